Context: an optimization exercise on an open-source flow, tuned for small area, a short achievable clock period and few clock cycles. The choices shown serve that exercise and are no tape-out recipe.
Where RTL was checked, it was by simulation tests only, not by an equivalence proof against the original.
The runs stand in the order in which they began. Some may have run side by side, so a run need not build on the results above it, and the first need not be the original design.
Not every run is shown, and edits may drop behaviour that the tests do not exercise.
Function not checked in runs 3, 4 and 7 to 13: the RTL went through the layout flow alone.
Power is estimated from default activity; no workload was simulated.

**flow/run.sh**
```bash
#!/bin/bash
# synth_recipe.tcl (not shown) runs the flow's synth.tcl, then flattens the netlist and writes it again
# the make line also repeats each setting of config.mk as NAME=value (left out here)
make -C /OpenROAD-flow-scripts/flow DESIGN_CONFIG=/design/flow/config.mk WORK_HOME=/design/flow/orfs CLKGATE_MAP_FILE= SYNTH_SCRIPT=/design/flow/synth_recipe.tcl finish
```
**flow/config.mk**
```make
export PLATFORM = sky130hd
export DESIGN_NAME = min_cpu
export DESIGN_NICKNAME = min_cpu
export VERILOG_FILES = /design/flow/design.v
export SDC_FILE = /design/flow/constraint.sdc
export NUM_CORES = 4
export LEC_CHECK = 0
export CAP_MARGIN = 20
export CORE_MARGIN = 2
export CORE_UTILIZATION = 40
export SLEW_MARGIN = 20
```
**flow/constraint.sdc**
```tcl
create_clock -name core_clock -period 8.0 [get_ports {clk}]
set_input_delay 1.6000 -clock core_clock [delete_from_list [all_inputs] [get_ports {clk}]]
set_output_delay 1.6000 -clock core_clock [all_outputs]
set_load 0.01 [all_outputs]
```
**flow/design.v**
```verilog
`timescale 1us/1ns
module controlstore (address, clock, reset, controlword);
    input [4:0] address;
    input clock;
    input reset;
    output [24:0] controlword;
    reg [24:0] controlword;
    reg [24:0] romword;
    always @(*) begin
        case (address)
        5'd0  : romword = 25 'b011_00_000_000_001_010_0_00_10111;		 
        5'd1  : romword = 25 'b011_00_000_000_001_001_0_00_00010;    	 
        5'd2  : romword = 25 'b101_11_000_000_000_000_0_00_00011;		 
        5'd3  : romword = 25 'b010_00_111_000_010_000_0_00_00100;		 
        5'd4  : romword = 25 'b101_01_000_000_000_001_0_10_00000;		 
        5'd5  : romword = 25 'b000_00_010_100_000_101_0_10_00000;		 
        5'd6  : romword = 25 'b011_00_000_000_001_010_0_00_00111;		 
        5'd7  : romword = 25 'b000_00_101_011_000_000_1_01_00000;		 
        5'd8  : romword = 25 'b110_00_101_011_100_000_1_01_00000;		 
        5'd9  : romword = 25 'b010_00_000_000_001_010_0_11_00110;		 
        5'd10 : romword = 25 'b011_00_111_101_001_010_0_00_01000;	 
        5'd11 : romword = 25 'b001_00_110_000_100_111_0_00_00110;	 
        5'd12 : romword = 25 'b001_00_111_000_110_000_0_00_01101;	 
        5'd13 : romword = 25 'b101_00_110_000_000_111_0_00_00110;	 
        5'd14 : romword = 25 'b011_00_111_100_001_010_0_00_01000;	 
        5'd15 : romword = 25 'b011_00_010_101_001_010_0_00_01000;	 
        5'd16 : romword = 25 'b011_00_001_110_001_010_0_00_01000;	 
        5'd17 : romword = 25 'b001_00_010_000_110_000_0_00_10010;	 
        5'd18 : romword = 25 'b011_00_101_010_001_010_0_00_00111;	 
        5'd19 : romword = 25 'b010_00_000_000_001_001_0_00_10100;	 
        5'd20 : romword = 25 'b101_10_111_001_000_000_0_00_00110;	 
        5'd21 : romword = 25 'b010_00_000_000_011_000_0_00_10110;	 
        5'd22 : romword = 25 'b001_00_101_010_000_111_0_00_00110;	 
        5'd23 : romword = 25 'b101_11_000_000_000_000_1_01_00000;	 
        default: romword = 25 'b000_00_000_000_000_000_0_00_00000;
        endcase
    end
    always @(posedge clock)
        if (reset) controlword <= 25 'b000_00_000_000_000_000_0_00_00000;
        else       controlword <= romword;
endmodule
`timescale 1us/1ns
module mineu (eucntl, opcntl, clock, reset, zflag, ifd, mem_addr, mem_we, mem_wdata, mem_rdata);
    input [17 : 0] eucntl;	 
    input [2 : 0] opcntl;	 
    input  clock;		 
    input  reset;		 
    output zflag;	 
    output [15:0] ifd;	 
    output [15:0] mem_addr;	 
    output mem_we;		 
    output [15:0] mem_wdata;	 
    input [15:0] mem_rdata;	 
    reg [3 : 0] cc;
    reg signed [15 : 0] regfile [0: 15], pc, t1, t2, di, irf, ire;
    reg signed [15 : 0] a, b;	 
    reg [2 : 0] alucntl;		 
    reg signed [ 15 : 0 ] aluout;	 
    reg carry;	 
    reg ccset;	 
    reg [3 : 0] ccreg;	 
    assign zflag = ccreg[0];
    reg[3 : 0] rx, ry;	 
    reg [2 : 0] asrccntl, bsrccntl, bdestcntl, memcntl;	 
    reg [1 : 0] adestcntl;	 
    wire ldt1 = 1'b1;	 
    assign ifd = irf;
    assign mem_addr = (memcntl == 3'b101 || memcntl == 3'b111) ? b : ((memcntl == 3'b000) ? 16'd0 : a);
    assign mem_we = (memcntl == 3'b111);
    assign mem_wdata = a;
        always @ (*)
    begin
        rx = ire [9 : 6];
        ry = ire [3 : 0];
    end
    always @(*)
    begin
    asrccntl = eucntl [ 17 : 15 ];	 
    bsrccntl = eucntl [ 12 : 10 ]; 	 
    alucntl = eucntl [ 6 : 4 ]; 	 
    adestcntl = eucntl [ 14 : 13];	 
        bdestcntl = eucntl [ 9 : 7 ];	 
    memcntl = eucntl [ 3 : 1 ];	 
    end
    always @ (*)
    begin
        case (asrccntl)
            3 'b011  :  a = pc;
            3 'b101  :  a = t1;
            3 'b010  :  a = regfile [ ry ];
            3 'b110  :  a = t2;
            3 'b001  :  a = regfile [ rx ];
            default  :  a = 0;
        endcase
        case (bsrccntl)
            3 'b111  :  b = di;
            3 'b010  :  b = regfile [ ry ];
            3 'b101  :  b = t1;
            3 'b110  :  b = t2;
            3 'b001  :  b = regfile [ rx ];
            default  :  b = 0;
        endcase
    end
    always @ (*)
    begin
    case (alucntl)
            3'b001  :  begin  ccset = 0; {carry , aluout} = a + 1; end
            3'b010  :  begin  ccset = 0; {carry , aluout} = a + b; end
            3'b110  :  begin
                            ccset = 1;
                            case (opcntl)
                                3 'b001  :  {carry , aluout} = a + b;
                                3 'b010  :  {carry , aluout} = a - b;
                                3 'b011  :  {carry , aluout} = {1'b0, a & b};
                                default  :  {carry , aluout} = a + 0;
                             endcase
                         end
            3'b100  :  begin  ccset = 1;  {carry , aluout} = a + 0;  end
            3'b011  :  begin  ccset = 0;  {carry , aluout} = a - 1;  end
            default :  begin  ccset = 0;  {carry , aluout} = a + 0;  end
        endcase
    end
    always @ (posedge clock)
    begin
        if (ldt1) t1 <= aluout;
        case (memcntl)
        3'b001  :  di <= mem_rdata;
        3'b010  :  irf <= mem_rdata;
        3'b101  :  di <= mem_rdata;
        default :  ;
    endcase
    case (adestcntl)
        2'b11  :  pc <= a;
        2'b01  :  t2 <= a;
        2'b10  :  regfile[ ry ] <= a;
        default :  ;
    endcase
    case (bdestcntl)
        3'b100  :  t2 <= b;
        3'b011  :  pc <= b;
        3'b101  :
            begin
                regfile [ rx ] <= b;
                t2 <= b;
            end
        3'b110  :
            begin
                regfile [ry ] <= b;
                t2 <= b;
            end
        3'b010  :  regfile [ ry ] <= b;
        3'b001  :  regfile [ rx ] <= b;
        default :  ;
    endcase
    if (reset) pc <= 0;
    end
    always @ (*) begin
        if (aluout == 0)  cc[0] = 1'b1;		 
        else
            cc [0] = 1 'b0;
            cc [1] = aluout [ 15 ];	 
            cc [2] = carry;		 
            cc [3] = 0; 	 
    end
    always @ (posedge clock)
        if (ccset) ccreg <= cc;
    always @(posedge clock)
        if (eucntl [ 0 ]) ire <= irf;
endmodule
`timescale 1us/1ns
module instdecoder (instcode, ib, sb, op_s);
    input [15:0] instcode;
    output [4:0] ib, sb;
    output [2:0] op_s;
    reg [4:0] ib, sb;
    reg [2:0] op_s;
    always @(*) begin
        casex (instcode)
            16'b001100xxxx00xxxx, 16'b010100xxxx00xxxx, 16'b011100xxxx00xxxx: 
                begin  ib = 17; sb = 0; op_s = instcode [15:13];  end
            16'b001100xxxx01xxxx, 16'b010100xxxx01xxxx, 16'b011100xxxx01xxxx:
                begin  ib = 5; sb = 12; op_s = instcode [15:13]; end
            16'b001100xxxx10xxxx, 16'b010100xxxx10xxxx, 16'b011100xxxx10xxxx:
                begin ib = 1; sb = 12; op_s = instcode[15:13]; end
            16'b000001xxxx00xxxx:
                begin ib = 15; sb = 0; op_s = instcode[15:13]; end
            16'b000001xxxx01xxxx:
                begin ib = 5; sb = 10; op_s = instcode[15:13]; end
            16'b000001xxxx10xxxx:
                begin ib = 1; sb = 10; op_s = instcode[15:13]; end
            16'b000010xxxx00xxxx:
                begin ib = 16; sb = 0; op_s = instcode[15:13]; end
            16'b000010xxxx01xxxx:
                begin ib = 5; sb = 11; op_s = instcode[15:13]; end
            16'b000010xxxx10xxxx:
                begin ib = 1; sb = 11; op_s = instcode[15:13]; end
            16'b000101xxxxxxxxxx:
                begin ib = 9; sb = 0; op_s = instcode[15:13]; end
            16'b000110xxxxxxxxxx:
                begin ib = 19; sb = 0; op_s = instcode[15:13]; end
            16'b001110xxxxxxxxxx:
                begin ib = 21; sb = 0; op_s = instcode[15:13]; end
            16'b000011xxxx01xxxx:
                begin ib = 5; sb = 14; op_s = instcode[15:13]; end
            16'b000011xxxx10xxxx:
                begin ib = 1; sb = 14; op_s = instcode[15:13]; end
            default:
                begin 
                ib = 31; sb = 31; op_s = 7;
                end
        endcase
    end
endmodule
`timescale 1us / 1ns
module nslogic (ibin, sbin, dbin, cbin, nssel, nextst);
    input [4:0] ibin, sbin, dbin;	 
    input cbin;	 
    input [1:0] nssel;	 
    output [4:0] nextst;	 
    reg [4:0] nextst;
    always @(*) begin
        case (nssel)
            2 'b00: nextst = dbin; 	 
            2 'b01: nextst = ibin;	 
            2 'b10: nextst = sbin;	 
            default: nextst = {dbin[4:1], cbin};	 
        endcase
    end
endmodule
`timescale 1us/1ns
module min_cpu (clk, rst, mem_addr, mem_we, mem_wdata, mem_rdata);
    input clk;			 
    input rst;			 
    output [15:0] mem_addr;	 
    output mem_we;		 
    output [15:0] mem_wdata;	 
    input [15:0] mem_rdata;	 
    wire [24:0] wcontword;
    wire [17:0] weucntl;
    wire [4:0] wnextst, wib, wsb, wdb;
    wire [15:0] wifd;
    wire [2:0] wop_s;
    wire [1:0] wnssel;
    wire wccz;
    assign wdb = wcontword [4:0];
    assign wnssel = wcontword [6:5];
    assign weucntl = wcontword [24:7];
    controlstore controlgen (.address (wnextst), .clock (clk), .reset (rst), .controlword (wcontword));
    mineu execunit (.eucntl (weucntl), .opcntl (wop_s), .clock (clk), .reset (rst), .zflag (wccz), .ifd (wifd),
                    .mem_addr (mem_addr), .mem_we (mem_we), .mem_wdata (mem_wdata), .mem_rdata (mem_rdata));
    instdecoder decoder (.instcode (wifd), .ib (wib), .sb (wsb), .op_s (wop_s));
    nslogic nextstgen (.ibin (wib), .sbin (wsb), .dbin (wdb), .cbin (wccz), .nssel (wnssel), .nextst (wnextst));
endmodule
```
==> results of run 1 <==
==> power breakdown <==
group	switching, µW	leakage [µW]	total (µW)	internal (µW)
clock network	874	0.000752	2190	1310
logic	4190	0.00652	6630	2450
registers	339	0.00341	3050	2720
total	5400	0.0107	11900	6480
==> registers in the layout (all words and copies together), names as in the netlist, named ones only <==
register and count:
controlgen.controlword 25, execunit.ccreg 1, execunit.di 16, execunit.ire 8, execunit.irf 16, execunit.pc 16
execunit.regfile 256, execunit.t1 16, execunit.t2 16
==> cell type report <==
type | instances | area (µm²) | area share (%)
Inverter | 71 | 269 | 0.973
Tap cell | 790 | 988 | 3.58
Clock inverter | 28 | 344 | 1.24
Sequential cell | 378 | 10700 | 38.8
Clock buffer | 55 | 1210 | 4.40
Timing Repair Buffer | 135 | 1140 | 4.12
Multi-Input combinational cell | 1703 | 13000 | 46.9
==> synthesized netlist by cell type (all sizes together) (18+ instances only) <==
| master | count |
|---|---|
| a211oi | 30 |
| nand2 | 147 |
| nand2b | 24 |
| buf | 39 |
| o21ai | 98 |
| nand3 | 36 |
| mux2i | 164 |
| nor2 | 302 |
| a21oi | 264 |
| mux2 | 34 |
| a22oi | 37 |
| clkbuf | 179 |
| dfxtp | 65 |
| a221oi | 29 |
| ha | 52 |
| inv | 69 |
| xnor2 | 18 |
| nor2b | 23 |
| nor3 | 24 |
| o22ai | 33 |
| edfxtp | 313 |
| mux4 | 122 |
==> metrics by stage <==
step | instances | area (µm²) | hold slack (ps) | utilization (%) | power [µW]
final | 3160 | 27600 | 453 | 45.0 | 11900
after global routing | 3160 | 27600 | 457 | 45.0 | 12500
after CTS | 3159 | 27600 | 451 | 45.0 | 11700
after detailed placement | 3076 | 26100 | 435 | 42.4 | 9490
after global placement | 3076 | 26000 | 433 | 42.4 | 9400
after floorplan | 2370 | 24700 | 420 | - | 7420
==> worst reg2reg max path: cells and delay by family (launching register included) <==
kind | cells | cell delay [ps]
AND/OR/NAND/NOR | 4 | 1890
buffers and inverters | 1 | 200
adder cells (fa/ha/maj) | 1 | 440
AO/OA/AOI/OAI | 9 | 3090
flip-flops | 1 | 930
==> kinds of logic (layout without fill, tap and decap cells) <==
logic type / after synthesis / in the layout / share of synthesized area (%)
fa+ha+maj: 55 / 55 / 2.88
buf+inv: 289 / 289 / 4.83
flops: 378 / 378 / 43.3
compound gates: 656 / 656 / 17.0
xor+xnor: 31 / 31 / 1.10
mux: 320 / 320 / 19.3
simple gates: 641 / 641 / 11.6
==> how the worst max path moves through the flow <==
stage	endpoint	depth (start not counted)	start
floorplan	execunit.ccreg[0]	25	register
global placement	execunit.ccreg[0]	15	controlgen.controlword[17]
detailed placement	execunit.ccreg[0]	15	controlgen.controlword[17]
CTS	execunit.ccreg[0]	15	controlgen.controlword[17]
global route	execunit.ccreg[0]	15	controlgen.controlword[17]
finish	execunit.ccreg[0]	15	controlgen.controlword[17]
==> routing by layer <==
| metal | track usage (%) | vias up |
|---|---|---|
| li1 | - | 8930 |
| met1 | 37.7 | 10200 |
| met2 | 46.0 | 1350 |
| met3 | 5.82 | 280 |
| met4 | 15.3 | 6 |
| met5 | 0 | - |
==> flow_summary.ini, run 1 <==
[setup_path]
crit_family = compound AO/OA/AOI/OAI gates
cp_slowest_cell = nor2b_2
rr_worst_depth = 15
r2r_slack_ps = 1250
crit_top_cell = a221oi_1
crit_chain = nor2b_2 > a221oi_1 > a21oi_2 > inv_1 > ha_1 > a221oi_1 > o31ai_1 > o31a_1 > a221o_1 > a221oi_2 > a21o_1 > o311ai_1 > nor4_1 > nand4b_1 > nor4b_2
arrival_ps = 7140
worstSetupEndpointType = register
cp_max_fo = 21
crit_type = register to register
crit_required_ps = 8390
r2r_end = execunit.ccreg[0]
r2r_start = controlgen.controlword[17]
crit_path_max_incr_delay_ps = 950
crit_buf_inv = 1
crit_path_start_kind = register

[logic_synthesis]
syn-num-nets = 2443
syn_avg_cell_area_um2 = 10.4
yosysWarnings = 4
synthArstFlopShare_pct = 0
synth_area_leader_cell = edfxtp_1
syn_area_um2 = 24700
ys_types = 90
ys_seq_area_share_pct = 43.3
synth.top_cells.by_area = edfxtp_1 (38%), mux4_2 (11%), mux2i_1 (6.6%)
ys_seq_elements = 378
synthFlopType = edfxtp_1
synth_top_area_share_pct = 38.0
synthCells = 2370
synth_edf_count = 313

[drt]
wl_per_cell_um = 29.7
wirelength_mm = 93.7
met1_length_mm = 35.7
drt-pass1-iter-count = 6
drc_errors = 0
dr_total_vias = 20700
wl_met3_mm = 9.54
drtAntennaViolNets = 0
top_layer = met5
first_iter_violations = 2758
dr_wl_met2_mm = 42.6
vias_per_cell = 6.56

[sta]
final-setup-viol-count = 0
tightest_slew_ps = 1090
fin_crit_sh_pct = 84.4
fmax_mhz = 148
rsz0062_at_grt = no
relSlewSlack_pct = 27.0
setup_slack_ps = 1250
layout_min_cycle_time_ps = 6750
hold_viol_final = 0
drv_slew = 0
fin_tns_setup_ps = 0
fin_skew_ps = 30.0

[clock_network]
cts_made_buffers = 45
hold_buffers = 0
clock_sinks = 378
path_clk_slew_ps = 60
cts_tree = done
cts_resized = 0
cts-root-buf = clkbuf_16
cts_setup_buffers = 0
cts_buffer_depth = 3
clk_latency_ps = 590
ctsHtreeMaxLevel = 2

[global_route]
grt_max_degree = 41
grt_pass1_vias = 19800
antenna_found_initial = 2
grt_usage_pct = 29.1
grt_first_pass_wirelength_mm = 136
overflow = 0

[worst_hold_path]
holdPathStages = 0
hold_path_startpoint = execunit.irf[6]
hp-class = register to register
holdPathEnd = execunit.ire[6]

[power_and_ir_drop]
p_leak_uw = 0.0107
p_per_area_nw_per_um2 = 430
peakVddDrop_mv = 0.233

[cells_and_area]
diodes = 0
synthToLayoutAreaGrowth_pct = 11.9
nNetsFinal = 2407
layout-drive-gt1-share_pct = 15.7
final_common_cell = edfxtp_1
final_cell_mix = edfxtp_1 (313), nor2_1 (301), a21oi_1 (256)
fillerInstances = 5630

[flow_run]
cap_violations = 0

[die]
initial_utilization_pct = 40.3
ioPinCount = 51
core_um2 = 61400
floorplan.rows = 91
die_x_um = 253
dieArea_um2 = 63800
dieHeight_um = 253

[place]
pre_cts_slack_ps = 1540
gp_congestion = 1.00
portBuffers = 50
dp_hpwl_mm = 64.6

[run_status]
status = timing/DRC/antenna clean
Testbench counts, summed over its fixed seeds: cycles 365,101.
==> run 2: changes to the inputs <==
==> flow/design.v (replaced) <==
module min_cpu (clk, rst, mem_addr, mem_we, mem_wdata, mem_rdata);
    input clk;
    input rst;
    output [15:0] mem_addr;
    output mem_we;
    output [15:0] mem_wdata;
    input [15:0] mem_rdata;
    reg [15:0] rf [0:15];
    reg [15:0] pc, ir, opa, opb;
    reg [1:0] ph;
    reg z, boot;
    wire [2:0] op  = ir[15:13];
    wire [2:0] cls = ir[12:10];
    wire [3:0] rx  = ir[9:6];
    wire [1:0] md  = ir[5:4];
    wire [3:0] ry  = ir[3:0];
    wire c_alu   = (cls == 3'b100);
    wire c_load  = (cls == 3'b001);
    wire c_store = (cls == 3'b010);
    wire c_test  = (cls == 3'b011);
    wire c_bz    = (cls == 3'b101);
    wire c_stk   = (cls == 3'b110);
    wire c_push  = c_stk & op[0];
    wire c_pop   = c_stk & ~op[0];
    wire memop   = (c_alu | c_load | c_store | c_test) & (md != 2'b00);
    wire ab      = md[1];
    wire rr      = (md == 2'b00);
    wire s_x = ~boot & memop & ab & (ph == 2'd0);
    wire s_d = ~boot & ((memop & (ph == {1'b0, ab})) | (c_stk & (ph == 2'd0)));
    wire s_w = ~boot & c_alu & memop & (ph == (ab ? 2'd2 : 2'd1));
    wire s_f = ~(s_x | s_d | s_w);
    wire ex  = ~boot;              
    wire [15:0] y = s_d ? mem_rdata : opb;
    reg  [15:0] alu;
    always @(*) begin
        case (op[1:0])
            2'b01:   alu = opa + y;
            2'b10:   alu = opa - y;
            default: alu = opa & y;
        endcase
    end
    wire [15:0] incdec = opb + (c_push ? 16'hFFFF : 16'h0001);
    wire taken = c_bz & z & ex;
    wire [15:0] faddr = taken ? opb : pc;
    assign mem_addr  = s_f ? faddr : (s_x ? pc : (c_push ? incdec : opb));
    assign mem_we    = (s_d & (c_store | c_push)) | s_w;
    assign mem_wdata = opa;
    reg        wen;
    reg [3:0]  wa;
    reg [15:0] wd;
    always @(*) begin
        wen = 1'b0; wa = ry; wd = alu;
        if (s_f & ex) begin
            if (c_alu & rr)        begin wen = 1'b1; wa = ry; wd = alu;    end
            else if (c_load & rr)  begin wen = 1'b1; wa = rx; wd = opb;    end
            else if (c_store & rr) begin wen = 1'b1; wa = ry; wd = opa;    end
            else if (c_pop)        begin wen = (rx != ry); wa = ry; wd = incdec; end
        end else if (s_d) begin
            if (c_load | c_pop)    begin wen = 1'b1; wa = rx; wd = mem_rdata; end
            else if (c_push)       begin wen = 1'b1; wa = ry; wd = incdec; end
        end
    end
    wire [3:0] nrx = mem_rdata[9:6];
    wire [3:0] nry = mem_rdata[3:0];
    wire [15:0] ra = (wen & (wa == nrx)) ? wd : rf[nrx];
    wire [15:0] rb = (wen & (wa == nry)) ? wd : rf[nry];
    always @(posedge clk) begin
        if (wen) rf[wa] <= wd;
    end
    always @(posedge clk) begin
        if (rst) begin
            boot <= 1'b1;
            ph <= 2'd0;
            pc <= 16'd0;
        end else begin
            boot <= 1'b0;
            if (s_f) begin
                ph <= 2'd0;
                pc <= faddr + 16'd1;
            end else begin
                ph <= ph + 2'd1;
                if (s_x) pc <= pc + 16'd1;
            end
        end
    end
    always @(posedge clk) begin
        if (s_f) begin
            ir  <= mem_rdata;
            opa <= ra;
            opb <= rb;
        end else if (s_x) begin
            opb <= opb + mem_rdata;
        end else if (s_d & c_alu) begin
            opa <= alu;
        end
    end
    always @(posedge clk) begin
        if (s_f & ex) begin
            if (c_alu & rr) z <= (alu == 16'd0);
            else if (c_load & rr) z <= (opb == 16'd0);
            else if (c_store & rr) z <= (opa == 16'd0);
        end else if (s_d) begin
            if (c_load | c_test) z <= (mem_rdata == 16'd0);
            else if (c_store) z <= (opa == 16'd0);
        end else if (s_w) begin
            z <= (opa == 16'd0);
        end
    end
endmodule
==> run 2 against run 1 <==
  * Power is 40% lower
  * Clock skew is 0.89 ps higher
  * Maximum frequency is 1.4% higher
  * Combinational power is 58% lower
  * Non-clock buffer count is 33 lower
  * Sequential share of layout area is 3.2 points higher
  * Critical endpoint is now mem_addr[12]
  * Routed wire length is 30% lower
  * Worst setup slack better by 96 ps
  * Largest power group unchanged
==> flow_summary.ini, run 2 <==
[sta]
fmax_mhz = 150
fin_tns_setup_ps = 0
fin_skew_ps = 30.9
drv_slew = 0
relSlewSlack_pct = 24.1
hold_viol_final = 0
rsz0062_at_grt = no
fin_crit_sh_pct = 83.2
final-setup-viol-count = 0
tightest_slew_ps = 1130
layout_min_cycle_time_ps = 6660
hold_ws_ps = 522

[logic_synthesis]
yosysWarnings = 1
synthArstFlopShare_pct = 0
syn_avg_cell_area_um2 = 12.4
yosysMostFrequentCell = edfxtp_1
ys_seq_elements = 323
yosys-top-cells-count = edfxtp_1 (304), mux4_2 (160), nand2_1 (141)
syn_area_um2 = 20100
synthCells = 1624
syn-num-nets = 1693
synth.top_cells.by_area = edfxtp_1 (45%), mux4_2 (18%), ha_1 (3.0%)
synth_top_area_share_pct = 45.4
synthFlopType = edfxtp_1
ys_seq_area_share_pct = 47.3
synth_area_leader_cell = edfxtp_1
ys_types = 81
synth_edf_count = 304

[drt]
vias_per_cell = 6.50
drtAntennaViolNets = 0
wl_per_cell_um = 28.0
wirelength_mm = 65.9
drt-pass1-iter-count = 7
dr_total_vias = 15300
first_iter_violations = 1630
drc_errors = 0

[cells_and_area]
seqCellArea_um2 = 9510
nNetsFinal = 1725
final_common_cell = edfxtp_1
fillerInstances = 4568
multi_input_area_um2 = 10100
largest_reg_flops = 256
final_cell_mix = edfxtp_1 (304), mux4_2 (160), nand2_1 (141)
regMostFlops = rf
final_core_util_pct = 45.5
diodes = 0
layout-drive-gt1-share_pct = 18.7
synthToLayoutAreaGrowth_pct = 12.9

[setup_path]
crit_path_start_kind = register
crit_buf_inv = 2
crit_chain = or3b_4 > a211oi_4 > a21o_1 > buf_4 > nand2_1 > nor3_1 > a221o_1 > clkdlybuf4s50_1
cp_slowest_cell = nor3_1
cp_max_fo = 24
worstSetupEndpointType = output port
r2r_start = ir[10]
rr_worst_depth = 16
crit_family = simple AND/OR/NAND/NOR gates
arrival_ps = 5060
crit_required_ps = 6400
crit_path_max_incr_delay_ps = 750
crit_type = register to output port
r2r_slack_ps = 1660
r2r_end = rf[3][14]

[clock_network]
cts-root-buf = clkbuf_16
cts_made_buffers = 37
cts_tree = done
hold_buffers = 0
cts_buffer_depth = 3
cts_setup_buffers = 0
cts_resized = 0
clk_latency_ps = 570
clock_sinks = 323
ctsHtreeMaxLevel = 2
path_clk_slew_ps = 70

[global_route]
grt_first_pass_wirelength_mm = 97.5
overflow = 0
antenna_found_initial = 1
grt_usage_pct = 24.9
grt_max_degree = 66
grt_pass1_vias = 15000

[worst_hold_path]
holdPathStages = 2
hold_path_startpoint = pc[1]
holdPathEnd = pc[1]
hp-class = register to register

[power_and_ir_drop]
peakVddDrop_mv = 0.198
p_leak_uw = 0.00755
p_per_area_nw_per_um2 = 314

[die]
initial_utilization_pct = 40.3
core_um2 = 49900
dieHeight_um = 228
die_x_um = 228
dieArea_um2 = 52000
floorplan.rows = 82
ioPinCount = 51

[place]
dp_hpwl_mm = 44.2
portBuffers = 50
gp_congestion = 0.962

[flow_run]
cap_violations = 0

[run_status]
status = timing/DRC/antenna clean
[run 2: worst register-to-register path, stage by stage (launching register included)]
cell and delay, ps:
edfxtp_1 550, or3b_4 480, a211oi_4 330, a21o_1 560, buf_4 480, mux2i_1 420, xor2_1 190, ha_1 340
and2_1 210, nand2_1 70, a21oi_1 50, o21ai_0 620, a211oi_1 170, a311oi_1 450, nand3_1 130, a221oi_1 530
inv_1 370
[run 2: metrics by stage]
step                      power, µW  instance area [µm²]  cells  worst slack [ps]
after CTS                      7090                22700   2353              1400
final                          7120                22700   2353              1340
after global routing           7430                22700   2353              1200
after detailed placement       5320                21400   2289              1130
after global placement         5280                21400   2289              1190
after floorplan                4320                20100   1624              1890
[run 2: worst max-delay path by stage]
stage / from / endpoint / slack [ps] / cells after the start
finish: ir[10] / mem_addr[12] / 1340 / 8
global route: ir[10] / mem_addr[12] / 1200 / 13
CTS: ir[10] / mem_addr[12] / 1400 / 8
detailed placement: mem_rdata[2] / rf[3][14] / 1130 / 17
global placement: mem_rdata[2] / rf[10][14] / 1190 / 17
floorplan: mem_rdata[6] / opa[9] / 1890 / 18
[run 2: final cells by class]
type / instances / area share (%)
multi-input cells: 1160 / 44.5
flip-flops and latches: 323 / 41.9
clock buffers: 45 / 4.45
repair buffers: 102 / 3.83
well taps: 672 / 3.71
clock inverters: 19 / 0.994
inverters: 32 / 0.530
[run 2: per-layer routing]
metal  up-vias  part of all wire, %  track usage, %
li1       6639                    -               -
met1      7740                   40            33.1
met2       760                   48            41.5
met3       152                  7.9            3.79
met4         2                  3.6            8.95
met5         -                0.077               0
[run 2: kinds of logic after synthesis]
group	share of synthesized area [%]
adders and majority gates	3.29
buffers and inverters	2.79
muxes	19.6
DFF	47.3
xor gates and xnor gates	2.27
AOI/OAI and AO/OA	13.7
and+or+nand+nor	11.0
[run 2: power by group]
group | total [µW] | internal, µW | switching (µW)
Clock | 1760 | 1030 | 728
Sequential | 2600 | 2370 | 230
Combinational | 2760 | 984 | 1770
Testbench counts for the RTL of run 2, summed over its fixed seeds: cycles 165,203.
==> run 3: changes to the inputs <==
==> flow/design.v (replaced) <==
module min_cpu (clk, rst, mem_addr, mem_we, mem_wdata, mem_rdata);
    input clk;
    input rst;
    output [15:0] mem_addr;
    output mem_we;
    output [15:0] mem_wdata;
    input [15:0] mem_rdata;
    function [15:0] add16;
        input [15:0] a, b;
        input ci;
        reg [15:0] g, p, gg, pp;
        reg [15:0] ng, np;
        integer i, l, s;
        begin
            g = a & b;
            p = a ^ b;
            gg = g; pp = p;
            gg[0] = g[0] | (p[0] & ci);
            for (l = 0; l < 4; l = l + 1) begin
                s = 1 << l;
                ng = gg; np = pp;
                for (i = 0; i < 16; i = i + 1)
                    if ((i & s) != 0) begin
                        ng[i] = gg[i] | (pp[i] & gg[(i & ~(s - 1)) - 1]);
                        np[i] = pp[i] & pp[(i & ~(s - 1)) - 1];
                    end
                gg = ng; pp = np;
            end
            add16 = p ^ {gg[14:0], ci};
        end
    endfunction
    function [15:0] aluf;
        input [1:0] op;
        input [15:0] a, b;
        begin
            if (op == 2'b11) aluf = a & b;
            else if (op == 2'b10) aluf = add16(a, ~b, 1'b1);
            else aluf = add16(a, b, 1'b0);
        end
    endfunction
    reg [15:0] rf [0:15];
    reg [15:0] pc, opa, opb;
    reg [3:0]  rx, ry;
    reg [1:0]  op;
    reg z;
    reg s_f, s_x, s_p, s_d, s_w;
    reg k_alurr, k_ldrr, k_strr, k_alum, k_ldm, k_stm, k_tst, k_bz, k_push, k_pop, k_popw;
    reg we, asel;
    wire [15:0] n = mem_rdata;
    wire [2:0] n_cls = n[12:10];
    wire n_m   = (n[5:4] != 2'b00);
    wire n_ab  = n[5];
    wire n_mcl = (n_cls == 3'b100) | (n_cls == 3'b001) | (n_cls == 3'b010) | (n_cls == 3'b011);
    wire n_stk = (n_cls == 3'b110);
    wire n_push = n_stk & n[13];
    wire n_bz  = (n_cls == 3'b101);
    wire n_x   = n_mcl & n_m & n_ab;
    wire n_p   = n_push;
    wire n_d   = (n_mcl & n_m & ~n_ab) | (n_stk & ~n[13]);
    wire [15:0] ralu = aluf(op, opa, opb);
    wire [15:0] malu = aluf(s_x ? 2'b01 : op, s_x ? opb : opa, mem_rdata);
    wire [15:0] incdec = add16(opb, {{15{k_push}}, 1'b1}, 1'b0);
    assign mem_addr  = asel ? pc : opb;
    assign mem_we    = we;
    assign mem_wdata = opa;
    reg        wen;
    reg [3:0]  wa;
    reg [15:0] wd;
    always @(*) begin
        wen = 1'b0; wa = ry; wd = ralu;
        if (s_f) begin
            if (k_alurr)     begin wen = 1'b1; wa = ry; wd = ralu;   end
            else if (k_ldrr) begin wen = 1'b1; wa = rx; wd = opb;    end
            else if (k_strr) begin wen = 1'b1; wa = ry; wd = opa;    end
            else if (k_popw) begin wen = 1'b1; wa = ry; wd = incdec; end
        end else if (s_p) begin
            wen = 1'b1; wa = ry; wd = incdec;
        end else if (s_d & (k_ldm | k_pop)) begin
            wen = 1'b1; wa = rx; wd = mem_rdata;
        end
    end
    wire [3:0] nrx = n[9:6];
    wire [3:0] nry = n[3:0];
    wire fwd = s_f & (k_alurr | k_ldrr | k_strr | k_popw);
    wire [15:0] ra = (fwd & (wa == nrx)) ? wd : rf[nrx];
    wire [15:0] rb = (fwd & (wa == nry)) ? wd : rf[nry];
    always @(posedge clk) begin
        if (wen) rf[wa] <= wd;
    end
    reg zn;
    always @(*) begin
        zn = z;
        if (s_f & (k_alurr | k_ldrr | k_strr)) zn = (wd == 16'd0);
        else if (s_d & (k_ldm | k_tst)) zn = (mem_rdata == 16'd0);
        else if ((s_d & k_stm) | s_w) zn = (opa == 16'd0);
    end
    always @(posedge clk) z <= zn;
    wire taken = k_bz & z;
    wire [15:0] faddr = taken ? opb : pc;
    always @(posedge clk) begin
        if (rst) begin
            s_f <= 1'b1; s_x <= 1'b0; s_p <= 1'b0; s_d <= 1'b0; s_w <= 1'b0;
            k_alurr <= 1'b0; k_ldrr <= 1'b0; k_strr <= 1'b0; k_alum <= 1'b0;
            k_ldm <= 1'b0; k_stm <= 1'b0; k_tst <= 1'b0; k_bz <= 1'b0;
            k_push <= 1'b0; k_pop <= 1'b0; k_popw <= 1'b0;
            we <= 1'b0;
            asel <= 1'b1;
            pc <= 16'd0;
        end else begin
            if (s_f) begin
                pc <= add16(faddr, 16'd0, 1'b1);
                s_f <= ~(n_x | n_p | n_d); s_x <= n_x; s_p <= n_p; s_d <= n_d; s_w <= 1'b0;
                k_alurr <= (n_cls == 3'b100) & ~n_m;
                k_ldrr  <= (n_cls == 3'b001) & ~n_m;
                k_strr  <= (n_cls == 3'b010) & ~n_m;
                k_alum  <= (n_cls == 3'b100) & n_m;
                k_ldm   <= (n_cls == 3'b001) & n_m;
                k_stm   <= (n_cls == 3'b010) & n_m;
                k_tst   <= (n_cls == 3'b011);
                k_bz    <= n_bz;
                k_push  <= n_push;
                k_pop   <= n_stk & ~n[13];
                k_popw  <= n_stk & ~n[13] & (nrx != nry);
                we      <= (n_cls == 3'b010) & n_m & ~n_ab;
                asel    <= n_x | ~(n_d | n_p | (n_bz & zn));
            end else begin
                if (s_x) pc <= add16(pc, 16'd0, 1'b1);
                s_x <= 1'b0;
                s_p <= 1'b0;
                s_d <= s_x | s_p;
                s_w <= s_d & k_alum;
                s_f <= (s_d & ~k_alum) | s_w;
                we  <= (s_x & k_stm) | s_p | (s_d & k_alum);
                asel <= (s_d & ~k_alum) | s_w;
            end
        end
    end
    always @(posedge clk) begin
        if (s_f) begin
            rx  <= nrx;
            ry  <= nry;
            op  <= n[14:13];
            opa <= ra;
            opb <= rb;
        end else if (s_x | s_p) begin
            opb <= s_x ? malu : incdec;
        end else if (s_d & k_alum) begin
            opa <= malu;
        end
    end
endmodule
--- a/flow/config.mk
+++ b/flow/config.mk
@@ -9,3 +9,4 @@
 export CORE_MARGIN = 2
 export CORE_UTILIZATION = 40
+export SETUP_SLACK_MARGIN = 4.5
 export SLEW_MARGIN = 20
==> run 3 against run 2 <==
  * Global-route usage rose by 0.91 points
  * First-iteration DRC count rose by 16%
  * Sequential share of layout area fell by 5.0 points
  * Hold slack got worse by 62 ps
  * Core utilization rose by 4.3 points
  * Combinational power fell by 1%
  * Synthesized area rose by 6.0%
  * Power fell by 4.9%
  * Routed wire length rose by 11%
  * Worst setup slack improved by 2300 ps
  * Critical endpoint is now asel
==> flow_summary.ini, run 3 <==
[run_status]
status = timing/DRC/antenna clean

[cells_and_area]
layout-drive-gt1-share_pct = 31.7
synthToLayoutAreaGrowth_pct = 22.7
final_cell_mix = edfxtp_1 (298), mux4_2 (160), nand2_1 (130)
regMostFlops = rf
largest_reg_flops = 256
nNetsFinal = 1992
final_common_cell = edfxtp_1
fin_area_um2 = 26100

[logic_synthesis]
yosysMostFrequentCell = edfxtp_1
synth_top_area_share_pct = 42.0
syn-num-nets = 1841
ys_seq_elements = 333
synth_edf_count = 298
synthCells = 1722
ys_seq_area_share_pct = 45.3
synthFlopType = edfxtp_1
ys_types = 87
syn_avg_cell_area_um2 = 12.4
synthArstFlopShare_pct = 0
syn_area_um2 = 21300
yosys-top-cells-count = edfxtp_1 (298), mux4_2 (160), nor2_1 (142)
synth_area_leader_cell = edfxtp_1
yosysWarnings = 1
synth.top_cells.by_area = edfxtp_1 (42%), mux4_2 (17%), ha_1 (4.8%)

[setup_path]
crit_path_max_incr_delay_ps = 490
r2r_slack_ps = 3680
cp_max_fo = 4
worstSetupEndpointType = register
r2r_start = opa[0]
crit_required_ps = 8430
crit_chain = inv_1 > ha_2 > fa_2 > nand2b_4 > nand2b_1 > a21oi_1 > fa_1 > nor2b_1 > o311ai_1 > a22o_1 > or3_1 > a211o_1 > a2111oi_4 > o211ai_1 > o41ai_4 > o211ai_2
cp_slowest_cell = fa_1
crit_path_start_kind = register
rr_worst_depth = 16
arrival_ps = 4750
crit_type = register to register
r2r_end = asel

[sta]
tightest_slew_ps = 1040
layout_min_cycle_time_ps = 4320
fmax_mhz = 232
drv_slew = 0
hold_viol_final = 0
fin_tns_setup_ps = 0
relSlewSlack_pct = 30.8
rsz0062_at_grt = yes
fin_crit_sh_pct = 54.0
fin_skew_ps = 23.9
final-setup-viol-count = 0

[clock_network]
cts-root-buf = clkbuf_16
cts_tree = done
clock_sinks = 333
ctsHtreeMaxLevel = 2
path_clk_slew_ps = 60
clk_latency_ps = 570
hold_buffers = 0
cts_made_buffers = 39
cts_buffer_depth = 3

[power_and_ir_drop]
p_per_area_nw_per_um2 = 259
pwr-share-comb_pct = 40.1
pwr-share-seq_pct = 34.6
p_leak_uw = 0.00925
peakVddDrop_mv = 0.162
intPower_uw = 4350
swShare_pct = 35.7
netSwitchingPower_uw = 2420
clock_power_share_pct = 25.2

[worst_hold_path]
holdPathEnd = k_tst
hold_path_startpoint = k_tst
hp-class = register to register
holdPathStages = 2

[global_route]
grt_pass1_vias = 16000
grt_first_pass_wirelength_mm = 106
grt_usage_pct = 25.8
grt_max_degree = 49
antenna_found_initial = 2
overflow = 0

[die]
floorplan.rows = 84
initial_utilization_pct = 40.5
ioPinCount = 51
die_x_um = 235
dieArea_um2 = 55100
core_um2 = 52600
dieHeight_um = 235

[drt]
drt-pass1-iter-count = 6
wirelength_mm = 72.9
wl_per_cell_um = 28.1
first_iter_violations = 1895
drtAntennaViolNets = 0
vias_per_cell = 6.32
drc_errors = 0
dr_total_vias = 16400

[place]
portBuffers = 50
postPlaceCellArea_um2 = 22800
dp_hpwl_mm = 46.6
gp_congestion = 0.988

[flow_run]
cap_violations = 0
run 3: changes by cell type after synthesis, moves of 17 or more:
cell and delta:
a211oi_1 +26, fa_1 +17, ha_1 +33, inv_1 +42, mux2i_1 +20, nand3_1 -20
nor2_1 +32, o21ai_0 -28, xnor2_1 +31
run 3: layout make-up:
class                           count  area (µm²)
Fill cell                        4505       26400
Multi-Input combinational cell   1206       11800
Sequential cell                   333        9660
Timing Repair Buffer              216        2190
Clock buffer                       48        1020
Tap cell                          688         861
Inverter                           76         372
Clock inverter                     21         200
Timing Repair inverter              1        7.51
Antenna cell                        1        2.50
run 3: stage by stage:
step | setup slack, ps | util [%] | total power, µW | hold WS, ps | cells
2_1_floorplan | 3860 | - | 3730 | 436 | 1722
3_3_place_gp | 2940 | 43.3 | 4400 | 452 | 2402
3_5_place_dp | 2900 | 43.3 | 4430 | 455 | 2402
4_1_cts | 3710 | 48.3 | 6470 | 464 | 2553
5_1_grt | 3510 | 49.7 | 7060 | 480 | 2589
6_report | 3680 | 49.7 | 6770 | 460 | 2590
run 3: worst max path at each step:
stage	from	endpoint	slack (ps)	depth (start not counted)
2_1_floorplan	mem_rdata[1]	opb[14]	3860	15
3_3_place_gp	mem_rdata[9]	opb[14]	2940	11
3_5_place_dp	mem_rdata[9]	opb[14]	2900	11
4_1_cts	opa[0]	asel	3710	19
5_1_grt	opb[1]	asel	3510	16
6_report	opa[0]	asel	3680	16
run 3: cell families after synthesis:
group                    synth area share (%)
AO/OA/AOI/OAI                            12.5
multiplexers                             20.0
adder cells (fa/ha/maj)                  6.64
flip-flops                               45.3
buffers and inverters                    3.35
XOR/XNOR                                 3.25
AND/OR/NAND/NOR                          8.93
run 3: timing repair:
item	CTS	global route
gates resized for setup	187	102
cloned	6	2
endpoints found under the setup margin	453	184
hold endpoints to repair	0	0
pin swaps	43	40
buffers inserted	76	34
run 3: power groups by stage:
stage	sequential [µW]	clock, µW	combinational, µW
floorplan	2340	0	1390
global placement	2410	0	1990
finish	2350	1710	2720
detailed placement	2410	0	2020
CTS	2340	1740	2390
global route	2350	1810	2900
run 3: worst max-delay path: cells and delay by family, from the launching register on:
| kind | cells | cell delay (ps) |
|---|---|---|
| buf+inv | 1 | 70 |
| fa+ha+maj | 3 | 1040 |
| flops | 1 | 440 |
| simple gates | 4 | 850 |
| compound gates | 8 | 1760 |
run 3: per-layer routing:
layer  vias up  wire (µm)  track usage (%)
met5         -          9                0
met4         2       3220             10.3
met3       177       6800             5.13
met2       850      34100             41.5
met1      8297      28700             34.5
li1       7050          -                -
==> run 4: changes to the inputs <==
--- a/flow/config.mk
+++ b/flow/config.mk
@@ -6,7 +6,8 @@
 export NUM_CORES = 4
 export LEC_CHECK = 0
+export ABC_CLOCK_PERIOD_IN_PS = 3300
 export CAP_MARGIN = 20
 export CORE_MARGIN = 2
-export CORE_UTILIZATION = 40
-export SETUP_SLACK_MARGIN = 4.5
+export CORE_UTILIZATION = 60
+export SETUP_SLACK_MARGIN = 4.7
 export SLEW_MARGIN = 20
==> run 4 against run 3 <==
  * Critical path depth up 1
  * Hold slack better by 1.0 ps
  * Sequential power down 2%
  * Clock power about the same
  * Critical endpoint unchanged
  * Highest routed layer unchanged
==> flow_summary.ini, run 4 <==
[clock_network]
clock_sinks = 333
cts_tree = done
cts_buffer_depth = 3
cts_made_buffers = 36
ctsHtreeMaxLevel = 2
clk_latency_ps = 570
cts-root-buf = clkbuf_16
path_clk_slew_ps = 60
hold_buffers = 0

[global_route]
grt_usage_pct = 43.2
antenna_found_initial = 3
grt_max_degree = 84
grt_first_pass_wirelength_mm = 113
grt_pass1_vias = 17000
overflow = 0

[sta]
fin_crit_sh_pct = 54.5
layout_min_cycle_time_ps = 4360
fmax_mhz = 229
fin_skew_ps = 16.1
drv_slew = 0
rsz0062_at_grt = yes
final-setup-viol-count = 0
hold_viol_final = 0
tightest_slew_ps = 1030
hold_ws_ps = 461
fin_tns_setup_ps = 0
relSlewSlack_pct = 31.0

[drt]
wirelength_mm = 79.4
drt-pass1-iter-count = 6
first_iter_violations = 2388
vias_per_cell = 7.38
wl_per_cell_um = 33.3
dr_total_vias = 17600
drtAntennaViolNets = 0
drc_errors = 0

[cells_and_area]
layout-drive-gt1-share_pct = 33.3
fillerInstances = 2168
diodes = 0
regMostFlops = rf
final_common_cell = edfxtp_1
synthToLayoutAreaGrowth_pct = 23.6
fin_area_um2 = 26300
nNetsFinal = 2022
final_cell_mix = edfxtp_1 (298), mux4_2 (160), buf_4 (148)
largest_reg_flops = 256

[logic_synthesis]
synthArstFlopShare_pct = 0
ys_seq_elements = 333
synthCells = 1722
syn_avg_cell_area_um2 = 12.4
syn-num-nets = 1841
yosysWarnings = 1
yosys-top-cells-count = edfxtp_1 (298), mux4_2 (160), nor2_1 (142)
syn_area_um2 = 21300
synth_edf_count = 298
synth_area_leader_cell = edfxtp_1
ys_types = 87
yosysMostFrequentCell = edfxtp_1
synthFlopType = edfxtp_1
ys_seq_area_share_pct = 45.3
synth_top_area_share_pct = 42.0
synth.top_cells.by_area = edfxtp_1 (42%), mux4_2 (17%), ha_1 (4.8%)

[setup_path]
r2r_slack_ps = 3640
cp_slowest_cell = edfxtp_1
crit_cells = 17
r2r_end = asel
crit_required_ps = 8440
crit_path_start_kind = register
r2r_start = opb[0]
arrival_ps = 4800
crit_path_max_incr_delay_ps = 450
cp_max_fo = 5
crit_chain = buf_4 > inv_2 > fa_2 > nand2b_4 > a21oi_4 > or2_1 > nand2_1 > fa_2 > xor2_2 > o221a_1 > o21ai_2 > or4_4 > a211o_1 > a2111oi_4 > o211ai_1 > o41ai_4 > o211ai_2
crit_family = compound AO/OA/AOI/OAI gates
worstSetupEndpointType = register
crit_type = register to register
crit_buf_inv = 2
crit_top_cell = fa_2
rr_worst_depth = 17

[place]
dp_hpwl_mm = 45.7
postPlaceCellArea_um2 = 22500
portBuffers = 50
gp_congestion = 1.02

[die]
dieHeight_um = 192
die_x_um = 192
dieArea_um2 = 37000
core_um2 = 34700
ioPinCount = 51
initial_utilization_pct = 61.3
floorplan.rows = 68

[power_and_ir_drop]
p_per_area_nw_per_um2 = 264
p_leak_uw = 0.00965
peakVddDrop_mv = 0.247

[worst_hold_path]
hp-class = register to register
holdPathEnd = k_tst
hold_path_startpoint = k_tst
holdPathStages = 2

[run_status]
status = timing/DRC/antenna clean

[flow_run]
cap_violations = 0
## run 4: repair_timing
item,in CTS,in global routing
cloned,8,2
endpoints found under the setup margin,340,248
pin swaps,52,60
setup buffers,98,45
resized for setup,206,114
## run 4: final cells by class
class / count / area, µm² / area share, %
multi-input combinational: 1206 / 11900 / 45.3
sequential: 333 / 9660 / 36.7
timing repair buffer: 249 / 2600 / 9.88
clock buffer: 43 / 958 / 3.64
tap: 455 / 569 / 2.16
inverter: 76 / 369 / 1.40
clock inverter: 22 / 233 / 0.885
timing repair inverter: 1 / 7.51 / 0.0285
## run 4: worst min-delay path: cells and delay by family (launching register included)
kind / cells / cell delay, ps
AO/OA/AOI/OAI: 1 / 50
flip-flops: 1 / 310
AND/OR/NAND/NOR: 1 / 60
## run 4: worst max path at each step
stage	startpoint	endpoint	slack, ps
global route	opb[0]	asel	3540
finish	opb[0]	asel	3640
CTS	opb[0]	asel	3800
floorplan	mem_rdata[1]	opb[14]	3860
global placement	mem_rdata[0]	opa[14]	2860
detailed placement	mem_rdata[0]	opb[14]	2780
## run 4: per-stage QoR
| step | util, % | total power [µW] | instances | setup slack, ps |
|---|---|---|---|---|
| final | 75.8 | 6950 | 2385 | 3640 |
| after global placement | 64.8 | 4410 | 2166 | 2860 |
| after CTS | 73.3 | 6550 | 2338 | 3800 |
| after detailed placement | 64.8 | 4430 | 2167 | 2780 |
| after floorplan | - | 3750 | 1722 | 3860 |
| after global routing | 75.8 | 7160 | 2385 | 3540 |
## run 4: cells by family after synthesis
kind of cell    synth area share, %
xor+xnor                       3.25
flops                          45.3
simple gates                   8.93
fa+ha+maj                      6.64
buf+inv                        3.35
mux                            20.0
compound gates                 12.5
## run 4: power breakdown
group	switching [µW]	internal, µW	leakage (µW)
combinational	1690	1240	0.00606
clock	748	967	0.000580
sequential	85.6	2220	0.00301
total	2530	4420	0.00965
## run 4: routing by layer
metal,GRT usage (%),vias up,wire length [µm]
met5,0,-,22
met4,26.9,4,6700
met3,12.2,438,10100
met2,68.0,1511,36100
met1,53.1,8557,26400
li1,-,7090,-
==> run 5: changes to the inputs <==
==> flow/design.v (replaced) <==
module min_cpu (clk, rst, mem_addr, mem_we, mem_wdata, mem_rdata);
    input clk;
    input rst;
    output [15:0] mem_addr;
    output mem_we;
    output [15:0] mem_wdata;
    input [15:0] mem_rdata;
    function sumzero;
        input [15:0] a, b;
        input ci;
        begin
            sumzero = ((a ^ b) == {a[14:0] | b[14:0], ci});
        end
    endfunction
    reg [15:0] rf [0:15];
    reg [15:0] pc, opa, opb;
    reg [3:0]  rx, ry;
    reg z;
    reg s_f, s_x, s_p, s_d, s_w;
    reg k_alurr, k_ldrr, k_strr, k_alum, k_ldm, k_stm, k_tst, k_bz, k_push, k_pop, k_popw;
    reg o_and, o_sub;
    reg we, asel;
    wire [15:0] n = mem_rdata;
    wire [2:0] n_cls = n[12:10];
    wire n_m   = (n[5:4] != 2'b00);
    wire n_ab  = n[5];
    wire n_mcl = (n_cls == 3'b100) | (n_cls == 3'b001) | (n_cls == 3'b010) | (n_cls == 3'b011);
    wire n_stk = (n_cls == 3'b110);
    wire n_push = n_stk & n[13];
    wire n_bz  = (n_cls == 3'b101);
    wire n_x   = n_mcl & n_m & n_ab;
    wire n_p   = n_push;
    wire n_d   = (n_mcl & n_m & ~n_ab) | (n_stk & ~n[13]);
    wire [15:0] rby = opb ^ {16{o_sub}};
    wire [15:0] rsum = opa + rby + o_sub;
    wire [15:0] ralu = o_and ? (opa & opb) : rsum;
    wire rzero = o_and ? ((opa & opb) == 16'd0) : sumzero(opa, rby, o_sub);
    wire m_sub = o_sub & ~s_x;
    wire [15:0] mx = s_x ? opb : opa;
    wire [15:0] my = mem_rdata ^ {16{m_sub}};
    wire [15:0] msum = mx + my + m_sub;
    wire [15:0] malu = (o_and & ~s_x) ? (opa & mem_rdata) : msum;
    wire [15:0] incdec = opb + {{15{k_push}}, 1'b1};
    assign mem_addr  = asel ? pc : opb;
    assign mem_we    = we;
    assign mem_wdata = opa;
    wire w_alu = s_f & k_alurr;
    wire w_a   = s_f & k_strr;
    wire w_b   = s_f & k_ldrr;
    wire w_inc = (s_f & k_popw) | s_p;
    wire w_rd  = s_d & (k_ldm | k_pop);
    wire wen = w_alu | w_a | w_b | w_inc | w_rd;
    wire [3:0] wa = (w_b | w_rd) ? rx : ry;
    wire [15:0] wd = ({16{w_alu}} & ralu) | ({16{w_a}} & opa) | ({16{w_b}} & opb) |
                     ({16{w_inc}} & incdec) | ({16{w_rd}} & mem_rdata);
    wire [3:0] nrx = n[9:6];
    wire [3:0] nry = n[3:0];
    wire fwd = s_f & (k_alurr | k_ldrr | k_strr | k_popw);
    wire [3:0] fwa = k_ldrr ? rx : ry;
    wire [15:0] ra = (fwd & (fwa == nrx)) ? wd : rf[nrx];
    wire [15:0] rb = (fwd & (fwa == nry)) ? wd : rf[nry];
    always @(posedge clk) begin
        if (wen) rf[wa] <= wd;
    end
    wire zrd = (mem_rdata == 16'd0);
    wire zopa = (opa == 16'd0);
    wire zopb = (opb == 16'd0);
    wire zn = (w_alu & rzero) | (w_a & zopa) | (w_b & zopb) |
              (s_d & (k_ldm | k_tst) & zrd) | (((s_d & k_stm) | s_w) & zopa) |
              (~(w_alu | w_a | w_b | (s_d & (k_ldm | k_tst | k_stm)) | s_w) & z);
    always @(posedge clk) z <= zn;
    wire taken = k_bz & z;
    wire [15:0] faddr = taken ? opb : pc;
    always @(posedge clk) begin
        if (rst) begin
            s_f <= 1'b1; s_x <= 1'b0; s_p <= 1'b0; s_d <= 1'b0; s_w <= 1'b0;
            k_alurr <= 1'b0; k_ldrr <= 1'b0; k_strr <= 1'b0; k_alum <= 1'b0;
            k_ldm <= 1'b0; k_stm <= 1'b0; k_tst <= 1'b0; k_bz <= 1'b0;
            k_push <= 1'b0; k_pop <= 1'b0; k_popw <= 1'b0;
            we <= 1'b0;
            asel <= 1'b1;
            pc <= 16'd0;
        end else begin
            if (s_f) begin
                pc <= faddr + 16'd1;
                s_f <= ~(n_x | n_p | n_d); s_x <= n_x; s_p <= n_p; s_d <= n_d; s_w <= 1'b0;
                k_alurr <= (n_cls == 3'b100) & ~n_m;
                k_ldrr  <= (n_cls == 3'b001) & ~n_m;
                k_strr  <= (n_cls == 3'b010) & ~n_m;
                k_alum  <= (n_cls == 3'b100) & n_m;
                k_ldm   <= (n_cls == 3'b001) & n_m;
                k_stm   <= (n_cls == 3'b010) & n_m;
                k_tst   <= (n_cls == 3'b011);
                k_bz    <= n_bz;
                k_push  <= n_push;
                k_pop   <= n_stk & ~n[13];
                k_popw  <= n_stk & ~n[13] & (nrx != nry);
                we      <= (n_cls == 3'b010) & n_m & ~n_ab;
                asel    <= n_x | ~(n_d | n_p | (n_bz & zn));
            end else begin
                if (s_x) pc <= pc + 16'd1;
                s_x <= 1'b0;
                s_p <= 1'b0;
                s_d <= s_x | s_p;
                s_w <= s_d & k_alum;
                s_f <= (s_d & ~k_alum) | s_w;
                we  <= (s_x & k_stm) | s_p | (s_d & k_alum);
                asel <= (s_d & ~k_alum) | s_w;
            end
        end
    end
    always @(posedge clk) begin
        if (s_f) begin
            rx  <= nrx;
            ry  <= nry;
            o_and <= (n[14:13] == 2'b11);
            o_sub <= (n[14:13] == 2'b10);
            opa <= ra;
            opb <= rb;
        end else if (s_x | s_p) begin
            opb <= s_x ? malu : incdec;
        end else if (s_d & k_alum) begin
            opa <= malu;
        end
    end
endmodule
--- a/flow/config.mk
+++ b/flow/config.mk
@@ -6,8 +6,7 @@
 export NUM_CORES = 4
 export LEC_CHECK = 0
-export ABC_CLOCK_PERIOD_IN_PS = 3300
 export CAP_MARGIN = 20
 export CORE_MARGIN = 2
-export CORE_UTILIZATION = 60
-export SETUP_SLACK_MARGIN = 4.7
+export CORE_UTILIZATION = 40
+export SETUP_SLACK_MARGIN = 4.0
 export SLEW_MARGIN = 20
==> run 5 against run 4 <==
  * Still clean on timing, DRC and antenna
  * Final cell count is 4.2% lower
  * Combinational power down 49%
  * Worst setup slack improved by 470 ps
  * Register-to-register slack gained 490 ps
  * Critical path type is now register to output port
  * Highest routed layer is now met4
==> flow_summary.ini, run 5 <==
[die]
floorplan.rows = 81
initial_utilization_pct = 40.6
dieArea_um2 = 51700
core_um2 = 49200
die_x_um = 227
ioPinCount = 51
dieHeight_um = 227

[logic_synthesis]
syn_avg_cell_area_um2 = 12.8
syn-num-nets = 1642
ys_seq_elements = 333
synth_area_leader_cell = edfxtp_1
ys_seq_area_share_pct = 48.3
synth_top_area_share_pct = 44.8
synth.top_cells.by_area = edfxtp_1 (45%), mux4_2 (18%), ha_1 (3.6%)
ys_types = 71
synthFlopType = edfxtp_1
synth_edf_count = 298
synthCells = 1563
synthArstFlopShare_pct = 0
yosysWarnings = 1
yosysMostFrequentCell = edfxtp_1
yosys-top-cells-count = edfxtp_1 (298), mux4_2 (160), nand2_1 (140)
syn_area_um2 = 20000

[clock_network]
hold_buffers = 0
ctsHtreeMaxLevel = 2
cts-root-buf = clkbuf_16
path_clk_slew_ps = 60
cts_tree = done
cts_made_buffers = 38
clk_latency_ps = 580
cts_buffer_depth = 3
clock_sinks = 333

[sta]
layout_min_cycle_time_ps = 3890
final-setup-viol-count = 0
relSlewSlack_pct = 15.5
fin_crit_sh_pct = 48.6
tightest_slew_ps = 1270
hold_viol_final = 0
fin_tns_setup_ps = 0
rsz0062_at_grt = yes
fmax_mhz = 257
fin_skew_ps = 24.0
drv_slew = 0

[power_and_ir_drop]
p_leak_uw = 0.00781
clock_power_share_pct = 31.5
swShare_pct = 32.9
intPower_uw = 3560
pwr-share-seq_pct = 40.3
netSwitchingPower_uw = 1750
pwr-share-comb_pct = 28.2
p_per_area_nw_per_um2 = 235
peakVddDrop_mv = 0.154
finalPower_uw = 5310

[drt]
drt-pass1-iter-count = 6
wl_per_cell_um = 25.8
drc_errors = 0
drtAntennaViolNets = 0
wirelength_mm = 59.0
vias_per_cell = 6.16
dr_total_vias = 14100
first_iter_violations = 1533

[cells_and_area]
largest_reg_flops = 256
final_cell_mix = edfxtp_1 (298), mux4_2 (160), nand2_1 (138)
seqCellArea_um2 = 9650
layout-drive-gt1-share_pct = 20.8
regMostFlops = rf
fillerInstances = 4355
multi_input_area_um2 = 9850
synthToLayoutAreaGrowth_pct = 13.1
nNetsFinal = 1671
final_common_cell = edfxtp_1
final_core_util_pct = 46.0
diodes = 0

[place]
portBuffers = 50
dp_hpwl_mm = 38.1
gp_congestion = 0.942

[global_route]
grt_first_pass_wirelength_mm = 89.0
overflow = 0
grt_max_degree = 58
antenna_found_initial = 0
grt_usage_pct = 23.2
grt_pass1_vias = 13900

[setup_path]
crit_required_ps = 6400
worstSetupEndpointType = output port
crit_type = register to output port
arrival_ps = 2290
crit_path_start_kind = register
cp_max_fo = 16

[flow_run]
cap_violations = 0

[run_status]
status = timing/DRC/antenna clean

[worst_hold_path]
hp-class = register to register
run 5: power groups by stage:
stage | clock (µW) | combinational (µW) | sequential (µW)
after floorplan | 0 | 1080 | 2070
final | 1670 | 1500 | 2140
after global routing | 1770 | 1630 | 2150
after CTS | 1710 | 1470 | 2130
after detailed placement | 0 | 1450 | 2170
after global placement | 0 | 1440 | 2170
run 5: worst max-delay path, stage by stage, from the launching register on:
cell and delay [ps]:
dfxtp_1 820, mux2_2 420, clkdlybuf4s50_1 480
run 5: layout make-up:
cell class / count / share of cell area [%]
multi-input cells: 1073 / 43.6
flip-flops and latches: 333 / 42.7
clock buffers: 46 / 4.34
repair buffers: 100 / 4.11
well taps: 664 / 3.68
clock inverters: 22 / 0.825
inverters: 46 / 0.764
run 5: what timing repair did:
| action | 4_1_cts | 5_1_grt |
|---|---|---|
| setup endpoints to repair | 29 | 73 |
| pin swaps | 0 | 0 |
| endpoints found under the hold margin | 0 | 0 |
| buffers inserted | 0 | 0 |
| resized for setup | 8 | 20 |
| gates cloned | 0 | 1 |
run 5: kinds of logic (layout without fill, tap and decap cells):
kind of cell	count (synthesis)	in the layout	share of synthesized area, %
compound gates	304	304	10.2
xor+xnor	99	99	4.34
fa+ha+maj	61	61	3.93
buf+inv	157	214	3.06
flops	333	333	48.3
mux	219	219	21.1
simple gates	390	390	9.04
run 5: routing by layer:
metal / wire, µm / vias to the layer above / part of all wire, % / global-route usage (%)
met5: 0 / - / 0 / 0
met4: 1670 / 0 / 2.8 / 8.01
li1: - / 6197 / - / -
met2: 28200 / 684 / 48 / 38.3
met1: 24200 / 7077 / 41 / 31.6
met3: 4980 / 107 / 8.4 / 3.21
run 5: path summary, 6_finish.rpt:
path	slack, ps	cells after the start	from	endpoint
worst max-delay path	4110	2	asel	mem_addr[14]
worst min-delay path	470	2	pc[3]	pc[3]
worst max register to register	4130	13	opb[2]	opa[12]
worst min register to register	470	2	pc[3]	pc[3]
run 5: stage by stage:
step | setup slack [ps] | std cells | cell area [µm²] | hold WS, ps
after floorplan | 3940 | 1563 | 20100 | 438
after global placement | 3180 | 2212 | 21300 | 451
after detailed placement | 3180 | 2214 | 21300 | 460
after CTS | 4010 | 2282 | 22500 | 467
after global routing | 3930 | 2284 | 22600 | 493
final | 4110 | 2284 | 22600 | 469
Testbench counts for the RTL of run 5, summed over its fixed seeds: cycles 168,454.
==> run 6: changes to the inputs <==
--- a/flow/config.mk
+++ b/flow/config.mk
@@ -9,4 +9,4 @@
 export CORE_MARGIN = 2
 export CORE_UTILIZATION = 40
-export SETUP_SLACK_MARGIN = 4.0
+export SETUP_SLACK_MARGIN = 4.6
 export SLEW_MARGIN = 20
==> run 6 against run 5 <==
  * Core utilization up 3.0 points
  * Worst setup slack better by 390 ps
  * Sequential share of layout area down 2.6 points
  * Critical path depth up 12
  * Highest routed layer unchanged
==> flow_summary.ini, run 6 <==
[run_status]
status = timing/DRC/antenna clean

[die]
dieArea_um2 = 51700
core_um2 = 49200
die_x_um = 227
ioPinCount = 51
dieHeight_um = 227
initial_utilization_pct = 40.6
floorplan.rows = 81

[global_route]
overflow = 0
antenna_found_initial = 0
grt_usage_pct = 24.5
grt_pass1_vias = 14400
grt_first_pass_wirelength_mm = 92.9
grt_max_degree = 65

[logic_synthesis]
synth_edf_count = 298
synthFlopType = edfxtp_1
synth_top_area_share_pct = 44.8
yosys.area_share.simple_pct = 9.04
synth_mux_area_share_pct = 21.1
syn_avg_cell_area_um2 = 12.8
synth_top_family_by_area = multiplexers
yosysMostFrequentCell = edfxtp_1
synthXorXnorAreaFrac_pct = 4.34
ys_seq_elements = 333
yosysWarnings = 1
yosys-top-cells-count = edfxtp_1 (298), mux4_2 (160), nand2_1 (140)
syn-num-nets = 1642
syn_area_um2 = 20000
synthCells = 1563
synthArstFlopShare_pct = 0
ys_seq_area_share_pct = 48.3
synth_fa_ha_area_share_pct = 3.93
synth_area_leader_cell = edfxtp_1
synth_compound_area_share_pct = 10.2
ys_types = 71
synth.top_cells.by_area = edfxtp_1 (45%), mux4_2 (18%), ha_1 (3.6%)

[power_and_ir_drop]
pwr-share-comb_pct = 33.0
intPower_uw = 3850
peakVddDrop_mv = 0.149
swShare_pct = 32.9
p_per_area_nw_per_um2 = 238
clock_power_share_pct = 30.9
pwr-share-seq_pct = 36.1
netSwitchingPower_uw = 1890
p_leak_uw = 0.00875

[drt]
drc_errors = 0
wirelength_mm = 62.9
dr_total_vias = 14800
vias_per_cell = 6.23
first_iter_violations = 1623
drtAntennaViolNets = 0
wl_per_cell_um = 26.4
drt-pass1-iter-count = 5

[setup_path]
startpoint = mem_rdata[3]
cp_max_fo = 4
r2r_start = o_sub
rr_worst_depth = 12
crit_path_max_incr_delay_ps = 340
arrival_ps = 3840
crit_type = primary input to register
crit_chain = buf_4 > buf_12 > xnor2_1 > ha_2 > buf_4 > buf_4 > o31ai_4 > a211oi_2 > o21ai_1 > nand2b_1 > xnor2_2 > nor2_1 > a311oi_2 > a21oi_1
r2r_end = opb[12]
crit_path_start_kind = primary input
worstSetupEndpointType = register
cp_slowest_cell = o31ai_4
r2r_slack_ps = 4570
crit_required_ps = 8330
crit_family = compound AO/OA/AOI/OAI gates
crit_top_cell = buf_4
crit_buf_inv = 4

[sta]
fin_crit_sh_pct = 43.8
tightest_slew_ps = 939
fin_skew_ps = 43.8
hold_viol_final = 0
relSlewSlack_pct = 37.2
layout_min_cycle_time_ps = 3500
final-setup-viol-count = 0
drv_slew = 0
rsz0062_at_grt = yes
fin_tns_setup_ps = 0
fmax_mhz = 285

[worst_hold_path]
holdPathEnd = k_tst
hp-class = register to register
hold_path_startpoint = k_tst
holdPathStages = 2

[cells_and_area]
synthToLayoutAreaGrowth_pct = 20.6
final_cell_mix = edfxtp_1 (298), mux4_2 (160), nand2_1 (137)
nNetsFinal = 1773
largest_reg_flops = 256
layout-drive-gt1-share_pct = 28.8
final_common_cell = edfxtp_1
diodes = 0
regMostFlops = rf
final_core_util_pct = 49.0
fillerInstances = 4236

[place]
gp_congestion = 0.941
portBuffers = 50
dp_hpwl_mm = 37.6

[clock_network]
hold_buffers = 0
ctsHtreeMaxLevel = 2
cts_buffer_depth = 3
cts_made_buffers = 37
cts_tree = done
clock_sinks = 333
path_clk_slew_ps = 60
clk_latency_ps = 600
cts-root-buf = clkbuf_16

[flow_run]
cap_violations = 0
## run 6: final cells by class
cell class	count	area (µm²)	area share [%]
Timing Repair Buffer	203	2000	8.30
Multi-Input combinational cell	1073	10200	42.3
Sequential cell	333	9660	40.1
Clock inverter	22	294	1.22
Clock buffer	43	948	3.94
Inverter	46	173	0.717
Tap cell	664	831	3.45
## run 6: worst max-delay path by stage
stage,end,cells after the start
after floorplan,opb[14],15
after CTS,mem_addr[4],2
after global routing,opb[15],15
after global placement,opb[14],13
final,opa[10],14
after detailed placement,opb[14],13
## run 6: metrics by stage
step	hold slack [ps]	setup slack, ps	cells	power, µW	area [µm²]
4_1_cts	459	4490	2366	5630	23700
6_report	460	4500	2384	5730	24100
3_3_place_gp	445	3140	2216	3610	21300
3_5_place_dp	449	3130	2217	3620	21400
2_1_floorplan	438	3950	1563	3180	20300
5_1_grt	494	4330	2384	5970	24100
## run 6: power by group through the flow
stage	sequential (µW)	clock [µW]	combinational [µW]
after CTS	2070	1800	1750
after global routing	2070	1860	2040
after detailed placement	2170	0	1450
after global placement	2170	0	1440
after floorplan	2070	0	1110
final	2070	1770	1900
## run 6: timing repair
| item | 4_1_cts | 5_1_grt |
|---|---|---|
| gates cloned | 5 | 0 |
| pin swaps | 27 | 32 |
| setup buffers | 79 | 17 |
| resized for setup | 103 | 68 |
| setup endpoints to repair | 396 | 180 |
## run 6: cells by family (layout without fill, tap and decap cells)
logic type | count (synthesis) | after routing
muxes | 219 | 219
DFF | 333 | 333
AOI/OAI and AO/OA | 304 | 304
buffers and inverters | 157 | 314
adders and majority gates | 61 | 61
xor gates and xnor gates | 99 | 99
and+or+nand+nor | 390 | 390
## run 6: tightest hold or removal path, cell delays in order, from the launching register on
cell and delay, ps:
dfxtp_1 310, nand2_1 60, a21oi_1 50
## run 6: metal layers
layer / up-vias / global-route usage (%) / share of wire (%)
met1: 7528 / 33.7 / 41
li1: 6404 / - / -
met4: 0 / 9.42 / 3.8
met2: 777 / 39.2 / 47
met3: 132 / 3.83 / 8.8
met5: - / 0 / 0
==> run 7: changes to the inputs <==
--- a/flow/design.v
+++ b/flow/design.v
@@ -8,7 +8,6 @@
     function sumzero;
         input [15:0] a, b;
-        input ci;
         begin
-            sumzero = ((a ^ b) == {a[14:0] | b[14:0], ci});
+            sumzero = ((a ^ b) == {a[14:0] | b[14:0], 1'b0});
         end
     endfunction
@@ -31,18 +30,19 @@
     wire n_x   = n_mcl & n_m & n_ab;
     wire n_p   = n_push;
+    wire n_sub = (n_cls == 3'b100) & (n[15:13] == 3'b010);
     wire n_d   = (n_mcl & n_m & ~n_ab) | (n_stk & ~n[13]);
-    wire [15:0] rby = opb ^ {16{o_sub}};
-    wire [15:0] rsum = opa + rby + o_sub;
-    wire [15:0] ralu = o_and ? (opa & opb) : rsum;
-    wire rzero = o_and ? ((opa & opb) == 16'd0) : sumzero(opa, rby, o_sub);
-    wire m_sub = o_sub & ~s_x;
+    wire [15:0] rsum = opa + opb;
+    wire [15:0] randv = opa & opb;
+    wire rzero = o_and ? (randv == 16'd0) : (o_sub ? ((opa ^ opb) == 16'hFFFF) : sumzero(opa, opb));
     wire [15:0] mx = s_x ? opb : opa;
-    wire [15:0] my = mem_rdata ^ {16{m_sub}};
-    wire [15:0] msum = mx + my + m_sub;
-    wire [15:0] malu = (o_and & ~s_x) ? (opa & mem_rdata) : msum;
+    wire [15:0] msum = mx + mem_rdata;
+    wire [15:0] malu = (o_and & ~s_x) ? (opa & mem_rdata) : (msum ^ {16{o_sub & ~s_x}});
     wire [15:0] incdec = opb + {{15{k_push}}, 1'b1};
     assign mem_addr  = asel ? pc : opb;
     assign mem_we    = we;
     assign mem_wdata = opa;
+    wire w_add = s_f & k_alurr & ~o_and & ~o_sub;
+    wire w_sub = s_f & k_alurr & o_sub;
+    wire w_and = s_f & k_alurr & o_and;
     wire w_alu = s_f & k_alurr;
     wire w_a   = s_f & k_strr;
@@ -52,5 +52,5 @@
     wire wen = w_alu | w_a | w_b | w_inc | w_rd;
     wire [3:0] wa = (w_b | w_rd) ? rx : ry;
-    wire [15:0] wd = ({16{w_alu}} & ralu) | ({16{w_a}} & opa) | ({16{w_b}} & opb) |
+    wire [15:0] wd = ({16{w_add}} & rsum) | ({16{w_sub}} & ~rsum) | ({16{w_and}} & randv) | ({16{w_a}} & opa) | ({16{w_b}} & opb) |
                      ({16{w_inc}} & incdec) | ({16{w_rd}} & mem_rdata);
     wire [3:0] nrx = n[9:6];
@@ -58,6 +58,15 @@
     wire fwd = s_f & (k_alurr | k_ldrr | k_strr | k_popw);
     wire [3:0] fwa = k_ldrr ? rx : ry;
-    wire [15:0] ra = (fwd & (fwa == nrx)) ? wd : rf[nrx];
-    wire [15:0] rb = (fwd & (fwa == nry)) ? wd : rf[nry];
+    reg [15:0] ra_rf, rb_rf;
+    integer ri;
+    always @(*) begin
+        ra_rf = 16'd0; rb_rf = 16'd0;
+        for (ri = 0; ri < 16; ri = ri + 1) begin
+            ra_rf = ra_rf | (rf[ri] & {16{nrx == ri}});
+            rb_rf = rb_rf | (rf[ri] & {16{nry == ri}});
+        end
+    end
+    wire [15:0] ra = (fwd & (fwa == nrx)) ? wd : ra_rf;
+    wire [15:0] rb = (fwd & (fwa == nry)) ? wd : rb_rf;
     always @(posedge clk) begin
         if (wen) rf[wa] <= wd;
@@ -116,5 +125,5 @@
             o_and <= (n[14:13] == 2'b11);
             o_sub <= (n[14:13] == 2'b10);
-            opa <= ra;
+            opa <= ra ^ {16{n_sub}};
             opb <= rb;
         end else if (s_x | s_p) begin
--- a/flow/config.mk
+++ b/flow/config.mk
@@ -9,4 +9,4 @@
 export CORE_MARGIN = 2
 export CORE_UTILIZATION = 40
-export SETUP_SLACK_MARGIN = 4.6
+export SETUP_SLACK_MARGIN = 4.7
 export SLEW_MARGIN = 20
==> run 7 against run 6 <==
  * Still clean
  * Final cell count increased by 14%
  * Power increased by 3.7%
  * Clock skew decreased by 26 ps
  * Hold slack improved by 9.9 ps
  * Sequential cell count unchanged
  * Largest cell class unchanged
  * Largest power group is now combinational cells
  * Highest routed layer unchanged
==> flow_summary.ini, run 7 <==
[run_status]
status = timing/DRC/antenna clean

[sta]
hold_viol_final = 0
hold_ws_ps = 470
fin_tns_setup_ps = 0
relSlewSlack_pct = 24.4
drv_slew = 0
fin_skew_ps = 17.8
final-setup-viol-count = 0
tightest_slew_ps = 1130
layout_min_cycle_time_ps = 3580
fmax_mhz = 279
rsz0062_at_grt = yes
fin_crit_sh_pct = 44.8

[cells_and_area]
synthToLayoutAreaGrowth_pct = 28.4
largest_reg_flops = 256
final_cells = 2717
nNetsFinal = 2153
final_common_cell = edfxtp_1
layout-drive-gt1-share_pct = 25.1
diodes = 0
final_cell_mix = edfxtp_1 (298), buf_4 (184), nand2_1 (159)
fin_area_um2 = 25100
regMostFlops = rf

[power_and_ir_drop]
p_per_area_nw_per_um2 = 237
netSwitchingPower_uw = 2110
swShare_pct = 35.5
pwr-share-seq_pct = 35.0
finalPower_uw = 5950
clock_power_share_pct = 27.6
intPower_uw = 3840
p_leak_uw = 0.00904
pwr-share-comb_pct = 37.4
peakVddDrop_mv = 0.179

[drt]
wirelength_mm = 83.5
vias_per_cell = 6.84
dr_total_vias = 18600
drt-pass1-iter-count = 9
wl_per_cell_um = 30.7
drtAntennaViolNets = 0
drc_errors = 0
first_iter_violations = 3239

[die]
die_x_um = 225
core_um2 = 48500
floorplan.rows = 81
ioPinCount = 51
dieArea_um2 = 50700
initial_utilization_pct = 40.3
dieHeight_um = 225

[global_route]
grt_pass1_vias = 17300
grt_first_pass_wirelength_mm = 118
overflow = 0
antenna_found_initial = 0
grt_usage_pct = 32.1
grt_max_degree = 59

[logic_synthesis]
synth_area_leader_cell = edfxtp_1
syn-num-nets = 1954
ys_seq_area_share_pct = 49.4
yosysMostFrequentCell = edfxtp_1
syn_avg_cell_area_um2 = 10.4
synth_top_area_share_pct = 45.8
synth.top_cells.by_area = edfxtp_1 (46%), ha_1 (3.9%), a22oi_1 (3.6%)
ys_types = 75
synth_edf_count = 298
syn_area_um2 = 19500
ys_seq_elements = 333
yosys-top-cells-count = edfxtp_1 (298), nand2_1 (164), nor2_1 (115)
synthArstFlopShare_pct = 0
synthCells = 1872
synthFlopType = edfxtp_1
yosysWarnings = 1

[setup_path]
worstSetupEndpointType = register
crit_path_start_kind = register
r2r_slack_ps = 4420
arrival_ps = 3890
cp_max_fo = 4
crit_required_ps = 8300
crit_type = register to register

[clock_network]
cts_tree = done
cts-root-buf = clkbuf_16
ctsHtreeMaxLevel = 2
cts_made_buffers = 36
clock_sinks = 333
cts_buffer_depth = 3
clk_latency_ps = 580
path_clk_slew_ps = 70

[place]
postPlaceCellArea_um2 = 21300
portBuffers = 50
dp.cells = 2489
gp_congestion = 1.00
dp_hpwl_mm = 50.9

[worst_hold_path]
hp-class = register to register

[flow_run]
cap_violations = 0
## run 7: cell types whose count changed in the layout (fill, tap and decap cells not counted), moves of 14 or more
| cell | previous run | this run |
|---|---|---|
| a221oi_2 | 0 | 15 |
| buf_4 | 125 | 184 |
| o21ai_0 | 50 | 66 |
| nand2_1 | 137 | 159 |
| nand4_1 | 7 | 34 |
| xor2_1 | 34 | 20 |
| a22oi_1 | 3 | 95 |
| a221oi_1 | 3 | 62 |
| a22o_1 | 6 | 76 |
| mux4_2 | 160 | 0 |
| mux2_2 | 17 | 3 |
| buf_6 | 15 | 37 |
| nand3_1 | 46 | 70 |
## run 7: logic make-up after synthesis
| group | Yosys count | synth area share, % |
|---|---|---|
| compound gates | 617 | 22.6 |
| xor+xnor | 90 | 4.03 |
| fa+ha+maj | 64 | 4.21 |
| buf+inv | 179 | 3.51 |
| flops | 333 | 49.4 |
| mux | 52 | 2.68 |
| simple gates | 537 | 13.6 |
## run 7: final timing paths
path,start,to,depth (start not counted)
setup reg to reg,opb[0],opb[12],12
hold / removal,k_tst,k_tst,2
setup / recovery,opb[0],opb[12],12
hold reg to reg,k_tst,k_tst,2
## run 7: repair_timing
action                     4_1_cts  5_1_grt
hold buffers                     0        0
setup endpoints to repair      263      144
pin swaps                       56       85
gates cloned                     5        3
resized for setup              264      151
setup buffers                  119       39
## run 7: power by group through the flow
stage | registers, µW | logic (µW) | clock network [µW]
CTS | 2080 | 1910 | 1650
floorplan | 2100 | 1030 | 0
global route | 2080 | 2340 | 1720
finish | 2080 | 2230 | 1640
global placement | 2180 | 1490 | 0
detailed placement | 2190 | 1500 | 0
## run 7: final cells by class
type | instances | area [µm²]
Tap cell | 622 | 778
Multi-Input combinational cell | 1360 | 10700
Fill cell | 4211 | 23400
Clock buffer | 48 | 987
Sequential cell | 333 | 9660
Timing Repair Buffer | 283 | 2650
Inverter | 57 | 236
Clock inverter | 14 | 134
## run 7: per-layer routing
metal	share of wire [%]	vias to the layer above	global-route usage (%)
met5	0	-	0
met4	8.1	0	20.6
met3	12	413	7.33
met2	43	1527	48.2
met1	37	8877	41.8
li1	-	7774	-
## run 7: critical path: stages, from the launching register on
cell and delay [ps]:
edfxtp_1 430, buf_6 150, fa_2 400, a21o_1 240, a221oi_4 330, a211oi_2 150, o41ai_2 430, xnor2_2 210
a21oi_2 150, o211ai_1 200, buf_6 200, o211ai_1 290, o21ai_1 130
## run 7: metrics by stage
step	setup WS, ps	util (%)
2_1_floorplan	4240	-
3_3_place_gp	2870	43.8
3_5_place_dp	2910	43.8
4_1_cts	4510	49.7
5_1_grt	4410	51.7
6_report	4420	51.7
==> run 8: changes to the inputs <==
--- a/flow/config.mk
+++ b/flow/config.mk
@@ -9,4 +9,5 @@
 export CORE_MARGIN = 2
 export CORE_UTILIZATION = 40
+export CTS_BUF_LIST = sky130_fd_sc_hd__clkbuf_4 sky130_fd_sc_hd__clkbuf_8
 export SETUP_SLACK_MARGIN = 4.7
 export SLEW_MARGIN = 20
==> run 8 against run 7 <==
  * Clock-buffer cell count up 22
  * Final cell count up 1.0%
  * Power down 0.96%
  * Largest cell class unchanged
  * Die area unchanged
  * Worst setup slack better by 110 ps
  * Maximum frequency up 3.1%
==> flow_summary.ini, run 8 <==
[flow_run]
cap_violations = 0

[sta]
final-setup-viol-count = 0
fin_crit_sh_pct = 43.4
relSlewSlack_pct = 29.1
fmax_mhz = 288
tightest_slew_ps = 1060
hold_viol_final = 0
drv_slew = 0
fin_skew_ps = 50.1
layout_min_cycle_time_ps = 3470
fin_tns_setup_ps = 0
rsz0062_at_grt = yes

[setup_path]
cp_max_fo = 4
arrival_ps = 3890
crit_type = register to register
rr_worst_depth = 12
crit_path_max_incr_delay_ps = 530
crit_required_ps = 8420
crit_family = compound AO/OA/AOI/OAI gates
cp_slowest_cell = edfxtp_1
crit_cells = 12
crit_top_cell = o211ai_1
crit_path_start_kind = register
worstSetupEndpointType = register
crit_chain = buf_4 > ha_4 > a21o_1 > a221oi_4 > a211oi_2 > o41ai_2 > xnor2_2 > a21oi_2 > o211ai_1 > buf_6 > o211ai_1 > o21ai_1
crit_buf_inv = 2

[place]
portBuffers = 50
gp_congestion = 1.00
dp_hpwl_mm = 50.9

[worst_hold_path]
holdPathStages = 2
hp-class = register to register

[die]
floorplan.rows = 81
initial_utilization_pct = 40.3
dieArea_um2 = 50700
core_um2 = 48500
die_x_um = 225
dieHeight_um = 225
ioPinCount = 51

[logic_synthesis]
syn_area_um2 = 19500
synth_edf_count = 298
ys_seq_area_share_pct = 49.4
synth.top_cells.by_area = edfxtp_1 (46%), ha_1 (3.9%), a22oi_1 (3.6%)
synth_area_leader_cell = edfxtp_1
syn-num-nets = 1954
syn_avg_cell_area_um2 = 10.4
yosys-top-cells-count = edfxtp_1 (298), nand2_1 (164), nor2_1 (115)
synthArstFlopShare_pct = 0
synthFlopType = edfxtp_1
synth_top_area_share_pct = 45.8
yosysMostFrequentCell = edfxtp_1
ys_seq_elements = 333
yosysWarnings = 1
synthCells = 1872
ys_types = 75

[drt]
top_layer = met4
met1_length_mm = 31.4
drt-pass1-iter-count = 8
drtAntennaViolNets = 0
first_iter_violations = 3021
vias_per_cell = 6.80
wl_met3_mm = 10.1
drc_errors = 0
dr_wl_met2_mm = 35.8
wl_per_cell_um = 30.3
wirelength_mm = 83.3
dr_total_vias = 18700

[run_status]
status = timing/DRC/antenna clean

[global_route]
overflow = 0
antenna_found_initial = 0
grt_usage_pct = 31.9
grt_pass1_vias = 17400
grt_max_degree = 59
grt_first_pass_wirelength_mm = 118

[power_and_ir_drop]
pwr-share-comb_pct = 36.8
clock_power_share_pct = 27.9
intPower_uw = 3760
peakVddDrop_mv = 0.129
p_leak_uw = 0.00895
p_per_area_nw_per_um2 = 238
netSwitchingPower_uw = 2130
pwr-share-seq_pct = 35.3
swShare_pct = 36.1

[cells_and_area]
synthToLayoutAreaGrowth_pct = 26.4
final_cell_mix = edfxtp_1 (298), buf_4 (189), nand2_1 (156)
largest_reg_flops = 256
final_core_util_pct = 50.9
fillerInstances = 4304
final_common_cell = edfxtp_1
seqCellArea_um2 = 9660
regMostFlops = rf
layout-drive-gt1-share_pct = 25.8
nNetsFinal = 2158
multi_input_area_um2 = 10500
diodes = 0

[clock_network]
clk_latency_ps = 700
cts_tree = done
cts_buffer_depth = 3
clock_sinks = 333
ctsHtreeMaxLevel = 2
cts-root-buf = clkbuf_8
path_clk_slew_ps = 60
cts_made_buffers = 56
==> run 8: kinds of logic (layout without fill, tap and decap cells) <==
logic type / count (synthesis) / after routing / share of synthesized area (%)
AOI/OAI and AO/OA: 617 / 617 / 22.6
adders and majority gates: 64 / 64 / 4.21
and+or+nand+nor: 537 / 537 / 13.6
xor gates and xnor gates: 90 / 90 / 4.03
buffers and inverters: 179 / 430 / 3.51
muxes: 52 / 52 / 2.68
DFF: 333 / 333 / 49.4
==> run 8: cell type report <==
class / count / area share (%)
multi-input cells: 1360 / 42.5
inverters: 57 / 0.942
well taps: 622 / 3.15
clock buffers: 70 / 3.62
repair buffers: 268 / 9.55
flip-flops and latches: 333 / 39.1
clock inverters: 35 / 1.14
==> run 8: power groups by stage <==
stage	registers, µW	logic [µW]	clock network, µW
global placement	2180	1490	0
finish	2080	2170	1640
global route	2080	2270	1740
CTS	2080	1850	1660
detailed placement	2190	1500	0
floorplan	2100	1030	0
==> run 8: what timing repair did <==
action                     CTS  global route
hold buffers                 0             0
gates resized for setup    263           116
pin swaps                   40            49
setup buffers               97            49
setup endpoints to repair  265           135
cloned                       3             2
hold endpoints to repair     0             0
==> run 8: final timing paths <==
path	startpoint	to	slack, ps
worst max-delay path	opb[2]	opb[12]	4530
worst min-delay path	k_tst	k_tst	470
worst min register to register	k_tst	k_tst	470
worst max register to register	opb[2]	opb[12]	4530
==> run 8: worst reg2reg max path, cell delays in order (launching register included) <==
cell and delay (ps):
edfxtp_1 530, buf_4 210, ha_4 250, a21o_1 220
a221oi_4 310, a211oi_2 150, o41ai_2 360, xnor2_2 200
a21oi_2 150, o211ai_1 190, buf_6 200, o211ai_1 310
o21ai_1 130
==> run 8: per-stage QoR <==
| step | instance area [µm²] | hold WS (ps) | total power, µW | setup slack, ps | std cells |
|---|---|---|---|---|---|
| 2_1_floorplan | 19900 | 438 | 3130 | 4240 | 1872 |
| 3_3_place_gp | 21300 | 454 | 3670 | 2870 | 2489 |
| 3_5_place_dp | 21300 | 459 | 3680 | 2910 | 2489 |
| 4_1_cts | 23800 | 469 | 5590 | 4530 | 2694 |
| 5_1_grt | 24700 | 504 | 6090 | 4510 | 2745 |
| 6_report | 24700 | 468 | 5890 | 4530 | 2745 |
==> run 8: per-layer routing <==
| layer | track usage, % | vias to the layer above |
|---|---|---|
| met3 | 8.11 | 404 |
| met4 | 20.3 | 0 |
| met1 | 41.4 | 8984 |
| li1 | - | 7803 |
| met5 | 0 | - |
| met2 | 47.6 | 1478 |
==> run 9: changes to the inputs <==
==> flow/flow/run.sh (new file) <==
#!/bin/bash
# Own flow: the standard layout, with Yosys's full/half-adder extraction turned off
# (ADDER_MAP_FILE empty), so that ABC maps the adders as plain logic.
set -euo pipefail
grep -q 'CLKGATE_MAP_FILE= ' standard.sh
sed 's/CLKGATE_MAP_FILE= /CLKGATE_MAP_FILE= ADDER_MAP_FILE= /' standard.sh > std_noadder.sh
bash std_noadder.sh finish > flow_make.log 2>&1
==> flow/standard.sh (new file) <==
#!/bin/bash
# synth_recipe.tcl (not shown) runs the flow's synth.tcl, then flattens the netlist and writes it again
# the make line also repeats each setting of config.mk as NAME=value (left out here)
make -C /OpenROAD-flow-scripts/flow DESIGN_CONFIG=/design/flow/config.mk WORK_HOME=/design/flow/orfs CLKGATE_MAP_FILE= SYNTH_SCRIPT=/design/flow/synth_recipe.tcl "${@:-finish}"
--- a/flow/config.mk
+++ b/flow/config.mk
@@ -9,5 +9,4 @@
 export CORE_MARGIN = 2
 export CORE_UTILIZATION = 40
-export CTS_BUF_LIST = sky130_fd_sc_hd__clkbuf_4 sky130_fd_sc_hd__clkbuf_8
 export SETUP_SLACK_MARGIN = 4.7
 export SLEW_MARGIN = 20
removed: flow/run.sh
==> run 9 against run 8 <==
  * Sequential share of layout area shrank 1.2 points
  * Sequential cell count is the same
  * Combinational power grew 2%
  * Clock skew shrank 25 ps
  * Core utilization grew 2.5 points
  * Synthesized cell count shrank 1.2%
  * Critical path type is now primary input to register
  * Highest routed layer is now met5
==> flow_summary.ini, run 9 <==
[run_status]
status = timing/DRC/antenna clean

[clock_network]
cts_made_buffers = 38
cts_buffer_depth = 3
path_clk_slew_ps = 70
cts_tree = done
ctsHtreeMaxLevel = 2
clock_sinks = 333
cts-root-buf = clkbuf_16
hold_buffers = 0
clk_latency_ps = 580

[logic_synthesis]
syn-num-nets = 1868
yosysWarnings = 1
syn_avg_cell_area_um2 = 10.4
synth_area_leader_cell = edfxtp_1
synth.top_cells.by_area = edfxtp_1 (46%), a221oi_1 (4.2%), xnor2_1 (4.1%)
synth_compound_area_share_pct = 23.6
ys_seq_elements = 333
ys_types = 87
yosysMostFrequentCell = edfxtp_1
synth_edf_count = 298
syn_area_um2 = 19300
synth_top_area_share_pct = 46.3
synth_top_family_by_area = compound AO/OA/AOI/OAI gates
yosys-top-cells-count = edfxtp_1 (298), nand2_1 (147), nor2_1 (125)
synthFlopType = edfxtp_1
synthXorXnorAreaFrac_pct = 5.64
synth_mux_area_share_pct = 3.31
yosys.area_share.simple_pct = 13.4
synthCells = 1850
synthArstFlopShare_pct = 0
synth_fa_ha_area_share_pct = 0.473
ys_seq_area_share_pct = 49.9

[power_and_ir_drop]
peakVddDrop_mv = 0.214
p_leak_uw = 0.00888
p_per_area_nw_per_um2 = 242

[drt]
wirelength_mm = 84.2
vias_per_cell = 6.95
drc_errors = 0
dr_total_vias = 19000
first_iter_violations = 3618
drt-pass1-iter-count = 9
wl_per_cell_um = 30.8
drtAntennaViolNets = 0

[global_route]
grt_util_met2_pct = 50.6
grt_first_pass_wirelength_mm = 120
grt_pass1_vias = 17900
overflow = 0
grtUsageMet1_pct = 41.3
use_met3_pct = 7.28
grt-busiest-layer = met2
grt_usage_pct = 32.4
antenna_found_initial = 1
grt_max_degree = 48

[die]
ioPinCount = 51
floorplan.rows = 80
core_um2 = 47700
dieHeight_um = 224
initial_utilization_pct = 40.5
dieArea_um2 = 50100
die_x_um = 224

[sta]
layout_min_cycle_time_ps = 3510
drv_slew = 0
fin_tns_setup_ps = 0
tightest_slew_ps = 1130
fin_skew_ps = 24.8
hold_viol_final = 0
fin_crit_sh_pct = 43.9
relSlewSlack_pct = 24.6
final-setup-viol-count = 0
fmax_mhz = 285
rsz0062_at_grt = yes

[setup_path]
crit_type = primary input to register
arrival_ps = 3840
crit_required_ps = 8330
crit_path_start_kind = primary input
worstSetupEndpointType = register
r2r_slack_ps = 4510
cp_max_fo = 18

[cells_and_area]
final_cell_mix = edfxtp_1 (298), buf_4 (237), nand2_1 (140)
largest_reg_flops = 256
fillerInstances = 4011
final_core_util_pct = 53.4
regMostFlops = rf
synthToLayoutAreaGrowth_pct = 31.9
layout-drive-gt1-share_pct = 29.4
nNetsFinal = 2105
final_common_cell = edfxtp_1

[worst_hold_path]
hp-class = register to register

[flow_run]
cap_violations = 0

[place]
gp_congestion = 0.928
dp_hpwl_mm = 46.8
portBuffers = 50
==> run 9: changes by cell type after synthesis, sizes merged, moves of 21 or more <==
cell and delta:
buf +21, ha -61, inv -33, mux2 +25
nand3 -32, xnor2 +23
==> run 9: path summary, 6_finish.rpt <==
check	to	cells after the start	startpoint
setup / recovery	opa[15]	8	mem_rdata[15]
hold / removal	pc[4]	2	pc[4]
setup reg to reg	opa[15]	12	opb[9]
hold reg to reg	pc[4]	2	pc[4]
==> run 9: cell families after synthesis <==
family | count (synthesis)
XOR/XNOR | 122
multiplexers | 60
adder cells (fa/ha/maj) | 9
AND/OR/NAND/NOR | 524
buffers and inverters | 179
AO/OA/AOI/OAI | 623
flip-flops | 333
==> run 9: worst max-delay path, cell delays in order <==
cell	delay, ps
clkdlybuf4s50_1	790
nand4b_1	220
buf_4	370
nand3_1	190
a211oi_2	390
a221oi_2	100
o31ai_1	90
nor3b_1	80
==> run 9: metrics by stage <==
| stage | instances | area (µm²) | total power, µW | worst slack [ps] | hold slack (ps) |
|---|---|---|---|---|---|
| after floorplan | 1850 | 19600 | 3210 | 3950 | 441 |
| after global placement | 2418 | 20700 | 3660 | 2650 | 450 |
| after detailed placement | 2418 | 20700 | 3680 | 2630 | 466 |
| after CTS | 2682 | 24600 | 5890 | 4490 | 480 |
| after global routing | 2730 | 25500 | 6350 | 4400 | 496 |
| final | 2731 | 25500 | 6170 | 4490 | 478 |
==> run 9: routing by layer <==
layer | vias to the layer above | share of wire (%)
li1 | 7783 | -
met3 | 465 | 14
met4 | 2 | 7.8
met5 | - | 0.015
met1 | 9054 | 35
met2 | 1666 | 43
==> run 9: area by class of cell <==
type                    count  area [µm²]  share of cell area, %
multi-input cells        1339       10200                   40.2
flip-flops and latches    333        9660                   37.9
repair buffers            352        3410                   13.4
clock buffers              44        1000                   3.94
well taps                 615         769                   3.02
clock inverters            24         292                   1.14
inverters                  23         108                  0.422
diodes                      1        2.50                0.00982
==> run 9: power by group <==
part / total (µW) / switching [µW] / internal (µW)
Clock: 1830 / 760 / 1070
Combinational: 2210 / 1300 / 907
Sequential: 2130 / 70.1 / 2060
==> run 9: timing repair <==
| action | in CTS | in global routing |
|---|---|---|
| setup buffers | 191 | 46 |
| pin swaps | 46 | 50 |
| endpoints found under the setup margin | 276 | 129 |
| hold endpoints to repair | 0 | 0 |
| gates resized for setup | 264 | 129 |
| gates cloned | 5 | 2 |
==> run 10: changes to the inputs <==
--- a/flow/design.v
+++ b/flow/design.v
@@ -30,10 +30,10 @@
     wire n_x   = n_mcl & n_m & n_ab;
     wire n_p   = n_push;
-    wire n_sub = (n_cls == 3'b100) & (n[15:13] == 3'b010);
     wire n_d   = (n_mcl & n_m & ~n_ab) | (n_stk & ~n[13]);
     wire [15:0] rsum = opa + opb;
+    wire [15:0] rdiff = opa - opb;
     wire [15:0] randv = opa & opb;
-    wire rzero = o_and ? (randv == 16'd0) : (o_sub ? ((opa ^ opb) == 16'hFFFF) : sumzero(opa, opb));
-    wire [15:0] mx = s_x ? opb : opa;
+    wire rzero = o_and ? (randv == 16'd0) : (o_sub ? (opa == opb) : sumzero(opa, opb));
+    wire [15:0] mx = s_x ? opb : (opa ^ {16{o_sub}});
     wire [15:0] msum = mx + mem_rdata;
     wire [15:0] malu = (o_and & ~s_x) ? (opa & mem_rdata) : (msum ^ {16{o_sub & ~s_x}});
@@ -52,5 +52,5 @@
     wire wen = w_alu | w_a | w_b | w_inc | w_rd;
     wire [3:0] wa = (w_b | w_rd) ? rx : ry;
-    wire [15:0] wd = ({16{w_add}} & rsum) | ({16{w_sub}} & ~rsum) | ({16{w_and}} & randv) | ({16{w_a}} & opa) | ({16{w_b}} & opb) |
+    wire [15:0] wd = ({16{w_add}} & rsum) | ({16{w_sub}} & rdiff) | ({16{w_and}} & randv) | ({16{w_a}} & opa) | ({16{w_b}} & opb) |
                      ({16{w_inc}} & incdec) | ({16{w_rd}} & mem_rdata);
     wire [3:0] nrx = n[9:6];
@@ -67,6 +67,6 @@
         end
     end
-    wire [15:0] ra = (fwd & (fwa == nrx)) ? wd : ra_rf;
-    wire [15:0] rb = (fwd & (fwa == nry)) ? wd : rb_rf;
+    wire hita = fwd & (fwa == nrx);
+    wire hitb = fwd & (fwa == nry);
     always @(posedge clk) begin
         if (wen) rf[wa] <= wd;
@@ -125,11 +125,7 @@
             o_and <= (n[14:13] == 2'b11);
             o_sub <= (n[14:13] == 2'b10);
-            opa <= ra ^ {16{n_sub}};
-            opb <= rb;
-        end else if (s_x | s_p) begin
-            opb <= s_x ? malu : incdec;
-        end else if (s_d & k_alum) begin
-            opa <= malu;
         end
+        if (s_f | (s_d & k_alum)) opa <= hita ? wd : (s_f ? ra_rf : malu);
+        if (s_f | s_x | s_p) opb <= hitb ? wd : (s_f ? rb_rf : (s_x ? malu : incdec));
     end
 endmodule
==> flow/run.sh (new file) <==
#!/bin/bash
# synth_recipe.tcl (not shown) runs the flow's synth.tcl, then flattens the netlist and writes it again
# the make line also repeats each setting of config.mk as NAME=value (left out here)
make -C /OpenROAD-flow-scripts/flow DESIGN_CONFIG=/design/flow/config.mk WORK_HOME=/design/flow/orfs CLKGATE_MAP_FILE= SYNTH_SCRIPT=/design/flow/synth_recipe.tcl finish
--- a/flow/config.mk
+++ b/flow/config.mk
@@ -9,4 +9,5 @@
 export CORE_MARGIN = 2
 export CORE_UTILIZATION = 40
+export CTS_BUF_LIST = sky130_fd_sc_hd__clkbuf_4 sky130_fd_sc_hd__clkbuf_8
 export SETUP_SLACK_MARGIN = 4.7
 export SLEW_MARGIN = 20
removed: flow/flow/run.sh
removed: flow/standard.sh
==> run 10 against run 9 <==
  * Clock-buffer cell count rose by 22
  * Clock skew increased by 33 ps
  * Maximum frequency is 4.3% higher
  * Critical path type unchanged
  * Sequential power hardly changed
  * Critical endpoint is now opb[12]
  * Sequential share of layout area is 0.20 points higher
  * Clock power down 22%
  * Still clean on timing, DRC and antenna
  * Hold slack got worse by 21 ps
  * Non-clock buffer count is 41 lower
  * Register-to-register slack better by 160 ps
==> flow_summary.ini, run 10 <==
[logic_synthesis]
ys_types = 82
syn_area_um2 = 19800
synth_area_leader_cell = edfxtp_1
synthCells = 1880
synthArstFlopShare_pct = 0
synth_top_area_share_pct = 45.3
yosys-top-cells-count = edfxtp_1 (298), nand2_1 (145), a21oi_1 (116)
ys_seq_area_share_pct = 48.8
yosysMostFrequentCell = edfxtp_1
syn-num-nets = 1978
synth_edf_count = 298
ys_seq_elements = 333
synthFlopType = edfxtp_1
syn_avg_cell_area_um2 = 10.5
yosysWarnings = 1
synth.top_cells.by_area = edfxtp_1 (45%), ha_1 (4.8%), a22oi_1 (3.9%)

[sta]
hold_viol_final = 0
tightest_slew_ps = 1010
rsz0062_at_grt = yes
drv_slew = 0
relSlewSlack_pct = 32.2
fin_tns_setup_ps = 0
layout_min_cycle_time_ps = 3370
fin_skew_ps = 57.9
setup_slack_ps = 4630
hold_ws_ps = 457
final-setup-viol-count = 0
fmax_mhz = 297
fin_crit_sh_pct = 42.1

[drt]
wirelength_mm = 87.8
drc_errors = 0
wl_per_cell_um = 31.0
drtAntennaViolNets = 0
first_iter_violations = 3627
drt-pass1-iter-count = 9
vias_per_cell = 6.85
dr_total_vias = 19400

[global_route]
grt_pass1_vias = 18200
antenna_found_initial = 3
grt_usage_pct = 33.4
grt_max_degree = 51
grt_first_pass_wirelength_mm = 123
overflow = 0

[setup_path]
crit_type = primary input to register
crit_path_max_incr_delay_ps = 310
crit_required_ps = 8340
r2r_slack_ps = 4670
r2r_start = opb[0]
cp_max_fo = 3
arrival_ps = 3710
rr_worst_depth = 12
worstSetupEndpointType = register
cp_slowest_cell = o31ai_4
crit_chain = buf_8 > buf_12 > ha_4 > inv_2 > fa_2 > nor2b_4 > o31ai_4 > buf_6 > a21oi_4 > buf_4 > a211oi_4 > xnor2_2 > o211ai_1 > o21ai_1
crit_path_start_kind = primary input
r2r_end = opb[14]

[power_and_ir_drop]
p_leak_uw = 0.00903
peakVddDrop_mv = 0.130
p_per_area_nw_per_um2 = 245

[clock_network]
clock_sinks = 333
path_clk_slew_ps = 60
cts_buffer_depth = 3
cts_made_buffers = 53
ctsHtreeMaxLevel = 2
clk_latency_ps = 670
cts-root-buf = clkbuf_8
cts_tree = done

[place]
pre_cts_slack_ps = 3260
portBuffers = 50
dp_hpwl_mm = 51.9
gp_congestion = 0.947

[die]
initial_utilization_pct = 40.5
ioPinCount = 51
die_x_um = 226
core_um2 = 48800
floorplan.rows = 81
dieHeight_um = 226
dieArea_um2 = 51200

[cells_and_area]
final_cell_mix = edfxtp_1 (298), buf_4 (203), nand2_1 (141)
final_core_util_pct = 51.9
final_common_cell = edfxtp_1
nNetsFinal = 2228
synthToLayoutAreaGrowth_pct = 28.3
regMostFlops = rf
largest_reg_flops = 256
layout-drive-gt1-share_pct = 27.3

[flow_run]
cap_violations = 0

[worst_hold_path]
holdPathStages = 2
holdPathEnd = k_tst
hold_path_startpoint = k_tst
hp-class = register to register

[run_status]
status = timing/DRC/antenna clean
[run 10: cell count changes in the layout (fill, tap and decap cells not counted), moves of 18 or more]
cell,delta
inv_1,+19
buf_4,-34
a21oi_1,+33
o21ai_0,-23
ha_1,+52
clkbuf_16,-38
ha_4,+18
clkbuf_8,+51
o21ai_1,+20
a221oi_1,-20
[run 10: worst max path at each step]
stage	startpoint	endpoint	slack (ps)
6_report	mem_rdata[0]	opb[12]	4630
5_1_grt	mem_rdata[0]	opb[12]	4590
4_1_cts	opa[9]	opa[15]	4630
3_5_place_dp	mem_rdata[2]	opb[15]	3260
3_3_place_gp	mem_rdata[2]	opb[15]	3290
2_1_floorplan	mem_rdata[1]	opb[14]	4480
[run 10: final cells by class]
| cell class | count | area, µm² |
|---|---|---|
| diodes | 2 | 5.00 |
| clock buffers | 66 | 827 |
| clock inverters | 25 | 165 |
| fillers | 4277 | 23500 |
| inverters | 58 | 256 |
| multi-input cells | 1372 | 10700 |
| flip-flops and latches | 333 | 9660 |
| well taps | 664 | 831 |
| repair buffers | 311 | 2880 |
| repair inverters | 1 | 7.51 |
[run 10: per-layer routing]
layer / part of all wire, % / up-vias / GRT usage, %
met1: 36 / 9193 / 42.1
met5: 0.073 / - / 0
met4: 8.1 / 2 / 22.5
li1: - / 7950 / -
met3: 14 / 458 / 9.63
met2: 42 / 1788 / 49.6
[run 10: cells by family after synthesis]
group / count (synthesis) / synth area share [%]
compound gates: 666 / 24.1
xor+xnor: 95 / 4.28
fa+ha+maj: 80 / 5.22
buf+inv: 175 / 3.35
flops: 333 / 48.8
mux: 34 / 1.79
simple gates: 497 / 12.5
[run 10: timing repair]
item,4_1_cts,5_1_grt
endpoints found under the hold margin,0,0
gates resized for setup,259,141
hold buffers,0,0
buffers inserted,130,44
cloned,5,4
pin swaps,41,55
endpoints found under the setup margin,497,275
[run 10: where the power goes]
group          leakage (µW)  internal (µW)  switching, µW
logic               0.00545           1050           1590
registers           0.00306           2080           73.3
clock network      0.000523            715            708
[run 10: metrics by stage]
stage	std cells	power, µW	instance area, µm²
after floorplan	1880	3440	20000
after global placement	2556	4080	21600
after detailed placement	2556	4100	21600
after CTS	2782	5930	24400
after global routing	2830	6450	25300
final	2832	6220	25300
[run 10: critical path, delay by kind of cell]
kind | cells | cell delay, ps
AOI/OAI and AO/OA | 5 | 950
xor gates and xnor gates | 1 | 100
adders and majority gates | 2 | 400
buffers and inverters | 5 | 600
and+or+nand+nor | 1 | 60
==> run 11: changes to the inputs <==
--- a/flow/config.mk
+++ b/flow/config.mk
@@ -10,4 +10,4 @@
 export CORE_UTILIZATION = 40
 export CTS_BUF_LIST = sky130_fd_sc_hd__clkbuf_4 sky130_fd_sc_hd__clkbuf_8
-export SETUP_SLACK_MARGIN = 4.7
+export SETUP_SLACK_MARGIN = 4.4
 export SLEW_MARGIN = 20
==> run 11 against run 10 <==
  * First-iteration DRC count shrank 19%
  * Sequential power hardly changed
  * Sequential share of layout area rose by 2.3 points
  * Synthesized cell count unchanged
  * Synthesized area unchanged
  * Maximum frequency shrank 5.5%
  * Non-clock buffer count decreased by 90
  * Critical path type is now register to register
  * Register-to-register slack worse by 240 ps
  * Die area stayed put
  * Sequential cell count is the same
  * Clock skew shrank 20 ps
  * Still clean
  * Global-route usage decreased by 1.3 points
==> flow_summary.ini, run 11 <==
[run_status]
status = timing/DRC/antenna clean

[sta]
final-setup-viol-count = 0
hold_viol_final = 0
layout_min_cycle_time_ps = 3570
tightest_slew_ps = 1090
fmax_mhz = 280
rsz0062_at_grt = yes
fin_tns_setup_ps = 0
relSlewSlack_pct = 27.4
fin_crit_sh_pct = 44.6
drv_slew = 0
fin_skew_ps = 38.4

[die]
initial_utilization_pct = 40.5
floorplan.rows = 81
core_um2 = 48800
dieArea_um2 = 51200
die_x_um = 226
ioPinCount = 51
dieHeight_um = 226

[logic_synthesis]
synthCells = 1880
yosys.area_share.simple_pct = 12.5
synth_mux_area_share_pct = 1.79
syn_area_um2 = 19800
synth_top_area_share_pct = 45.3
syn_avg_cell_area_um2 = 10.5
yosysMostFrequentCell = edfxtp_1
synthArstFlopShare_pct = 0
synth_fa_ha_area_share_pct = 5.22
synthXorXnorAreaFrac_pct = 4.28
synthFlopType = edfxtp_1
synth_edf_count = 298
synth_compound_area_share_pct = 24.1
yosys-top-cells-count = edfxtp_1 (298), nand2_1 (145), a21oi_1 (116)
yosysWarnings = 1
ys_types = 82
synth_area_leader_cell = edfxtp_1
ys_seq_elements = 333
syn-num-nets = 1978
ys_seq_area_share_pct = 48.8
synth_top_family_by_area = compound AO/OA/AOI/OAI gates
synth.top_cells.by_area = edfxtp_1 (45%), ha_1 (4.8%), a22oi_1 (3.9%)

[drt]
vias_per_cell = 6.77
wl_per_cell_um = 30.6
drc_errors = 0
drt-pass1-iter-count = 7
drtAntennaViolNets = 0
first_iter_violations = 2925
dr_total_vias = 18600
wirelength_mm = 83.9

[power_and_ir_drop]
peakVddDrop_mv = 0.132
finalPower_uw = 5930
p_leak_uw = 0.00843
p_per_area_nw_per_um2 = 248

[place]
postPlaceCellArea_um2 = 21400
portBuffers = 50
gp_congestion = 0.967
dp_hpwl_mm = 52.0

[worst_hold_path]
hold_path_startpoint = pc[5]
hp-class = register to register

[cells_and_area]
final_common_cell = edfxtp_1
regMostFlops = rf
layout-drive-gt1-share_pct = 19.0
largest_reg_flops = 256
final_cell_mix = edfxtp_1 (298), buf_4 (150), nand2_1 (143)
fillerInstances = 4482
synthToLayoutAreaGrowth_pct = 20.9
nNetsFinal = 2137
fin_area_um2 = 23900

[clock_network]
clock_sinks = 333
hold_buffers = 0
cts_buffer_depth = 3
ctsHtreeMaxLevel = 2
cts-root-buf = clkbuf_8
cts_tree = done
cts_made_buffers = 53
clk_latency_ps = 660
path_clk_slew_ps = 70

[global_route]
grt_first_pass_wirelength_mm = 119
antenna_found_initial = 1
overflow = 0
grt_pass1_vias = 17400
grt_max_degree = 53
grt_usage_pct = 32.0

[setup_path]
r2r_slack_ps = 4430
crit_required_ps = 8350
worstSetupEndpointType = register
r2r_end = opb[6]
startpoint = opb[0]
r2r_start = opb[0]
rr_worst_depth = 10
crit_end = opb[6]
cp_max_fo = 17
crit_path_start_kind = register
arrival_ps = 3910
crit_type = register to register

[flow_run]
cap_violations = 0
==> run 11: cell counts after synthesis <==
Identical to the previous run, type by type.
==> run 11: logic make-up after synthesis <==
kind of cell             count (synthesis)
AO/OA/AOI/OAI                          666
AND/OR/NAND/NOR                        497
flip-flops                             333
buffers and inverters                  175
XOR/XNOR                                95
adder cells (fa/ha/maj)                 80
multiplexers                            34
==> run 11: where the power goes <==
group          total [µW]  switching [µW]  internal, µW  leakage, µW
Sequential           2190             103          2090      0.00306
Clock                1470             702           769     0.000540
Combinational        2270            1400           866      0.00484
Total                5930            2210          3720      0.00843
==> run 11: critical path: stages, from the launching register on <==
cell and delay, ps:
edfxtp_1 500, buf_4 190, ha_1 260, fa_1 460
a211oi_1 360, o21bai_1 120, a21o_1 210, a221o_1 390
a221o_4 540, inv_1 110, o21ai_0 140
==> run 11: per-stage QoR <==
stage               hold slack, ps  utilization [%]  std cells  setup WS, ps
finish                         473             48.9       2744          4430
global route                   497             48.9       2743          4370
CTS                            468             47.7       2694          4400
detailed placement             458             43.9       2552          3150
global placement               455             43.9       2552          3200
floorplan                      438                -       1880          4380
==> run 11: area by class of cell <==
class | instances | area [µm²] | area share (%)
inverter | 58 | 244 | 1.02
clock buffer | 69 | 862 | 3.61
antenna | 1 | 2.50 | 0.0105
tap | 664 | 831 | 3.48
multi-input combinational | 1372 | 10100 | 42.3
sequential | 333 | 9660 | 40.4
clock inverter | 26 | 175 | 0.733
timing repair buffer | 221 | 2020 | 8.46
==> run 11: how the worst min path moves through the flow <==
stage / end / depth (start not counted) / slack (ps)
3_3_place_gp: pc[5] / 2 / 450
5_1_grt: k_alum / 2 / 500
6_report: pc[5] / 2 / 470
3_5_place_dp: pc[5] / 2 / 460
2_1_floorplan: k_tst / 2 / 440
4_1_cts: pc[5] / 2 / 470
==> run 11: repair_timing <==
item / in CTS / in global routing
setup endpoints to repair: 390 / 270
cloned: 3 / 0
gates resized for setup: 104 / 67
hold endpoints to repair: 0 / 0
pin swaps: 8 / 26
setup buffers: 44 / 49
==> run 11: metal layers <==
| metal | vias up | wire length (µm) | global-route usage, % |
|---|---|---|---|
| met4 | 2 | 6200 | 20.5 |
| li1 | 7768 | - | - |
| met1 | 8857 | 30900 | 41.0 |
| met3 | 393 | 10800 | 8.07 |
| met5 | - | 32 | 0 |
| met2 | 1554 | 35900 | 48.4 |
==> run 12: changes to the inputs <==
--- a/flow/config.mk
+++ b/flow/config.mk
@@ -10,4 +10,5 @@
 export CORE_UTILIZATION = 40
 export CTS_BUF_LIST = sky130_fd_sc_hd__clkbuf_4 sky130_fd_sc_hd__clkbuf_8
-export SETUP_SLACK_MARGIN = 4.4
+export SETUP_SLACK_MARGIN = 4.8
 export SLEW_MARGIN = 20
+export TNS_END_PERCENT = 5
==> run 12 against run 11 <==
  * Still clean
  * Hold slack better by 2.7 ps
  * Clock power up 5%
  * Die area unchanged
  * Maximum frequency up 0.94%
  * Via count up 1.0%
  * Sequential share of layout area down 1.1 points
  * Power up 3.7%
  * Combinational power up 7%
  * Global-route usage up 1.3 points
  * Design area up 2.9%
  * Routed wire length up 3.8%
  * Clock skew down 9.9 ps
  * Critical path type unchanged
  * Critical endpoint is now opa[1]
==> flow_summary.ini, run 12 <==
[drt]
dr_total_vias = 18800
vias_per_cell = 6.76
wl_per_cell_um = 31.4
drtAntennaViolNets = 0
first_iter_violations = 2801
wirelength_mm = 87.1
drc_errors = 0
drt-pass1-iter-count = 7

[sta]
layout_min_cycle_time_ps = 3530
relSlewSlack_pct = 29.4
final-setup-viol-count = 0
fmax_mhz = 283
fin_tns_setup_ps = 0
fin_crit_sh_pct = 44.1
drv_slew = 0
hold_viol_final = 0
setup_slack_ps = 4470
rsz0062_at_grt = yes
tightest_slew_ps = 1060
fin_skew_ps = 28.6

[logic_synthesis]
synth_edf_count = 298
synthCells = 1880
syn_avg_cell_area_um2 = 10.5
syn_area_um2 = 19800
synthArstFlopShare_pct = 0
ys_seq_area_share_pct = 48.8
yosysMostFrequentCell = edfxtp_1
ys_types = 82
synth_top_area_share_pct = 45.3
syn-num-nets = 1978
yosysWarnings = 1
ys_seq_elements = 333
synth_area_leader_cell = edfxtp_1
synthFlopType = edfxtp_1
yosys-top-cells-count = edfxtp_1 (298), nand2_1 (145), a21oi_1 (116)
synth.top_cells.by_area = edfxtp_1 (45%), ha_1 (4.8%), a22oi_1 (3.9%)

[die]
dieHeight_um = 226
die_x_um = 226
initial_utilization_pct = 40.5
core_um2 = 48800
ioPinCount = 51
floorplan.rows = 81
dieArea_um2 = 51200

[place]
postPlaceCellArea_um2 = 21500
pre_cts_slack_ps = 3230
dp.cells = 2549
dp_hpwl_mm = 53.3
portBuffers = 50
gp_congestion = 0.934

[clock_network]
clk_latency_ps = 670
clock_sinks = 333
path_clk_slew_ps = 60
cts_tree = done
cts-root-buf = clkbuf_8
ctsHtreeMaxLevel = 2
cts_made_buffers = 56
cts_buffer_depth = 3
hold_buffers = 0

[cells_and_area]
layout-drive-gt1-share_pct = 22.3
synthToLayoutAreaGrowth_pct = 24.4
regMostFlops = rf
fin_area_um2 = 24600
final_common_cell = edfxtp_1
final_cell_mix = edfxtp_1 (298), buf_4 (154), nand2_1 (142)
nNetsFinal = 2164
final_cells = 2777
largest_reg_flops = 256
fillerInstances = 4441

[worst_hold_path]
hp-class = register to register
holdPathStages = 2
hold_path_startpoint = pc[5]
holdPathEnd = pc[5]

[setup_path]
r2r_slack_ps = 4470
r2r_start = s_f
r2r_end = opa[1]
crit_required_ps = 8490
worstSetupEndpointType = register
crit_type = register to register
crit_path_start_kind = register
arrival_ps = 4020
rr_worst_depth = 7
cp_max_fo = 37

[power_and_ir_drop]
p_leak_uw = 0.00868
p_per_area_nw_per_um2 = 250
finalPower_uw = 6150
peakVddDrop_mv = 0.163

[global_route]
grt_usage_pct = 33.4
antenna_found_initial = 3
grt_max_degree = 51
overflow = 0
grt_pass1_vias = 17600
grt_first_pass_wirelength_mm = 123

[flow_run]
cap_violations = 0

[run_status]
status = timing/DRC/antenna clean
run 12: cells by family after synthesis:
logic type,after synthesis,share of synthesized area (%)
AO/OA/AOI/OAI,666,24.1
AND/OR/NAND/NOR,497,12.5
flip-flops,333,48.8
buffers and inverters,175,3.35
XOR/XNOR,95,4.28
adder cells (fa/ha/maj),80,5.22
multiplexers,34,1.79
run 12: what timing repair did:
action | 4_1_cts | 5_1_grt
resized for setup | 144 | 120
buffers inserted | 84 | 33
endpoints found under the setup margin | 466 | 441
cloned | 3 | 3
pin swaps | 25 | 40
run 12: final cells by class:
class / instances / area (µm²) / share of cell area, %
Multi-Input combinational cell: 1372 / 10400 / 42.4
Sequential cell: 333 / 9660 / 39.3
Timing Repair Buffer: 245 / 2330 / 9.47
Clock buffer: 70 / 882 / 3.59
Tap cell: 664 / 831 / 3.38
Inverter: 58 / 241 / 0.982
Clock inverter: 34 / 225 / 0.916
Antenna cell: 1 / 2.50 / 0.0102
run 12: metal layers:
| layer | GRT usage, % | up-vias | wire (µm) |
|---|---|---|---|
| met5 | 0 | - | 14 |
| met4 | 21.6 | 2 | 6340 |
| met3 | 8.98 | 389 | 11000 |
| met1 | 41.9 | 9030 | 32000 |
| li1 | - | 7836 | - |
| met2 | 50.7 | 1503 | 37700 |
run 12: worst max-delay path, stage by stage, from the launching register on:
cell and delay, ps:
dfxtp_2 470, buf_4 430, buf_4 540, and3_1 760, a222oi_1 200, nand3_1 640, nor2_1 100, a21oi_1 160
run 12: worst max-delay path by stage:
stage	startpoint	to	slack, ps	depth (start not counted)
6_report	s_f	opa[1]	4470	7
2_1_floorplan	mem_rdata[1]	opb[14]	4460	11
3_5_place_dp	mem_rdata[0]	opb[14]	3230	13
3_3_place_gp	mem_rdata[0]	opb[14]	3280	13
5_1_grt	s_f	opa[1]	4400	7
4_1_cts	opa[1]	mem_wdata[1]	4520	2
run 12: power by group:
| group | internal, µW | total (µW) | switching, µW |
|---|---|---|---|
| logic | 947 | 2440 | 1490 |
| clock network | 798 | 1540 | 738 |
| registers | 2090 | 2170 | 89.3 |
run 12: through the flow:
step	util, %	hold WS [ps]
floorplan	-	438
global placement	43.9	456
detailed placement	44.0	470
CTS	48.8	478
global route	50.3	498
finish	50.4	476
==> run 13: changes to the inputs <==
--- a/flow/config.mk
+++ b/flow/config.mk
@@ -6,4 +6,5 @@
 export NUM_CORES = 4
 export LEC_CHECK = 0
+export ABC_AREA = 1
 export CAP_MARGIN = 20
 export CORE_MARGIN = 2
==> run 13 against run 12 <==
  * Still clean on timing, DRC and antenna
  * First-iteration DRC count is 2.5% higher
  * Register-to-register slack better by 70 ps
  * Clock-buffer cell count stayed put
  * Critical path type is now register to output port
  * Largest power group unchanged
==> flow_summary.ini, run 13 <==
[sta]
hold_viol_final = 0
fin_crit_sh_pct = 43.9
setup_slack_ps = 4490
hold_ws_ps = 494
final-setup-viol-count = 0
rsz0062_at_grt = yes
fmax_mhz = 285
fin_skew_ps = 31.8
fin_tns_setup_ps = 0
drv_slew = 0
relSlewSlack_pct = 17.2
layout_min_cycle_time_ps = 3510
tightest_slew_ps = 1240

[worst_hold_path]
holdPathEnd = k_tst
holdPathStages = 2
hold_path_startpoint = k_tst
hp-class = register to register

[logic_synthesis]
yosysWarnings = 1
syn_area_um2 = 21600
synthFlopType = edfxtp_1
synth_area_leader_cell = edfxtp_1
synth_edf_count = 298
syn-num-nets = 2930
ys_seq_area_share_pct = 44.6
synthArstFlopShare_pct = 0
synth_top_area_share_pct = 41.3
synth.top_cells.by_area = edfxtp_1 (41%), nand2_1 (13%), inv_1 (7.0%)
syn_avg_cell_area_um2 = 7.64
ys_types = 53
synthCells = 2832
ys_seq_elements = 333
yosysMostFrequentCell = nand2_1
yosys-top-cells-count = nand2_1 (772), inv_1 (405), nor2_1 (300)

[global_route]
use_met3_pct = 7.26
antenna_found_initial = 1
grt_util_met2_pct = 58.3
overflow = 0
grtUsageMet1_pct = 43.9
grt_max_degree = 36
grt_first_pass_wirelength_mm = 147
grt_pass1_vias = 20800
grt_usage_pct = 36.8
grt-busiest-layer = met2

[power_and_ir_drop]
pwr-share-comb_pct = 47.2
finalPower_uw = 7490
swShare_pct = 44.6
p_leak_uw = 0.0112
peakVddDrop_mv = 0.132
intPower_uw = 4150
pwr-share-seq_pct = 29.2
netSwitchingPower_uw = 3340
p_per_area_nw_per_um2 = 296
clock_power_share_pct = 23.6

[run_status]
status = timing/DRC/antenna clean

[drt]
drtAntennaViolNets = 0
wirelength_mm = 105
first_iter_violations = 2870
dr_total_vias = 22100
vias_per_cell = 5.94
drt-pass1-iter-count = 8
wl_per_cell_um = 28.2
drc_errors = 0

[setup_path]
arrival_ps = 1910
crit_path_max_incr_delay_ps = 620
crit_chain = clkdlybuf4s50_1
crit_type = register to output port
cp_max_fo = 5
r2r_start = opb[8]
r2r_slack_ps = 4540
crit_path_start_kind = register
crit_family = buffers and inverters
worstSetupEndpointType = output port
rr_worst_depth = 12
r2r_end = rf[6][12]
crit_required_ps = 6400
crit_buf_inv = 1
cp_slowest_cell = clkdlybuf4s50_1
crit_cells = 1

[die]
die_x_um = 237
floorplan.rows = 85
ioPinCount = 51
dieArea_um2 = 56000
core_um2 = 53700
dieHeight_um = 237
initial_utilization_pct = 40.3

[clock_network]
cts-root-buf = clkbuf_8
hold_buffers = 0
clk_latency_ps = 700
cts_tree = done
path_clk_slew_ps = 70
cts_made_buffers = 60
cts_buffer_depth = 3
clock_sinks = 333
ctsHtreeMaxLevel = 2

[place]
dp_hpwl_mm = 73.8
gp_congestion = 1.02
pre_cts_slack_ps = 3050
portBuffers = 50

[cells_and_area]
synthToLayoutAreaGrowth_pct = 17.0
final_core_util_pct = 47.2
final_cell_mix = nand2_1 (745), inv_1 (385), edfxtp_1 (298)
layout-drive-gt1-share_pct = 12.6
regMostFlops = rf
fillerInstances = 5383
nNetsFinal = 3084
largest_reg_flops = 256
final_common_cell = nand2_1

[flow_run]
cap_violations = 0
run 13: power groups by stage:
| stage | combinational [µW] | sequential (µW) | clock [µW] |
|---|---|---|---|
| 2_1_floorplan | 1880 | 2190 | 0 |
| 3_3_place_gp | 2970 | 2340 | 0 |
| 3_5_place_dp | 2960 | 2330 | 0 |
| 4_1_cts | 3200 | 2230 | 1790 |
| 5_1_grt | 3780 | 2180 | 1870 |
| 6_report | 3540 | 2180 | 1770 |
run 13: cell type report:
type                    instances  area [µm²]  share of cell area, %
multi-input cells            2002       10400                   41.2
flip-flops and latches        333        9660                   38.1
inverters                     420        1630                   6.44
repair buffers                169        1450                   5.71
clock buffers                  70         901                   3.56
well taps                     696         871                   3.44
clock inverters                38         375                   1.48
diodes                          1        2.50                0.00988
run 13: what timing repair did:
item	CTS	global route
gates cloned	0	1
setup endpoints to repair	558	403
buffers inserted	46	44
gates resized for setup	101	120
pin swaps	11	5
run 13: how the worst max path moves through the flow:
stage / from / to
after floorplan: mem_rdata[1] / opa[14]
final: opa[5] / mem_wdata[5]
after CTS: opb[9] / mem_addr[9]
after detailed placement: mem_rdata[7] / opa[13]
after global routing: mem_rdata[10] / opa[15]
after global placement: mem_rdata[9] / opa[13]
run 13: metal layers:
metal | wire length (µm) | vias to the layer above
li1 | - | 9792
met1 | 38600 | 10400
met2 | 46400 | 1467
met3 | 9820 | 494
met4 | 10400 | 0
met5 | 0 | -
run 13: per-stage QoR:
stage / cell area (µm²) / cells
final: 25300 / 3729
after global routing: 25300 / 3728
after CTS: 24800 / 3682
after detailed placement: 23000 / 3528
after global placement: 23000 / 3527
after floorplan: 21700 / 2832
run 13: cells by family (layout without fill, tap and decap cells):
logic type / count (synthesis) / count (layout) / synth area share, %
XOR/XNOR: 54 / 54 / 2.19
AND/OR/NAND/NOR: 1399 / 1399 / 27.1
buffers and inverters: 497 / 697 / 8.88
adder cells (fa/ha/maj): 80 / 80 / 4.76
other: 0 / 1 / 0
AO/OA/AOI/OAI: 469 / 469 / 12.5
flip-flops: 333 / 333 / 44.6
==> run 14: changes to the inputs <==
==> flow/design.v: back to that of run 5 <==
--- a/flow/config.mk
+++ b/flow/config.mk
@@ -6,10 +6,8 @@
 export NUM_CORES = 4
 export LEC_CHECK = 0
-export ABC_AREA = 1
 export CAP_MARGIN = 20
 export CORE_MARGIN = 2
-export CORE_UTILIZATION = 40
+export CORE_UTILIZATION = 50
 export CTS_BUF_LIST = sky130_fd_sc_hd__clkbuf_4 sky130_fd_sc_hd__clkbuf_8
-export SETUP_SLACK_MARGIN = 4.8
+export SETUP_SLACK_MARGIN = 4.7
 export SLEW_MARGIN = 20
-export TNS_END_PERCENT = 5
==> run 14 against run 13 <==
  * Still clean
  * Critical path depth is 11 higher
  * Sequential share of layout area grew 1.7 points
  * Clock skew is 24 ps higher
  * Power shrank 25%
  * Sequential power shrank 6%
  * Routed wire length is 37% lower
  * Via count shrank 31%
  * Non-clock buffer count increased by 73
  * First-iteration DRC count shrank 33%
  * Clock power is 11% lower
  * Maximum frequency increased by 1.8%
  * Critical path type is now primary input to register
  * Largest cell class unchanged
==> flow_summary.ini, run 14 <==
[sta]
fmax_mhz = 290
fin_skew_ps = 55.3
rsz0062_at_grt = yes
final-setup-viol-count = 0
relSlewSlack_pct = 37.4
hold_viol_final = 0
fin_tns_setup_ps = 0
fin_crit_sh_pct = 43.1
drv_slew = 0
layout_min_cycle_time_ps = 3450
tightest_slew_ps = 940

[clock_network]
clk_latency_ps = 670
hold_buffers = 0
path_clk_slew_ps = 70
ctsHtreeMaxLevel = 2
cts_buffer_depth = 3
cts-root-buf = clkbuf_8
clock_sinks = 333
cts_made_buffers = 57
cts_tree = done

[logic_synthesis]
ys_seq_area_share_pct = 48.3
synth_edf_count = 298
syn-num-nets = 1642
synthFlopType = edfxtp_1
synth.top_cells.by_area = edfxtp_1 (45%), mux4_2 (18%), ha_1 (3.6%)
synthCells = 1563
syn_avg_cell_area_um2 = 12.8
yosysWarnings = 1
synth_top_area_share_pct = 44.8
synth_area_leader_cell = edfxtp_1
syn_area_um2 = 20000
yosysMostFrequentCell = edfxtp_1
ys_seq_elements = 333
yosys-top-cells-count = edfxtp_1 (298), mux4_2 (160), nand2_1 (140)
ys_types = 71
synthArstFlopShare_pct = 0

[drt]
wl_per_cell_um = 28.3
first_iter_violations = 1924
vias_per_cell = 6.54
drc_errors = 0
drt-pass1-iter-count = 6
dr_total_vias = 15200
wirelength_mm = 65.8
drtAntennaViolNets = 0

[global_route]
grt_first_pass_wirelength_mm = 96.1
antenna_found_initial = 4
grt_max_degree = 65
grt_usage_pct = 31.8
overflow = 0
grt_pass1_vias = 14600

[die]
floorplan.rows = 73
dieArea_um2 = 41600
initial_utilization_pct = 50.5
ioPinCount = 51
dieHeight_um = 204
core_um2 = 39500
die_x_um = 204

[setup_path]
cp_slowest_cell = a21oi_2
arrival_ps = 3850
crit_path_max_incr_delay_ps = 300
crit_required_ps = 8400
crit_chain = buf_6 > xnor2_4 > ha_4 > nand2b_1 > o21ai_2 > a211o_1 > nand4_1 > a21oi_2 > mux2i_2 > nor3_2 > a311oi_1 > nor3_1
crit_path_start_kind = primary input
worstSetupEndpointType = register
crit_type = primary input to register
crit_family = compound AO/OA/AOI/OAI gates
cp_max_fo = 8
crit_buf_inv = 1

[flow_run]
cap_violations = 0

[power_and_ir_drop]
pwr-share-seq_pct = 36.3
finalPower_uw = 5650
pwr-share-comb_pct = 35.8
p_per_area_nw_per_um2 = 233
p_leak_uw = 0.00888
swShare_pct = 34.3
netSwitchingPower_uw = 1940
intPower_uw = 3720
peakVddDrop_mv = 0.136
clock_power_share_pct = 28.0

[place]
gp_congestion = 0.912
postPlaceCellArea_um2 = 21200
dp_hpwl_mm = 38.0
portBuffers = 50

[cells_and_area]
final_cell_mix = edfxtp_1 (298), mux4_2 (160), buf_4 (159)
largest_reg_flops = 256
final_core_util_pct = 61.4
final_common_cell = edfxtp_1
synthToLayoutAreaGrowth_pct = 21.6
fin_area_um2 = 24300
layout-drive-gt1-share_pct = 33.7
regMostFlops = rf
nNetsFinal = 1833

[run_status]
status = timing/DRC/antenna clean

[worst_hold_path]
hp-class = register to register
[run 14: cell count changes after synthesis, moves of 106 or more]
cell,change
nand2_1,-632
inv_1,-359
nor2_1,-209
mux4_2,+160
nand3_1,-152
o21ai_0,-107
o22ai_1,-106
[run 14: cell type report]
class	instances	area, µm²
tap	525	657
antenna	2	5.00
fill	3069	15300
clock inverter	25	174
multi-input combinational	1074	10300
inverter	46	176
sequential	333	9660
clock buffer	80	988
timing repair buffer	242	2290
[run 14: repair_timing]
item                       CTS  global route
buffers inserted            87            49
gates cloned                 5             0
setup endpoints to repair  426           234
gates resized for setup    187            81
pin swaps                   18            27
[run 14: logic make-up after synthesis]
family | share of synthesized area [%]
flops | 48.3
xor+xnor | 4.34
buf+inv | 3.06
compound gates | 10.2
simple gates | 9.04
fa+ha+maj | 3.93
mux | 21.1
[run 14: routing by layer]
| layer | vias up | share of wire (%) | wire, µm | track usage (%) |
|---|---|---|---|---|
| met4 | 0 | 4.9 | 3240 | 13.9 |
| met1 | 7606 | 40 | 26200 | 44.2 |
| met5 | - | 0 | 0 | 0 |
| li1 | 6551 | - | - | - |
| met2 | 883 | 46 | 30200 | 49.4 |
| met3 | 178 | 9.3 | 6150 | 5.90 |
[run 14: worst paths after layout]
| path | start | end | slack [ps] | depth (start not counted) |
|---|---|---|---|---|
| max reg2reg | opb[1] | opa[15] | 4560 | 15 |
| min reg2reg | pc[2] | pc[2] | 470 | 2 |
| max | mem_rdata[1] | opa[15] | 4550 | 12 |
| min | pc[2] | pc[2] | 470 | 2 |
[run 14: worst min-delay path: stages, from the launching register on]
cell     delay [ps]
dfxtp_1         320
nand2_1          50
a21oi_1          50
[run 14: power groups by stage]
stage	sequential [µW]	combinational [µW]	clock [µW]
after floorplan	2070	1110	0
after global placement	2170	1460	0
after detailed placement	2170	1470	0
after CTS	2040	1830	1610
after global routing	2050	2140	1690
final	2050	2020	1580
[run 14: through the flow]
step                      hold slack (ps)  worst slack [ps]  cells
final                                 465              4550   2327
after global routing                  480              4410   2326
after CTS                             466              4590   2276
after detailed placement              458              3160   2079
after global placement                450              3150   2079
after floorplan                       438              3950   1563
Testbench counts for the RTL of run 14, summed over its fixed seeds: cycles 168,454.

-- static timing again, ports no longer ideal --
The results above use ideal ports. As a check the final layouts listed here were re-extracted and re-timed, cells and wires unchanged. Step 1: set_driving_cell puts a clkbuf_16 on clk and a buf_2 on each other input, an assumption about the parent block. Step 2, shift: input delay + t, output delay - t, t = (earliest + latest rising clock arrival at the registers) / 2. This alone moves slack from input paths to output paths. a / b / c = no drivers / after step 1 / after step 2; a / b = the first two.
run	shift t [ns]	setup slack, ns	hold slack, ns	worst slew at a driven data input, ns
run 1	0.647	1.245 / 1.245 / 1.245	0.453 / 0.453 / 0.453	0.06
run 2	0.613	1.341 / 1.285 / 0.917	0.522 / 0.522 / 0.522	0.05
run 3	0.617	3.681 / 3.681 / 3.506	0.460 / 0.460 / 0.460	0.21
run 4	0.617	3.640 / 3.640 / 3.529	0.461 / 0.461 / 0.461	0.22
run 5	0.620	4.108 / 4.053 / 3.528	0.469 / 0.469 / 0.469	0.07
run 6	0.633	4.497 / 4.425 / 3.792	0.460 / 0.460 / 0.460	0.18
run 7	0.625	4.416 / 4.416 / 3.878	0.470 / 0.470 / 0.470	0.08
run 8	0.730	4.525 / 4.525 / 3.846	0.468 / 0.468 / 0.468	0.14
run 9	0.623	4.486 / 4.510 / 3.886	0.478 / 0.478 / 0.478	0.11
run 10	0.696	4.630 / 4.589 / 3.943	0.457 / 0.457 / 0.457	0.05
run 11	0.692	4.435 / 4.386 / 3.778	0.473 / 0.473 / 0.473	0.05
run 12	0.706	4.468 / 4.468 / 3.871	0.476 / 0.476 / 0.476	0.04
run 13	0.738	4.490 / 4.431 / 3.841	0.494 / 0.494 / 0.494	0.04
run 14	0.701	4.552 / 4.546 / 3.854	0.465 / 0.465 / 0.465	0.13
After both steps setup and hold are still met in every run listed. The setup slack of run 6, which loses most, moves by -0.072 ns with the drivers and by -0.705 ns with both steps.
